Background: an optimization exercise with open tools, aiming at small area. Do not read the settings as production practice.
Function was checked by simulation only, so behaviour that the tests miss may differ from the original.
The runs stand in the order in which they began. Some may have run side by side, so a run need not build on the results above it, and the first need not be the original design.
Not every run is shown, and edits may drop behaviour that the tests do not exercise.
The clock port is modelled as an ideal driver; clocking choices that lean on that would not hold on a real chip.
No activity file was given, so power comes from the tool's default toggle rates.

`flow/run.sh`:
```
#!/bin/bash
# synth_recipe.tcl (not shown) runs the flow's synth.tcl, then flattens the netlist and writes it again
# the make line also repeats each setting of config.mk as NAME=value (left out here)
make -C /OpenROAD-flow-scripts/flow DESIGN_CONFIG=/design/flow/config.mk WORK_HOME=/design/flow/orfs CLKGATE_MAP_FILE= SYNTH_SCRIPT=/design/flow/synth_recipe.tcl finish
```
`flow/config.mk`:
```
export PLATFORM = sky130hd
export DESIGN_NAME = traffic_top
export DESIGN_NICKNAME = traffic_top
export VERILOG_FILES = /design/flow/design.v
export SDC_FILE = /design/flow/constraint.sdc
export NUM_CORES = 4
export LEC_CHECK = 0
export CAP_MARGIN = 20
export CORE_MARGIN = 2
export CORE_UTILIZATION = 40
export SLEW_MARGIN = 20
```
`flow/constraint.sdc`:
```
create_clock -name core_clock -period 10.0 [get_ports {MAX10_CLK1_50}]
set_input_delay 2.0000 -clock core_clock [delete_from_list [all_inputs] [get_ports {MAX10_CLK1_50}]]
set_output_delay 2.0000 -clock core_clock [all_outputs]
set_load 0.01 [all_outputs]
```
`flow/design.v`:
```
module debounce_button #(
    parameter integer CNT_MAX = 1_000_000    
)(
    input  wire clk,
    input  wire reset_n,       
    input  wire noisy_btn_n,   
    output reg  clean_pulse    
);
    reg sync0, sync1;
    always @(posedge clk or negedge reset_n) begin
        if (!reset_n) begin
            sync0 <= 1'b1;
            sync1 <= 1'b1;
        end else begin
            sync0 <= noisy_btn_n;
            sync1 <= sync0;
        end
    end
    wire btn_level = ~sync1;   
    reg [$clog2(CNT_MAX+1)-1:0] cnt;
    reg stable_level;       
    reg prev_stable_level;  
    always @(posedge clk or negedge reset_n) begin
        if (!reset_n) begin
            cnt              <= 0;
            stable_level     <= 1'b0;
            prev_stable_level<= 1'b0;
            clean_pulse      <= 1'b0;
        end else begin
            clean_pulse <= 1'b0;
            if (btn_level != stable_level) begin
                if (cnt == CNT_MAX) begin
                    stable_level <= btn_level;
                    cnt          <= 0;
                end else begin
                    cnt <= cnt + 1'b1;
                end
            end else begin
                cnt <= 0;
            end
            prev_stable_level <= stable_level;
            if (stable_level && !prev_stable_level) begin
                clean_pulse <= 1'b1;
            end
        end
    end
endmodule
module blink_generator #(
    parameter integer HALF_PERIOD_TICKS = 25_000_000  
)(
    input  wire clk,
    input  wire reset_n,       
    input  wire enable,        
    output reg  blink_out      
);
    reg [$clog2(HALF_PERIOD_TICKS)-1:0] cnt;
    always @(posedge clk or negedge reset_n) begin
        if (!reset_n) begin
            cnt      <= 0;
            blink_out<= 1'b0;
        end else if (enable) begin
            if (cnt == HALF_PERIOD_TICKS - 1) begin
                cnt       <= 0;
                blink_out <= ~blink_out;
            end else begin
                cnt <= cnt + 1'b1;
            end
        end else begin
            cnt       <= 0;
            blink_out <= 1'b0;
        end
    end
endmodule
module phase_timer #(
    parameter integer W = 32
)(
    input  wire clk,
    input  wire reset_n,       
    input  wire state_active,  
	 input wire [W-1:0] duration_ticks,
    output reg  done
);
    reg [W-1:0] cnt;
    reg        prev_active;
    always @(posedge clk or negedge reset_n) begin
        if (!reset_n) begin
            cnt         <= 0;
            done        <= 1'b0;
            prev_active <= 1'b0;
        end else begin
            done <= 1'b0;   
            if (state_active && !prev_active) begin
                cnt <= 0;
            end else if (state_active) begin
                if (cnt >= duration_ticks - 1) begin
                    done <= 1'b1;      
                end else begin
                    cnt <= cnt + 1'b1;
                end
            end else begin
    cnt <= cnt;    
end
            prev_active <= state_active;
        end
    end
endmodule
module sevenseg_decoder(
    input  wire [3:0] bin,
    output reg  [6:0] seg
);
    always @(*) begin
        case (bin)
            4'h0: seg = 7'b1000000;
            4'h1: seg = 7'b1111001;
            4'h2: seg = 7'b0100100;
            4'h3: seg = 7'b0110000;
            4'h4: seg = 7'b0011001;
            4'h5: seg = 7'b0010010;
            4'h6: seg = 7'b0000010;
            4'h7: seg = 7'b1111000;
            4'h8: seg = 7'b0000000;
            4'h9: seg = 7'b0010000;
            4'hA: seg = 7'b0001000;
            4'hB: seg = 7'b0000011;
            4'hC: seg = 7'b1000110;
            4'hD: seg = 7'b0100001;
            4'hE: seg = 7'b0000110;
            4'hF: seg = 7'b0001110;
            default: seg = 7'b1111111;  
        endcase
    end
endmodule
module traffic_fsm(
    input  wire        clk,
    input  wire        reset_n,
    input  wire        clean_ped_button,    
    input  wire        night_mode,          
    input  wire        green_done,
    input  wire        yellow_done,
    input  wire        red_done,
    input  wire        walk_done,
    output reg         red_led,
    output reg         yellow_led,
    output reg         green_led,
    output reg         walk_led,
    output reg         dont_walk_led,
    output reg         walk_enable,         
    output reg         blink_enable,         
	 output reg 		  ped_request_out
);
localparam  S_GREEN  = 3'b000,
            S_YELLOW = 3'b001,
            S_RED    = 3'b010,
            S_WALK   = 3'b011,
            S_NIGHT  = 3'b100;
reg [2:0] state, next_state;
reg ped_request;
always @(posedge clk or negedge reset_n) begin
    if (!reset_n)
        ped_request <= 1'b0;
    else begin
        if (clean_ped_button && !night_mode)
            ped_request <= 1'b1;
        else if (state == S_WALK)
            ped_request <= 1'b0;
    end
end
always @(posedge clk or negedge reset_n) begin
    if (!reset_n)
        state <= S_GREEN;
    else
        state <= next_state;
end
always @(*) begin
    next_state = state;  
    case(state)
        S_GREEN: begin
            if (night_mode)
                next_state = S_NIGHT;
            else if (green_done)
                next_state = S_YELLOW;
        end
        S_YELLOW: begin
            if (night_mode)
                next_state = S_NIGHT;
            else if (yellow_done)
                next_state = S_RED;
        end
        S_RED: begin
            if (night_mode)
                next_state = S_NIGHT;
            else if (red_done && ped_request)
                next_state = S_WALK;
            else if (red_done && !ped_request)
                next_state = S_GREEN;
        end
        S_WALK: begin
            if (night_mode)
                next_state = S_NIGHT;
            else if (walk_done)
                next_state = S_GREEN;
        end
        S_NIGHT: begin
            if (!night_mode)
                next_state = S_GREEN;
        end
        default: next_state = S_GREEN;
    endcase
end
always @(*) begin
    red_led        = 0;
    yellow_led     = 0;
    green_led      = 0;
    walk_led       = 0;
    dont_walk_led  = 1;    
    walk_enable    = 0;
    blink_enable   = 0;
	 ped_request_out = ped_request;
    case(state)
        S_GREEN: begin
            green_led      = 1;
            dont_walk_led  = 1;
        end
        S_YELLOW: begin
            yellow_led     = 1;
            dont_walk_led  = 1;
        end
        S_RED: begin
            red_led        = 1;
            dont_walk_led  = 1;
        end
        S_WALK: begin
            red_led        = 1;
            walk_led       = 1;
            dont_walk_led  = 0;
            walk_enable    = 1;
        end
        S_NIGHT: begin
            blink_enable   = 1;
        end
    endcase
end
endmodule
module walk_countdown_timer #(
    parameter integer START_VALUE    = 4'd5,          
    parameter integer TICKS_PER_SEC  = 50_000_000     
)(
    input  wire       clk,
    input  wire       reset_n,        
    input  wire       start,          
    input  wire       enable,         
    output reg [3:0]  value,          
    output reg        done            
);
    reg [$clog2(TICKS_PER_SEC)-1:0] tick_cnt;
    reg        active;      
    always @(posedge clk or negedge reset_n) begin
        if (!reset_n) begin
            tick_cnt <= 0;
            value    <= START_VALUE;
            active   <= 1'b0;
            done     <= 1'b0;
        end else begin
            done <= 1'b0;   
            if (start) begin
                value    <= START_VALUE;
                tick_cnt <= 0;
                active   <= 1'b1;
            end else if (active && enable) begin
                if (tick_cnt == TICKS_PER_SEC - 1) begin
                    tick_cnt <= 0;
                    if (value != 4'd0) begin
                        value <= value - 4'd1;
                    end else begin
                        active <= 1'b0;    
                        done   <= 1'b1;    
                    end
                end else begin
                    tick_cnt <= tick_cnt + 1'b1;
                end
            end else begin
                tick_cnt <= 0;
            end
        end
    end
endmodule
module traffic_top(
    input  wire        MAX10_CLK1_50,  
    input  wire [1:0]  KEY,            
    input  wire [9:0]  SW,             
    output wire [9:0]  LEDR,           
    output wire [6:0]  HEX0           
);
    localparam integer TICKS_1S = 1000;  
    localparam integer PW = $clog2(10 * TICKS_1S);  
    wire clk        = MAX10_CLK1_50;
    wire reset_n    = KEY[0];       
    wire ped_btn_n  = KEY[1];       
    wire night_mode = SW[0];        
    wire clean_ped_button;
    debounce_button #(
        .CNT_MAX     (TICKS_1S / 50)
    ) db_inst (
        .clk         (clk),
        .reset_n     (reset_n),
        .noisy_btn_n (ped_btn_n),
        .clean_pulse (clean_ped_button)
    );
    wire red_led_raw;
    wire yellow_led_raw;
    wire green_led_raw;
    wire walk_led;
    wire dont_walk_led;
	 wire ped_request_indicator;
    wire walk_enable;
    wire blink_enable;
    wire green_done;
    wire yellow_done;
    wire red_done;
    wire walk_done;
    wire blink_signal;
    wire [3:0] walk_digit;
    wire [6:0] hex0_seg;
    traffic_fsm fsm_inst (
        .clk             (clk),
        .reset_n         (reset_n),
        .clean_ped_button(clean_ped_button),
        .night_mode      (night_mode),
        .green_done      (green_done),
        .yellow_done     (yellow_done),
        .red_done        (red_done),
        .walk_done       (walk_done),
        .red_led         (red_led_raw),
        .yellow_led      (yellow_led_raw),
        .green_led       (green_led_raw),
        .walk_led        (walk_led),
        .dont_walk_led   (dont_walk_led),
        .walk_enable     (walk_enable),
        .blink_enable    (blink_enable),
		  .ped_request_out (ped_request_indicator)
    );
	wire low_mode  = SW[1];
	wire high_mode = SW[2];
	wire [PW-1:0] green_ticks  = high_mode ? (10 * TICKS_1S) :
										low_mode  ? (5  * TICKS_1S) :
														(7  * TICKS_1S);
	wire [PW-1:0] yellow_ticks = high_mode ? (3 * TICKS_1S) :
										low_mode  ? (2 * TICKS_1S) :
														(3 * TICKS_1S);
	wire [PW-1:0] red_ticks    = high_mode ? (7 * TICKS_1S) :
										low_mode  ? (4 * TICKS_1S) :
														(5 * TICKS_1S);
phase_timer #(.W(PW)) green_timer (
    .clk          (clk),
    .reset_n      (reset_n),
    .state_active (green_led_raw),
    .duration_ticks(green_ticks),
    .done         (green_done)
);
phase_timer #(.W(PW)) yellow_timer (
    .clk          (clk),
    .reset_n      (reset_n),
    .state_active (yellow_led_raw),
    .duration_ticks(yellow_ticks),
    .done         (yellow_done)
);
phase_timer #(.W(PW)) red_timer (
    .clk          (clk),
    .reset_n      (reset_n),
    .state_active (red_led_raw),
    .duration_ticks(red_ticks),
    .done         (red_done)
);
    reg walk_enable_d;
    always @(posedge clk or negedge reset_n) begin
        if (!reset_n)
            walk_enable_d <= 1'b0;
        else
            walk_enable_d <= walk_enable;
    end
    wire walk_start_pulse = walk_enable & ~walk_enable_d;
    walk_countdown_timer #(
        .START_VALUE   (4'd7),
        .TICKS_PER_SEC (TICKS_1S)
    ) walk_timer_inst (
        .clk     (clk),
        .reset_n (reset_n),
        .start   (walk_start_pulse),
        .enable  (walk_enable),
        .value   (walk_digit),
        .done    (walk_done)
    );
    sevenseg_decoder hex0_dec (
        .bin (walk_digit),
        .seg (hex0_seg)
    );
    assign HEX0 = hex0_seg;
    blink_generator #(
        .HALF_PERIOD_TICKS(TICKS_1S / 2)  
    ) blink_inst (
        .clk       (clk),
        .reset_n   (reset_n),
        .enable    (blink_enable),
        .blink_out (blink_signal)
    );
    wire yellow_for_led = blink_enable ? blink_signal : yellow_led_raw;
    assign LEDR[0] = green_led_raw;
    assign LEDR[1] = yellow_for_led;
    assign LEDR[2] = red_led_raw;
    assign LEDR[3] = walk_led;
    assign LEDR[4] = dont_walk_led;
	 assign LEDR[5] = ped_request_indicator;
	 assign LEDR[6] = SW[1];  
	 assign LEDR[7] = SW[2];  
    assign LEDR[9:8] = 2'b00;    
endmodule
```
==> impl_metrics.env, run 1 <==
export IMPL_postCtsSetupBuffers=0
export IMPL_whs_endpoint="db_inst.sync1$_DFF_PN1_"
export IMPL_ys_warnings_count=7
export IMPL_die_w_um=117
export IMPL_synth_most_common_cell="dfrtp_1"
export IMPL_p_sw_mw=0.429
export IMPL_critPathRequiredTime_ns=8.00
export IMPL_cts_buffers=9
export IMPL_finClkSkew_ns=0.00811
export IMPL_tightest_slew_ns=0.933
export IMPL_grt_use_total_pct=16.6
export IMPL_power_density_nw_per_um2=208
export IMPL_start_kind="primary input"
export IMPL_fmax_mhz=189
export IMPL_instances_no_fill=740
export IMPL_syn_cell_area_um2=5150
export IMPL_final_util_pct=45.6
export IMPL_wl_per_cell_um=14.2
export IMPL_r2r_start="red_timer.cnt[11]$_DFFE_PN0P_"
export IMPL_hp_class="reg -> reg"
export IMPL_die_h_um=117
export IMPL_wl_mm=10.5
export IMPL_synth_edf_count=0
export IMPL_drc=0
export IMPL_dieArea_um2=13800
export IMPL_seqPwrFrac_pct=41.7
export IMPL_ant_nets=0
export IMPL_yosys_top_cells_count="dfrtp_1, nand2_1, nor2_1"
export IMPL_cts_sinks=89
export IMPL_h_tree_depth=3
export IMPL_leakage_nw=2.49
export IMPL_row_count=41
export IMPL_drive_gt1_share_pct=6.87
export IMPL_busiest_layer="met2"
export IMPL_syn_instance_count=557
export IMPL_yosysTopAreaCell="dfrtp_1"
export IMPL_slew_headroom_pct=37.2
export IMPL_antenna_found_initial=0
export IMPL_cts_tree="built"
export IMPL_clkPwrFrac_pct=28.9
export IMPL_avgSynthCellArea_um2=9.24
export IMPL_grt_setup_unrepaired="false"
export IMPL_critPathKind="in -> out"
export IMPL_ctsHoldBuffers=0
export IMPL_swShare_pct=35.9
export IMPL_synth_async_reset_ratio_pct=100
export IMPL_area_growth_syn_to_layout_pct=11.4
export IMPL_end_kind="primary output"
export IMPL_via_per_inst=5.46
export IMPL_first_pass_iters=4
export IMPL_multi_input_area_um2=2690
export IMPL_setup_slack_ns=4.70
export IMPL_diodes=0
export IMPL_place_gp_congestion=0.820
export IMPL_root_buffer="clkbuf_16"
export IMPL_holdCritStartpoint="db_inst.sync0$_DFF_PN1_"
export IMPL_whs_ns=0.361
export IMPL_arrival_ns=3.30
export IMPL_hold_viol=0
export IMPL_critPathMaxStageDelay_ns=0.68
export IMPL_fin_crit_ns=5.30
export IMPL_grt_ovfl_total=0
export IMPL_maxCapViolCount=0
export IMPL_reg2regPathDepth=7
export IMPL_ys_flop_type="dfrtp_1"
export IMPL_crit_buf_inv=2
export IMPL_drt_iter0_markers=220
export IMPL_final_seq_area_um2=2230
export IMPL_synth_top_area_share_pct=40.8
export IMPL_vias=4044
export IMPL_ioPinCount=30
export IMPL_cp_top_family="buffers and inverters"
export IMPL_critPathMostFrequentCell="clkdlybuf4s50_1"
export IMPL_tns_ns=0
export IMPL_irDropWorstVdd_mv=0.122
export IMPL_grt_start_max_net_pins=70
export IMPL_status="no timing/DRC/antenna violations"
export IMPL_placement_io_buffers=20
export IMPL_post_cts_resized=0
export IMPL_nFillCells=1217
export IMPL_synth_distinct_cells=59
export IMPL_synth_top_cells_by_area="dfrtp_1, ha_1, nand2_1"
export IMPL_dpl_cell_count=724
export IMPL_p_int_mw=0.765
export IMPL_hpwl_mm=7.39
export IMPL_met2_usage_pct=26.4
export IMPL_p_comb_share_pct=29.4
export IMPL_clock_latency_ns=0.35
export IMPL_clock_path_buffers=2
export IMPL_worstPathMaxFanout=8
export IMPL_slew_violations=0
export IMPL_r2r_setup_slack_ns=7.23
export IMPL_synth_seq_cells=89
export IMPL_grt_pass1_vias=3997
export IMPL_design_core_area_um2=12600
export IMPL_worstPathCellList="clkdlybuf4s50_1, clkdlybuf4s50_1"
export IMPL_place_worst_setup_slack_ns=4.71
export IMPL_setup_viol_count_final=0
export IMPL_yosysSeqAreaShare_pct=43.4
export IMPL_num_nets_final=607
export IMPL_use_met1_pct=22.3
export IMPL_initial_core_util_pct=41.0
export IMPL_grt_use_met3_pct=4.38
export IMPL_grt_pass1_wl_mm=19.0
export IMPL_fin_crit_sh_pct=53.0
export IMPL_cp_slowest_cell="clkdlybuf4s50_1"
export IMPL_worstReg2RegEnd="red_timer.cnt[4]$_DFFE_PN0P_"
export IMPL_clk_pin_slew_ns=0.06
export IMPL_hold_depth=0
placed cells by master, fill, tap and decap left out, drive strengths merged, types with 10 or more instances in the layout:
| cell | instances |
|---|---|
| dfrtp | 84 |
| nand2 | 51 |
| nor2 | 49 |
| a21oi | 35 |
| o21ai | 34 |
| ha | 31 |
| nand3 | 29 |
| inv | 22 |
| clkdlybuf4s50 | 19 |
| or3 | 18 |
| or4 | 16 |
| and3 | 13 |
| xnor2 | 13 |
| o211ai | 11 |
| o31ai | 11 |
| nand2b | 10 |
| nand4 | 10 |
power groups by stage:
stage          Clock (mW)  Sequential [mW]  Combinational [mW]
2_1_floorplan           0            0.464               0.272
3_3_place_gp            0            0.500               0.347
3_5_place_dp            0            0.503               0.353
4_1_cts             0.358            0.497               0.355
5_1_grt             0.375            0.510               0.400
6_report            0.345            0.498               0.351
how the worst max path moves through the flow:
stage | startpoint | to | slack [ns] | depth (start not counted)
floorplan | SW[2] | yellow_timer.cnt[8]$_DFFE_PN0P_ | 5.88 | 8
global placement | SW[2] | LEDR[7] | 4.70 | 2
detailed placement | SW[2] | LEDR[7] | 4.71 | 2
CTS | SW[2] | LEDR[7] | 4.71 | 2
global route | SW[2] | LEDR[7] | 4.67 | 2
finish | SW[2] | LEDR[7] | 4.70 | 2
cell families (layout without fill, tap and decap cells):
kind of cell / after synthesis / count (layout) / share of synthesized area (%)
AO/OA/AOI/OAI: 122 / 122 / 15.0
XOR/XNOR: 22 / 22 / 3.74
adder cells (fa/ha/maj): 33 / 33 / 7.95
buffers and inverters: 48 / 58 / 4.40
flip-flops: 89 / 89 / 43.4
multiplexers: 7 / 7 / 1.43
other: 2 / 3 / 0.146
AND/OR/NAND/NOR: 234 / 234 / 23.9
sequential cells by signal (all words and copies together), names as in the netlist, 3 cells and up:
name and count:
db_inst.cnt 5, yellow_timer.cnt 14, walk_timer_inst.value 4, fsm_inst.state 3
red_timer.cnt 14, walk_timer_inst.tick_cnt 10, blink_inst.cnt 9, green_timer.cnt 14
routing by layer:
metal | vias up | share of wire, %
met1 | 1950 | 48
met2 | 64 | 47
met3 | 9 | 3.9
met4 | 0 | 1.1
met5 | - | 0
li1 | 2021 | -
area by class of cell:
type	count	share of cell area, %
multi-input combinational	421	47.0
sequential	89	39.0
clock buffer	9	3.93
tap	172	3.75
timing repair buffer	22	3.71
clock inverter	7	1.38
inverter	20	1.31
per-stage QoR:
step,instance area [um^2],power [mW]
floorplan,5150,0.736
global placement,5430,0.847
detailed placement,5430,0.857
CTS,5730,1.21
global route,5730,1.29
finish,5730,1.19
==> run 2, diff against run 1 <==
==> flow/design.v (replaced) <==
module debounce_button(
    input  wire clk,
    input  wire reset_n,
    input  wire noisy_btn_n,
    output reg  clean_pulse
);
    reg sync0, sync1;
    reg [4:0] cnt;
    reg stable_level, prev_stable_level;
    wire btn_level = ~sync1;
    always @(posedge clk or negedge reset_n) begin
        if (!reset_n) begin
            sync0             <= 1'b1;
            sync1             <= 1'b1;
            cnt               <= 5'd0;
            stable_level      <= 1'b0;
            prev_stable_level <= 1'b0;
            clean_pulse       <= 1'b0;
        end else begin
            sync0 <= noisy_btn_n;
            sync1 <= sync0;
            if (btn_level != stable_level) begin
                if (cnt == 5'd20) begin
                    stable_level <= btn_level;
                    cnt          <= 5'd0;
                end else begin
                    cnt <= cnt + 5'd1;
                end
            end else begin
                cnt <= 5'd0;
            end
            prev_stable_level <= stable_level;
            clean_pulse       <= stable_level & ~prev_stable_level;
        end
    end
endmodule
module blink_generator(
    input  wire half,
    output wire blink_out
);
    assign blink_out = half;
endmodule
module phase_timer(
    input  wire       clk,
    input  wire       reset_n,
    input  wire       clear,
    output reg        half,
    output reg  [3:0] sec
);
    reg [8:0] sub;
    wire sub_end = (sub == 9'd499);
    always @(posedge clk or negedge reset_n) begin
        if (!reset_n) begin
            sub  <= 9'd0;
            half <= 1'b0;
            sec  <= 4'd0;
        end else if (clear) begin
            sub  <= 9'd0;
            half <= 1'b0;
            sec  <= 4'd0;
        end else if (sub_end) begin
            sub  <= 9'd0;
            half <= ~half;
            if (half)
                sec <= sec + 4'd1;
        end else begin
            sub <= sub + 9'd1;
        end
    end
endmodule
module sevenseg_decoder(
    input  wire [2:0] elapsed,
    output reg  [6:0] seg
);
    always @(*) begin
        case (elapsed)
            3'd7: seg = 7'b1000000;  
            3'd6: seg = 7'b1111001;  
            3'd5: seg = 7'b0100100;  
            3'd4: seg = 7'b0110000;  
            3'd3: seg = 7'b0011001;  
            3'd2: seg = 7'b0010010;  
            3'd1: seg = 7'b0000010;  
            default: seg = 7'b1111000;  
        endcase
    end
endmodule
module traffic_fsm(
    input  wire       clk,
    input  wire       reset_n,
    input  wire       clean_ped_button,
    input  wire       night_mode,
    input  wire       low_mode,
    input  wire       high_mode,
    input  wire [3:0] sec,
    output wire       change,
    output wire       green,
    output wire       yellow,
    output wire       red,
    output wire       walk,
    output wire       night,
    output reg        ped_request_out
);
    localparam S_GREEN  = 3'b000,
               S_YELLOW = 3'b001,
               S_RED    = 3'b010,
               S_WALK   = 3'b011,
               S_NIGHT  = 3'b100;
    reg [2:0] state, next_state;
    reg       done;
    assign green  = (state == S_GREEN);
    assign yellow = (state == S_YELLOW);
    assign red    = (state == S_RED);
    assign walk   = (state == S_WALK);
    assign night  = (state == S_NIGHT);
    reg [3:0] secs;
    always @(*) begin
        case (state)
            S_GREEN:  secs = high_mode ? 4'd10 : low_mode ? 4'd5 : 4'd7;
            S_YELLOW: secs = high_mode ? 4'd3  : low_mode ? 4'd2 : 4'd3;
            S_RED:    secs = high_mode ? 4'd7  : low_mode ? 4'd4 : 4'd5;
            default:  secs = 4'd8;
        endcase
    end
    wire expired = ~night & (sec >= secs);
    always @(*) begin
        next_state = state;
        if (night) begin
            if (!night_mode) next_state = S_GREEN;
        end else if (night_mode) begin
            next_state = S_NIGHT;
        end else if (done) begin
            case (state)
                S_GREEN:  next_state = S_YELLOW;
                S_YELLOW: next_state = S_RED;
                S_RED:    next_state = ped_request_out ? S_WALK : S_GREEN;
                default:  next_state = S_GREEN;
            endcase
        end
    end
    assign change = night ? ~night_mode : (night_mode | done);
    always @(posedge clk or negedge reset_n) begin
        if (!reset_n) begin
            state           <= S_GREEN;
            done            <= 1'b0;
            ped_request_out <= 1'b0;
        end else begin
            state <= next_state;
            done  <= expired & ~done;
            if (clean_ped_button && !night_mode)
                ped_request_out <= 1'b1;
            else if (walk)
                ped_request_out <= 1'b0;
        end
    end
endmodule
module walk_countdown_timer(
    input  wire       clk,
    input  wire       reset_n,
    input  wire       walk,
    input  wire [3:0] sec,
    output reg  [2:0] elapsed
);
    always @(posedge clk or negedge reset_n) begin
        if (!reset_n)
            elapsed <= 3'd0;
        else if (walk && !sec[3])
            elapsed <= sec[2:0];
    end
endmodule
module traffic_top(
    input  wire        MAX10_CLK1_50,
    input  wire [1:0]  KEY,
    input  wire [9:0]  SW,
    output wire [9:0]  LEDR,
    output wire [6:0]  HEX0
);
    wire clk        = MAX10_CLK1_50;
    wire reset_n    = KEY[0];
    wire night_mode = SW[0];
    wire clean_ped_button;
    debounce_button db_inst (
        .clk         (clk),
        .reset_n     (reset_n),
        .noisy_btn_n (KEY[1]),
        .clean_pulse (clean_ped_button)
    );
    wire       clear;
    wire       half;
    wire [3:0] sec;
    phase_timer timer_inst (
        .clk     (clk),
        .reset_n (reset_n),
        .clear   (clear),
        .half    (half),
        .sec     (sec)
    );
    wire green, yellow, red, walk, night, ped_request;
    traffic_fsm fsm_inst (
        .clk              (clk),
        .reset_n          (reset_n),
        .clean_ped_button (clean_ped_button),
        .night_mode       (night_mode),
        .low_mode         (SW[1]),
        .high_mode        (SW[2]),
        .sec              (sec),
        .change           (clear),
        .green            (green),
        .yellow           (yellow),
        .red              (red),
        .walk             (walk),
        .night            (night),
        .ped_request_out  (ped_request)
    );
    wire [2:0] elapsed;
    walk_countdown_timer walk_timer_inst (
        .clk     (clk),
        .reset_n (reset_n),
        .walk    (walk),
        .sec     (sec),
        .elapsed (elapsed)
    );
    sevenseg_decoder hex0_dec (
        .elapsed (elapsed),
        .seg     (HEX0)
    );
    wire blink_signal;
    blink_generator blink_inst (
        .half      (half),
        .blink_out (blink_signal)
    );
    assign LEDR[0]   = green;
    assign LEDR[1]   = night ? blink_signal : yellow;
    assign LEDR[2]   = red | walk;
    assign LEDR[3]   = walk;
    assign LEDR[4]   = ~walk;
    assign LEDR[5]   = ped_request;
    assign LEDR[6]   = SW[1];
    assign LEDR[7]   = SW[2];
    assign LEDR[9:8] = 2'b00;
endmodule
==> impl_metrics.env, run 2 <==
export IMPL_synth_edf_count=0
export IMPL_post_cts_resized=0
export IMPL_critPathKind="in -> out"
export IMPL_hold_depth=0
export IMPL_synth_seq_cells=32
export IMPL_hp_class="reg -> reg"
export IMPL_row_count=24
export IMPL_yosys_top_cells_count="dfrtp_1, nor2_1, a21oi_1, inv_1, nand3_1"
export IMPL_path_depth=2
export IMPL_setup_slack_ns=4.92
export IMPL_ys_flop_type="dfrtp_1"
export IMPL_cp_slowest_cell="clkdlybuf4s50_1"
export IMPL_design_core_area_um2=4290
export IMPL_final_cell_mix="dfrtp_1, nor2_1, clkdlybuf4s50_1"
export IMPL_grt_pass1_vias=1236
export IMPL_dpl_cell_count=241
export IMPL_placement_io_buffers=20
export IMPL_place_worst_setup_slack_ns=4.93
export IMPL_syn_cell_area_um2=1760
export IMPL_diodes=0
export IMPL_slew_violations=0
export IMPL_cts_sinks=32
export IMPL_instances_no_fill=249
export IMPL_cp_top_family="buffers and inverters"
export IMPL_clk_pin_slew_ns=0.06
export IMPL_ctsHoldBuffers=0
export IMPL_synth_top_area_share_pct=42.6
export IMPL_reg2regPathDepth=8
export IMPL_tns_ns=0
export IMPL_cts_buffers=5
export IMPL_avgSynthCellArea_um2=9.83
export IMPL_leakage_nw=0.931
export IMPL_drive_gt1_share_pct=9.64
export IMPL_grt_start_max_net_pins=33
export IMPL_drc=0
export IMPL_nFillCells=393
export IMPL_critPathRequiredTime_ns=8.00
export IMPL_irDropWorstVdd_mv=0.0846
export IMPL_cts_tree="built"
export IMPL_synth_async_reset_ratio_pct=100
export IMPL_power_mw=0.283
export IMPL_largest_reg_flops=9
export IMPL_end_kind="primary output"
export IMPL_finClkSkew_ns=0.00958
export IMPL_clock_latency_ns=0.28
export IMPL_yosysTopAreaCell="dfrtp_1"
export IMPL_arrival_ns=3.08
export IMPL_synth_top_cells_by_area="dfrtp_1, nor2_1, ha_1"
export IMPL_wl_per_cell_um=12.6
export IMPL_grt_pass1_wl_mm=5.54
export IMPL_vias=1263
export IMPL_via_per_inst=5.07
export IMPL_ant_nets=0
export IMPL_place_gp_congestion=0.785
export IMPL_ioPinCount=30
export IMPL_worstPathCellList="clkdlybuf4s50_1, clkdlybuf4s50_1"
export IMPL_yosysSeqAreaShare_pct=45.6
export IMPL_grt_use_total_pct=14.3
export IMPL_syn_instance_count=179
export IMPL_grt_ovfl_total=0
export IMPL_die_w_um=70.3
export IMPL_root_buffer="clkbuf_8"
export IMPL_postCtsSetupBuffers=0
export IMPL_critPathMaxStageDelay_ns=0.55
export IMPL_final_common_cell="dfrtp_1"
export IMPL_wl_mm=3.13
export IMPL_largest_register="timer_inst.sub"
export IMPL_maxCapViolCount=0
export IMPL_fin_crit_sh_pct=50.8
export IMPL_fin_crit_ns=5.08
export IMPL_fmax_mhz=197
export IMPL_worstPathMaxFanout=4
export IMPL_power_density_nw_per_um2=136
export IMPL_first_pass_iters=4
export IMPL_num_nets_final=217
export IMPL_whs_ns=0.355
export IMPL_crit_buf_inv=2
export IMPL_setup_viol_count_final=0
export IMPL_antenna_found_initial=0
export IMPL_status="no timing/DRC/antenna violations"
export IMPL_h_tree_depth=2
export IMPL_hold_viol=0
export IMPL_grt_setup_unrepaired="false"
export IMPL_critPathMostFrequentCell="clkdlybuf4s50_1"
export IMPL_initial_core_util_pct=41.0
export IMPL_area_growth_syn_to_layout_pct=17.9
export IMPL_reg_largest_list="timer_inst.sub (9), db_inst.cnt (5), timer_inst.sec (4)"
export IMPL_dieArea_um2=4950
export IMPL_synth_most_common_cell="dfrtp_1"
export IMPL_synth_distinct_cells=43
export IMPL_start_kind="primary input"
export IMPL_die_h_um=70.3
export IMPL_ys_warnings_count=5
export IMPL_clock_path_buffers=2
export IMPL_drt_iter0_markers=37
export IMPL_hpwl_mm=2.34
[run 2: cell count changes in the layout (fill, tap and decap cells not counted), moves of 11 or more]
cell / before / now
dfrtp_1: 84 / 30
nand2_1: 51 / 9
o21ai_0: 33 / 4
a21oi_1: 35 / 10
ha_1: 31 / 8
nor2_1: 49 / 27
nand3_1: 29 / 10
or3_1: 18 / 1
or4_1: 16 / 0
o211ai_1: 11 / 0
o31ai_1: 11 / 0
[run 2: per-layer routing]
metal	wire, um	track usage, %
met5	0	0
met4	61	6.41
met3	120	4.47
met2	1500	23.1
met1	1450	17.5
[run 2: cell families (layout without fill, tap and decap cells)]
| kind of cell | count (synthesis) | in the layout | synth area share, % |
|---|---|---|---|
| compound gates | 23 | 23 | 7.82 |
| xor+xnor | 14 | 14 | 6.97 |
| fa+ha+maj | 8 | 8 | 5.69 |
| buf+inv | 23 | 40 | 6.47 |
| flops | 32 | 32 | 45.6 |
| mux | 7 | 7 | 5.05 |
| other cells | 1 | 2 | 0.213 |
| simple gates | 71 | 71 | 22.2 |
[run 2: through the flow]
step,area [um^2],util (%)
floorplan,1760,-
global placement,1960,45.7
detailed placement,1960,45.7
CTS,2080,48.3
global route,2080,48.3
finish,2080,48.3
[run 2: worst paths after layout]
check	start	slack [ns]	end
worst max-delay path	SW[2]	4.92	LEDR[7]
worst min-delay path	db_inst.sync0$_DFF_PN1_	0.36	db_inst.sync1$_DFF_PN1_
worst max register to register	fsm_inst.state[0]$_DFFE_PN0P_	7.86	fsm_inst.done$_DFF_PN0_
worst min register to register	db_inst.sync0$_DFF_PN1_	0.36	db_inst.sync1$_DFF_PN1_
max in group asynchronous	KEY[0]	7.55	db_inst.sync0$_DFF_PN1_
min in group asynchronous	KEY[0]	2.12	fsm_inst.ped_request_out$_DFFE_PN0P_
[run 2: final cells by class]
class / instances / area, um^2 / area share, %
multi-input cells: 125 / 847 / 40.8
well taps: 52 / 65.1 / 3.13
inverters: 11 / 41.3 / 1.99
repair buffers: 21 / 208 / 10.0
clock inverters: 3 / 42.5 / 2.05
flip-flops and latches: 32 / 803 / 38.7
clock buffers: 5 / 68.8 / 3.32
[run 2: where the power goes]
part	total (mW)	internal (mW)	switching (mW)
sequential	0.138	0.134	0.00453
clock	0.121	0.0736	0.0469
combinational	0.0241	0.0117	0.0124
total	0.283	0.219	0.0638
==> run 3, diff against run 2 <==
--- a/flow/design.v
+++ b/flow/design.v
@@ -9,9 +9,11 @@
     reg stable_level, prev_stable_level;
     wire btn_level = ~sync1;
+    wire differ    = btn_level ^ stable_level;
+    wire cnt_end   = cnt[4] & cnt[2] & cnt[1];
     always @(posedge clk or negedge reset_n) begin
         if (!reset_n) begin
             sync0             <= 1'b1;
             sync1             <= 1'b1;
-            cnt               <= 5'd0;
+            cnt               <= 5'b01000;
             stable_level      <= 1'b0;
             prev_stable_level <= 1'b0;
@@ -20,14 +22,10 @@
             sync0 <= noisy_btn_n;
             sync1 <= sync0;
-            if (btn_level != stable_level) begin
-                if (cnt == 5'd20) begin
-                    stable_level <= btn_level;
-                    cnt          <= 5'd0;
-                end else begin
-                    cnt <= cnt + 5'd1;
-                end
-            end else begin
-                cnt <= 5'd0;
-            end
+            if (differ && !cnt_end)
+                cnt <= {cnt[3:0], ~(cnt[4] ^ cnt[1])};
+            else
+                cnt <= 5'b01000;
+            if (differ && cnt_end)
+                stable_level <= btn_level;
             prev_stable_level <= stable_level;
             clean_pulse       <= stable_level & ~prev_stable_level;
@@ -45,25 +43,22 @@
     input  wire       reset_n,
     input  wire       clear,
-    output reg        half,
-    output reg  [3:0] sec
+    input  wire       expired,
+    output reg  [4:0] hs
 );
     reg [8:0] sub;
-    wire sub_end = (sub == 9'd499);
+    wire sub_end = (sub == 9'b000100001);
     always @(posedge clk or negedge reset_n) begin
         if (!reset_n) begin
-            sub  <= 9'd0;
-            half <= 1'b0;
-            sec  <= 4'd0;
-        end else if (clear) begin
-            sub  <= 9'd0;
-            half <= 1'b0;
-            sec  <= 4'd0;
-        end else if (sub_end) begin
-            sub  <= 9'd0;
-            half <= ~half;
-            if (half)
-                sec <= sec + 4'd1;
+            sub <= 9'd0;
+            hs  <= 5'd0;
         end else begin
-            sub <= sub + 9'd1;
+            if (clear || sub_end)
+                sub <= 9'd0;
+            else
+                sub <= {sub[7:0], ~(sub[8] ^ sub[4])};
+            if (clear)
+                hs <= 5'd0;
+            else
+                hs <= (sub_end ? hs + 5'd1 : hs) | {expired, expired, 3'b000};
         end
     end
@@ -95,4 +90,5 @@
     input  wire [3:0] sec,
     output wire       change,
+    output wire       expired,
     output wire       green,
     output wire       yellow,
@@ -108,5 +104,5 @@
                S_NIGHT  = 3'b100;
     reg [2:0] state, next_state;
-    reg       done;
+    wire      done = sec[3] & sec[2];
     assign green  = (state == S_GREEN);
     assign yellow = (state == S_YELLOW);
@@ -123,5 +119,5 @@
         endcase
     end
-    wire expired = ~night & (sec >= secs);
+    assign expired = ~night & (sec >= secs);
     always @(*) begin
         next_state = state;
@@ -143,9 +139,7 @@
         if (!reset_n) begin
             state           <= S_GREEN;
-            done            <= 1'b0;
             ped_request_out <= 1'b0;
         end else begin
             state <= next_state;
-            done  <= expired & ~done;
             if (clean_ped_button && !night_mode)
                 ped_request_out <= 1'b1;
@@ -186,13 +180,14 @@
         .clean_pulse (clean_ped_button)
     );
-    wire       clear;
-    wire       half;
-    wire [3:0] sec;
+    wire       clear, expired;
+    wire [4:0] hs;
+    wire       half = hs[0];
+    wire [3:0] sec  = hs[4:1];
     phase_timer timer_inst (
         .clk     (clk),
         .reset_n (reset_n),
         .clear   (clear),
-        .half    (half),
-        .sec     (sec)
+        .expired (expired),
+        .hs      (hs)
     );
     wire green, yellow, red, walk, night, ped_request;
@@ -206,4 +201,5 @@
         .sec              (sec),
         .change           (clear),
+        .expired          (expired),
         .green            (green),
         .yellow           (yellow),
==> flow/flow/run.sh (new file) <==
#!/bin/bash
# Standard ORFS layout with two changes:
#  1. after the standard synthesis, the combinational logic is mapped again
#     for area with ABC (the registers are kept as they are, same cells and
#     names), and the new netlist is proven equivalent to the old one;
#  2. port buffers use buf_1 and clock tree synthesis uses small clock buffers
#     without dummy loads.
set -euo pipefail
WORK=$(pwd)
FLOW=$WORK/flow
R=$WORK/orfs/results/$FLOW_PLATFORM/traffic_top/base

bash standard.sh synth > synth.log 2>&1

cp "$R/1_2_yosys.v" resynth_in.v
LIB=$(ls "$FLOW_HOME"/platforms/"$FLOW_PLATFORM"/lib/sky130_fd_sc_hd__tt_025C_1v80.lib)
sed -e "s#@LIB@#$LIB#g" -e "s#@ABC@#$FLOW/area.abc#g" "$FLOW/resynth.ys" > resynth.ys
sed -e "s#@LIB@#$LIB#g" -e "s#@FLOW@#$FLOW#g" "$FLOW/equiv.ys" > equiv.ys
if yosys -s resynth.ys > resynth.log 2>&1 && yosys -s equiv.ys > equiv.log 2>&1; then
    cp resynth_out.v "$R/1_2_yosys.v"
    rm -f "$R/1_synth.odb" "$R/1_synth.sdc"
    echo "resynthesis used" > resynth_status.txt
else
    echo "resynthesis failed, standard netlist kept" > resynth_status.txt
fi

bash standard.sh \
    "BUFFER_PORTS_ARGS=-buffer_cell sky130_fd_sc_hd__buf_1" \
    "CTS_ARGS=-sink_clustering_enable -repair_clock_nets -dont_use_dummy_load -buf_list sky130_fd_sc_hd__clkbuf_2 sky130_fd_sc_hd__clkbuf_4" \
    finish > layout.log 2>&1
==> flow/flow/area.abc (new file) <==
strash
&get -n
&deepsyn -T 40
&dch -f
&nf -R 1000
&put
==> flow/flow/conb.v (new file) <==
module sky130_fd_sc_hd__conb_1(output HI, output LO);
  assign HI = 1'b1;
  assign LO = 1'b0;
endmodule
==> flow/flow/equiv.ys (new file) <==
# Prove the new netlist equivalent to the standard one. The registers are the
# same cells with the same names in both, so equiv_make pairs them.
read_liberty -ignore_miss_func @LIB@
read_verilog -overwrite @FLOW@/conb.v
read_verilog resynth_in.v
rename traffic_top gold
rename -hide gold/w:_*_
read_verilog resynth_out.v
rename traffic_top gate
rename -hide gate/w:_*_
flatten gold gate
delete t:$scopeinfo
async2sync
opt_clean
equiv_make gold gate equiv
hierarchy -top equiv
equiv_simple -undef
equiv_induct -undef
equiv_status -assert
==> flow/flow/resynth.ys (new file) <==
# Map the combinational logic of the standard synthesis again, for area.
read_liberty -ignore_miss_func @LIB@
read_verilog resynth_in.v
hierarchy -top traffic_top
blackbox sky130_fd_sc_hd__df* sky130_fd_sc_hd__conb_1
flatten
delete t:$scopeinfo
opt -purge
abc -liberty @LIB@ -dont_use *lpflow* -dont_use *probe* -dont_use *clkdly* -dont_use *dlygate* -dont_use *dlymetal* -script @ABC@
opt_clean -purge
stat -liberty @LIB@
write_verilog -noattr -noexpr resynth_out.v
==> flow/standard.sh (new file) <==
#!/bin/bash
# synth_recipe.tcl (not shown) runs the flow's synth.tcl, then flattens the netlist and writes it again
# the make line also repeats each setting of config.mk as NAME=value (left out here)
make -C /OpenROAD-flow-scripts/flow DESIGN_CONFIG=/design/flow/config.mk WORK_HOME=/design/flow/orfs CLKGATE_MAP_FILE= SYNTH_SCRIPT=/design/flow/synth_recipe.tcl "${@:-finish}"
removed: flow/run.sh
==> impl_metrics.env, run 3 <==
export IMPL_status="stopped before the end"
export IMPL_placement_io_buffers=20
export IMPL_place_gp_congestion=0.849
export IMPL_syn_cell_area_um2=1290
export IMPL_ys_warnings_count=5
export IMPL_row_count=20
export IMPL_failing_step="4_1_cts"
export IMPL_die_h_um=60.8
export IMPL_initial_core_util_pct=42.3
export IMPL_avgSynthCellArea_um2=10.4
export IMPL_die_w_um=60.8
export IMPL_ioPinCount=30
export IMPL_hpwl_mm=1.56
export IMPL_syn_instance_count=124
export IMPL_first_error="[ERROR STA-0564] clock_tree_synthesis positional arguments not supported."
export IMPL_place_worst_setup_slack_ns=5.72
run 3: power by group through the flow:
stage               sequential, mW  combinational (mW)  clock (mW)
floorplan                    0.146              0.0158           0
global placement             0.147              0.0231           0
detailed placement           0.147              0.0239           0
run 3: how the worst min path moves through the flow:
stage                            startpoint                 endpoint  cells past startpoint
floorplan           db_inst.sync0$_DFF_PN1_  db_inst.sync1$_DFF_PN1_                      0
global placement    db_inst.sync0$_DFF_PN1_  db_inst.sync1$_DFF_PN1_                      0
detailed placement  db_inst.sync0$_DFF_PN1_  db_inst.sync1$_DFF_PN1_                      0
run 3: per-stage QoR:
| stage | power, mW | area (um^2) | instances |
|---|---|---|---|
| after floorplan | 0.161 | 1300 | 125 |
| after global placement | 0.170 | 1430 | 190 |
| after detailed placement | 0.171 | 1430 | 190 |
==> run 4, diff against run 3 <==
--- a/flow/flow/run.sh
+++ b/flow/flow/run.sh
@@ -27,4 +27,4 @@
 bash standard.sh \
     "BUFFER_PORTS_ARGS=-buffer_cell sky130_fd_sc_hd__buf_1" \
-    "CTS_ARGS=-sink_clustering_enable -repair_clock_nets -dont_use_dummy_load -buf_list sky130_fd_sc_hd__clkbuf_2 sky130_fd_sc_hd__clkbuf_4" \
+    "CTS_ARGS=-sink_clustering_enable -repair_clock_nets -dont_use_dummy_load -buf_list {sky130_fd_sc_hd__clkbuf_2 sky130_fd_sc_hd__clkbuf_4}" \
     finish > layout.log 2>&1
==> impl_metrics.env, run 4 <==
export IMPL_clk_pin_slew_ns=0.08
export IMPL_reg_largest_list="timer_inst.sub (9), db_inst.cnt (5), timer_inst.hs (5)"
export IMPL_place_gp_congestion=0.849
export IMPL_ant_nets=0
export IMPL_cts_sinks=31
export IMPL_ioPinCount=30
export IMPL_row_count=20
export IMPL_power_mw=0.227
export IMPL_initial_core_util_pct=42.3
export IMPL_nFillCells=306
export IMPL_ys_warnings_count=5
export IMPL_die_h_um=60.8
export IMPL_avgSynthCellArea_um2=10.4
export IMPL_antenna_found_initial=0
export IMPL_post_cts_resized=0
export IMPL_hold_viol=0
export IMPL_worstPathMaxFanout=3
export IMPL_finClkSkew_ns=0.0188
export IMPL_start_kind="primary input"
export IMPL_postCtsSetupBuffers=0
export IMPL_vias=948
export IMPL_cp_slowest_cell="buf_1"
export IMPL_cts_buffers=5
export IMPL_wl_mm=2.21
export IMPL_cp_top_family="buffers and inverters"
export IMPL_largest_reg_flops=9
export IMPL_drc=0
export IMPL_design_core_area_um2=3050
export IMPL_via_per_inst=4.86
export IMPL_first_pass_iters=4
export IMPL_clock_path_buffers=2
export IMPL_tns_ns=0
export IMPL_syn_cell_area_um2=1290
export IMPL_area_growth_syn_to_layout_pct=13.8
export IMPL_dieArea_um2=3700
export IMPL_grt_start_max_net_pins=32
export IMPL_fmax_mhz=234
export IMPL_maxCapViolCount=0
export IMPL_critPathKind="in -> out"
export IMPL_h_tree_depth=2
export IMPL_fin_crit_ns=4.28
export IMPL_wl_per_cell_um=11.3
export IMPL_critPathMostFrequentCell="buf_1"
export IMPL_arrival_ns=2.28
export IMPL_placement_io_buffers=20
export IMPL_critPathRequiredTime_ns=8.00
export IMPL_end_kind="primary output"
export IMPL_cts_tree="built"
export IMPL_worstPathCellList="buf_1, buf_1"
export IMPL_diodes=0
export IMPL_drt_iter0_markers=64
export IMPL_slew_headroom_pct=37.4
export IMPL_fin_crit_sh_pct=42.8
export IMPL_grt_setup_unrepaired="false"
export IMPL_final_cell_mix="dfrtp_1, buf_1, nor2_1, nand2_1"
export IMPL_leakage_nw=0.664
export IMPL_final_common_cell="dfrtp_1"
export IMPL_num_nets_final=166
export IMPL_clock_latency_ns=0.32
export IMPL_grt_pass1_vias=853
export IMPL_die_w_um=60.8
export IMPL_status="no timing/DRC/antenna violations"
export IMPL_ctsHoldBuffers=0
export IMPL_drive_gt1_share_pct=5.96
export IMPL_hp_class="reg -> reg"
export IMPL_irDropWorstVdd_mv=0.0627
export IMPL_grt_pass1_wl_mm=3.65
export IMPL_largest_register="timer_inst.sub"
export IMPL_grt_use_total_pct=13.8
export IMPL_power_density_nw_per_um2=155
export IMPL_root_buffer="clkbuf_4"
export IMPL_setup_viol_count_final=0
export IMPL_slew_violations=0
export IMPL_syn_instance_count=124
export IMPL_crit_buf_inv=2
export IMPL_grt_ovfl_total=0
export IMPL_tightest_slew_ns=0.939
export IMPL_critPathMaxStageDelay_ns=0.16
export IMPL_hpwl_mm=1.56
[run 4: cell type report]
| type | count | area (um^2) | area share (%) |
|---|---|---|---|
| Sequential cell | 31 | 779 | 53.0 |
| Timing Repair Buffer | 21 | 82.6 | 5.61 |
| Multi-Input combinational cell | 89 | 498 | 33.8 |
| Tap cell | 44 | 55.1 | 3.74 |
| Clock buffer | 5 | 37.5 | 2.55 |
| Inverter | 5 | 18.8 | 1.28 |
[run 4: metrics by stage]
step / std cells / setup slack (ns) / utilization, % / cell area (um^2) / hold slack, ns
2_1_floorplan: 125 / 6.00 / - / 1300 / 0.345
3_3_place_gp: 190 / 5.73 / 47.0 / 1430 / 0.346
3_5_place_dp: 190 / 5.72 / 47.0 / 1430 / 0.349
4_1_cts: 195 / 5.72 / 48.2 / 1470 / 0.361
5_1_grt: 195 / 5.67 / 48.2 / 1470 / 0.364
6_report: 195 / 5.72 / 48.2 / 1470 / 0.360
[run 4: final timing paths]
kind / depth (start not counted) / startpoint / end / slack, ns
max in group asynchronous: 2 / KEY[0] / db_inst.sync1$_DFF_PN1_ / 7.99
min reg2reg: 0 / db_inst.sync0$_DFF_PN1_ / db_inst.sync1$_DFF_PN1_ / 0.36
min: 0 / db_inst.sync0$_DFF_PN1_ / db_inst.sync1$_DFF_PN1_ / 0.36
min in group asynchronous: 2 / KEY[0] / fsm_inst.ped_request_out$_DFFE_PN0P_ / 1.67
max: 2 / SW[2] / LEDR[7] / 5.72
max reg2reg: 6 / fsm_inst.state[0]$_DFFE_PN0P_ / timer_inst.sub[1]$_DFF_PN0_ / 7.78
[run 4: per-layer routing]
metal  part of all wire (%)  track usage, %  vias to the layer above
met5                      0               0                        -
li1                       -               -                      476
met1                     48            16.6                      444
met4                   0.68            7.45                        0
met3                    5.3            4.48                        2
met2                     46            22.1                       26
[run 4: report_power, final]
group	switching (mW)	internal [mW]
Clock	0.0360	0.0234
Sequential	0.00637	0.138
Combinational	0.0130	0.0104
Total	0.0553	0.172
==> run 5, diff against run 4 <==
--- a/flow/design.v
+++ b/flow/design.v
@@ -5,29 +5,33 @@
     output reg  clean_pulse
 );
+    localparam [4:0] CNT_ZERO  = 5'b01010,
+                     CNT_PRESS = 5'b11010;
     reg sync0, sync1;
     reg [4:0] cnt;
-    reg stable_level, prev_stable_level;
+    reg stable_level;
     wire btn_level = ~sync1;
     wire differ    = btn_level ^ stable_level;
-    wire cnt_end   = cnt[4] & cnt[2] & cnt[1];
+    wire cnt_end   = cnt[2] & ~cnt[1] & cnt[0];
+    wire pressed   = cnt[4] & cnt[3] & cnt[1];
+    wire feedback  = (~cnt[4] & ~cnt[1]) | (cnt[4] & cnt[1] & ~cnt[3]);
     always @(posedge clk or negedge reset_n) begin
         if (!reset_n) begin
-            sync0             <= 1'b1;
-            sync1             <= 1'b1;
-            cnt               <= 5'b01000;
-            stable_level      <= 1'b0;
-            prev_stable_level <= 1'b0;
-            clean_pulse       <= 1'b0;
+            sync0        <= 1'b1;
+            sync1        <= 1'b1;
+            cnt          <= CNT_ZERO;
+            stable_level <= 1'b0;
+            clean_pulse  <= 1'b0;
         end else begin
             sync0 <= noisy_btn_n;
             sync1 <= sync0;
             if (differ && !cnt_end)
-                cnt <= {cnt[3:0], ~(cnt[4] ^ cnt[1])};
+                cnt <= {cnt[3:0], feedback};
+            else if (differ && btn_level)
+                cnt <= CNT_PRESS;
             else
-                cnt <= 5'b01000;
+                cnt <= CNT_ZERO;
             if (differ && cnt_end)
                 stable_level <= btn_level;
-            prev_stable_level <= stable_level;
-            clean_pulse       <= stable_level & ~prev_stable_level;
+            clean_pulse <= pressed;
         end
     end
==> flow/flow/run.sh (replaced) <==
#!/bin/bash
# Standard ORFS layout with three changes:
#  1. after the standard synthesis, the combinational logic is mapped again
#     for area with ABC (four seeds, the smallest result is kept); registers
#     keep their cells and names, and the new netlist is proven equivalent to
#     the standard one before it is used;
#  2. port buffers use buf_1;
#  3. the clock tree is a single clock buffer at the centroid of the
#     registers, in place of TritonCTS's H-tree (clock_tree.tcl).
set -euo pipefail
export WORK=$(pwd)

FLOW=$WORK/flow
R=$WORK/orfs/results/$FLOW_PLATFORM/traffic_top/base
LIB=$(ls "$FLOW_HOME"/platforms/"$FLOW_PLATFORM"/lib/sky130_fd_sc_hd__tt_025C_1v80.lib)
PORTS="BUFFER_PORTS_ARGS=-buffer_cell sky130_fd_sc_hd__buf_1"

bash standard.sh synth > synth.log 2>&1

cp "$R/1_2_yosys.v" resynth_in.v
best=""
best_area=""
for seed in 0 1 2 3; do
    printf 'strash\n&get -n\n&deepsyn -T 40 -S %d\n&dch -f\n&nf -R 1000\n&put\n' $seed > area_$seed.abc
    sed -e "s#@LIB@#$LIB#g" -e "s#@ABC@#$WORK/area_$seed.abc#g" \
        -e "s#resynth_out.v#resynth_out_$seed.v#" "$FLOW/resynth.ys" > resynth_$seed.ys
    yosys -s resynth_$seed.ys > resynth_$seed.log 2>&1 &
done
wait || true
for seed in 0 1 2 3; do
    a=$(grep "Chip area" resynth_$seed.log | tail -1 | awk '{print $NF}' || true)
    [[ -n "$a" && -f resynth_out_$seed.v ]] || continue
    if [[ -z "$best" ]] || awk "BEGIN{exit !($a < $best_area)}"; then
        best=$seed; best_area=$a
    fi
done
echo "best seed: ${best:-none} area ${best_area:-none}" > resynth_status.txt
if [[ -n "$best" ]]; then
    cp resynth_out_$best.v resynth_out.v
    sed -e "s#@LIB@#$LIB#g" -e "s#@FLOW@#$FLOW#g" "$FLOW/equiv.ys" > equiv.ys
    if yosys -s equiv.ys > equiv.log 2>&1; then
        cp resynth_out.v "$R/1_2_yosys.v"
        rm -f "$R/1_synth.odb" "$R/1_synth.sdc"
        echo "resynthesis used" >> resynth_status.txt
    else
        echo "equivalence not proven, standard netlist kept" >> resynth_status.txt
    fi
fi

bash standard.sh "$PORTS" place > place.log 2>&1

openroad -no_init -exit "$FLOW/clock_tree.tcl" > clock_tree.log 2>&1

bash standard.sh "$PORTS" finish > layout.log 2>&1
==> flow/flow/clock_tree.tcl (new file) <==
# Clock tree: one clock buffer at the centroid of the registers drives every
# register; written as the CTS step's results so the standard flow goes on
# from there.
set results $::env(WORK)/orfs/results/$::env(FLOW_PLATFORM)/traffic_top/base
set platform $::env(FLOW_HOME)/platforms/$::env(FLOW_PLATFORM)
read_lef $platform/lef/sky130_fd_sc_hd.tlef
read_lef $platform/lef/sky130_fd_sc_hd_merged.lef
read_liberty $platform/lib/sky130_fd_sc_hd__tt_025C_1v80.lib
read_db $results/3_place.odb
read_sdc $results/3_place.sdc
source $platform/setRC.tcl

set block [ord::get_db_block]

set clk_net [$block findNet MAX10_CLK1_50]
set sx 0
set sy 0
set n 0
foreach it [$clk_net getITerms] {
  set b [[$it getInst] getBBox]
  set sx [expr {$sx + ([$b xMin] + [$b xMax]) / 2}]
  set sy [expr {$sy + ([$b yMin] + [$b yMax]) / 2}]
  incr n
}
set dbu [$block getDbUnitsPerMicron]
set x [expr {double($sx) / $n / $dbu}]
set y [expr {double($sy) / $n / $dbu}]
puts "clock sinks $n, buffer at $x $y"
insert_buffer -buffer_cell sky130_fd_sc_hd__clkbuf_16 -net MAX10_CLK1_50 \
  -location [list $x $y] -buffer_name clkbuf_root -net_name clk_root
set buf_inst [[lindex [[$block findNet MAX10_CLK1_50] getITerms] 0] getInst]
puts "clock buffer [$buf_inst getName], net [[[$buf_inst findITerm X] getNet] getName]"
[[$buf_inst findITerm X] getNet] setSigType CLOCK
global_connect
detailed_placement
check_placement -verbose
set_propagated_clock [all_clocks]
estimate_parasitics -placement
report_clock_skew
report_checks -path_delay min_max
write_db $results/4_1_cts.odb
write_sdc -no_timestamp $results/4_cts.sdc
removed: flow/flow/area.abc
==> impl_metrics.env, run 5 <==
export IMPL_ant_nets=0
export IMPL_fin_crit_ns=4.32
export IMPL_finClkSkew_ns=0.00359
export IMPL_syn_cell_area_um2=1280
export IMPL_syn_instance_count=122
export IMPL_leakage_nw=0.621
export IMPL_postLayoutCellArea_um2=1460
export IMPL_whs_endpoint="db_inst.sync1$_DFF_PN1_"
export IMPL_critPathMaxStageDelay_ns=0.17
export IMPL_num_nets_final=160
export IMPL_arrival_ns=2.32
export IMPL_largest_reg_flops=9
export IMPL_irDropWorstVdd_mv=0.0744
export IMPL_antenna_found_initial=0
export IMPL_final_common_cell="dfrtp_1"
export IMPL_hpwl_mm=1.56
export IMPL_start_kind="primary input"
export IMPL_die_w_um=60.7
export IMPL_cp_slowest_cell="buf_1"
export IMPL_r2r_setup_slack_ns=7.88
export IMPL_hold_viol=0
export IMPL_clk_pin_slew_ns=0.11
export IMPL_power_density_nw_per_um2=160
export IMPL_setup_viol_count_final=0
export IMPL_worstPathMaxFanout=4
export IMPL_vias=944
export IMPL_status="no timing/DRC/antenna violations"
export IMPL_design_core_area_um2=3050
export IMPL_diodes=0
export IMPL_row_count=20
export IMPL_critPathKind="in -> out"
export IMPL_place_gp_congestion=0.808
export IMPL_dieArea_um2=3680
export IMPL_ys_warnings_count=5
export IMPL_multi_input_area_um2=527
export IMPL_wl_per_cell_um=11.7
export IMPL_cp_top_family="buffers and inverters"
export IMPL_area_growth_syn_to_layout_pct=13.5
export IMPL_worstReg2RegEnd="timer_inst.hs[3]$_DFF_PN0_"
export IMPL_hp_class="reg -> reg"
export IMPL_reg2regPathDepth=7
export IMPL_grt_setup_unrepaired="false"
export IMPL_crit_buf_inv=2
export IMPL_final_util_pct=47.7
export IMPL_clock_latency_ns=0.17
export IMPL_grt_use_total_pct=13.0
export IMPL_drt_iter0_markers=50
export IMPL_reg_largest_list="timer_inst.sub (9), db_inst.cnt (5), timer_inst.hs (5)"
export IMPL_drive_gt1_share_pct=4.83
export IMPL_grt_pass1_wl_mm=3.86
export IMPL_holdCritStartpoint="db_inst.sync0$_DFF_PN1_"
export IMPL_first_pass_iters=4
export IMPL_drc=0
export IMPL_nFillCells=315
export IMPL_avgSynthCellArea_um2=10.5
export IMPL_placed_area_um2=1430
export IMPL_via_per_inst=4.99
export IMPL_grt_pass1_vias=834
export IMPL_hold_depth=0
export IMPL_final_cell_mix="dfrtp_1, buf_1, nor2_1, nand2_1, nor2b_1"
export IMPL_maxCapViolCount=0
export IMPL_die_h_um=60.7
export IMPL_tightest_slew_ns=0.734
export IMPL_initial_core_util_pct=42.0
export IMPL_grt_ovfl_total=0
export IMPL_worstPathCellList="buf_1, buf_1"
export IMPL_fmax_mhz=232
export IMPL_grt_start_max_net_pins=31
export IMPL_ioPinCount=30
export IMPL_slew_headroom_pct=50.6
export IMPL_fin_crit_sh_pct=43.2
export IMPL_placement_io_buffers=20
export IMPL_largest_register="timer_inst.sub"
export IMPL_critPathMostFrequentCell="buf_1"
export IMPL_final_seq_area_um2=756
export IMPL_r2r_start="timer_inst.sub[7]$_DFF_PN0_"
export IMPL_wl_mm=2.21
export IMPL_slew_violations=0
export IMPL_tns_ns=0
export IMPL_end_kind="primary output"
export IMPL_critPathRequiredTime_ns=8.00
run 5: stage by stage:
step,cells,hold WS (ns),worst slack [ns],power [mW]
global placement,188,0.347,5.69,0.186
global route,189,0.372,5.65,0.247
detailed placement,188,0.352,5.68,0.187
finish,189,0.365,5.68,0.234
floorplan,123,0.345,6.00,0.175
run 5: layout make-up:
cell class	instances	share of cell area, %
multi-input combinational	90	36.2
clock buffer	1	1.72
sequential	30	51.9
timing repair buffer	21	5.67
tap	44	3.78
inverter	3	0.773
run 5: how the worst max path moves through the flow:
| stage | slack [ns] | to | depth (start not counted) | startpoint |
|---|---|---|---|---|
| 6_report | 5.68 | LEDR[7] | 2 | SW[2] |
| 5_1_grt | 5.65 | LEDR[7] | 2 | SW[2] |
| 3_5_place_dp | 5.68 | LEDR[7] | 2 | SW[2] |
| 3_3_place_gp | 5.69 | LEDR[7] | 2 | SW[2] |
| 2_1_floorplan | 6.00 | LEDR[6] | 0 | SW[1] |
run 5: routing by layer:
layer	wire length, um	track usage [%]
met1	1120	19.6
met2	968	21.8
met3	107	0.853
met4	10	0.621
met5	0	0
run 5: power by group:
part           total (mW)  internal (mW)  switching [mW]  leakage, nW
clock network      0.0491         0.0187          0.0304       0.0123
logic              0.0327         0.0146          0.0182        0.220
registers           0.152          0.140          0.0115        0.388
total               0.234          0.174          0.0600        0.621
==> run 6, diff against run 5 <==
--- a/flow/design.v
+++ b/flow/design.v
@@ -102,45 +102,34 @@
     output reg        ped_request_out
 );
-    localparam S_GREEN  = 3'b000,
-               S_YELLOW = 3'b001,
-               S_RED    = 3'b010,
-               S_WALK   = 3'b011,
-               S_NIGHT  = 3'b100;
-    reg [2:0] state, next_state;
-    wire      done = sec[3] & sec[2];
-    assign green  = (state == S_GREEN);
-    assign yellow = (state == S_YELLOW);
-    assign red    = (state == S_RED);
-    assign walk   = (state == S_WALK);
-    assign night  = (state == S_NIGHT);
-    reg [3:0] secs;
+    reg [2:0] state;
+    assign night  = state[2];
+    assign green  = ~state[2] & ~state[1] & ~state[0];
+    assign yellow = ~state[1] & state[0];
+    assign red    = state[1] & ~state[0];
+    assign walk   = state[1] & state[0];
+    wire done = sec[3] & sec[2];
+    reg expired_r;
     always @(*) begin
-        case (state)
-            S_GREEN:  secs = high_mode ? 4'd10 : low_mode ? 4'd5 : 4'd7;
-            S_YELLOW: secs = high_mode ? 4'd3  : low_mode ? 4'd2 : 4'd3;
-            S_RED:    secs = high_mode ? 4'd7  : low_mode ? 4'd4 : 4'd5;
-            default:  secs = 4'd8;
+        case (state[1:0])
+            2'b00:   expired_r = high_mode ? sec[3] & sec[1] :
+                                 low_mode  ? sec[3] | sec[2] & (sec[1] | sec[0]) :
+                                             sec[3] | sec[2] & sec[1] & sec[0];
+            2'b01:   expired_r = sec[1] & (sec[0] | low_mode & ~high_mode);
+            2'b10:   expired_r = sec[2] & (high_mode ? sec[1] & sec[0] :
+                                           low_mode  | sec[1] | sec[0]);
+            default: expired_r = sec[3];
         endcase
     end
-    assign expired = ~night & (sec >= secs);
-    always @(*) begin
-        next_state = state;
-        if (night) begin
-            if (!night_mode) next_state = S_GREEN;
-        end else if (night_mode) begin
-            next_state = S_NIGHT;
-        end else if (done) begin
-            case (state)
-                S_GREEN:  next_state = S_YELLOW;
-                S_YELLOW: next_state = S_RED;
-                S_RED:    next_state = ped_request_out ? S_WALK : S_GREEN;
-                default:  next_state = S_GREEN;
-            endcase
-        end
-    end
+    assign expired = expired_r;
+    wire       advance = ~night & done;
+    wire       red_to_walk = red & ped_request_out;
+    wire [1:0] after   = {yellow | red_to_walk, ~state[1] & ~state[0] | red_to_walk};
+    wire [2:0] next_state = night_mode ? 3'b100 :
+                            night      ? 3'b000 :
+                            advance    ? {1'b0, after} : state;
     assign change = night ? ~night_mode : (night_mode | done);
     always @(posedge clk or negedge reset_n) begin
         if (!reset_n) begin
-            state           <= S_GREEN;
+            state           <= 3'b000;
             ped_request_out <= 1'b0;
         end else begin
==> impl_metrics.env, run 6 <==
export IMPL_start_kind="primary input"
export IMPL_critPathMostFrequentCell="buf_1"
export IMPL_clk_pin_slew_ns=0.11
export IMPL_ys_warnings_count=5
export IMPL_drt_iter0_markers=72
export IMPL_wl_mm=2.23
export IMPL_drive_gt1_share_pct=4.03
export IMPL_fin_crit_sh_pct=43.2
export IMPL_antenna_found_initial=0
export IMPL_hold_viol=0
export IMPL_grt_ovfl_total=0
export IMPL_vias=953
export IMPL_fmax_mhz=232
export IMPL_critPathKind="in -> out"
export IMPL_arrival_ns=2.32
export IMPL_die_h_um=60.3
export IMPL_tightest_slew_ns=0.922
export IMPL_cp_slowest_cell="buf_1"
export IMPL_ant_nets=0
export IMPL_maxCapViolCount=0
export IMPL_critPathMaxStageDelay_ns=0.17
export IMPL_tns_ns=0
export IMPL_row_count=20
export IMPL_final_seq_area_um2=756
export IMPL_grt_pass1_wl_mm=3.64
export IMPL_irDropWorstVdd_mv=0.0821
export IMPL_hp_class="reg -> reg"
export IMPL_cp_top_family="buffers and inverters"
export IMPL_grt_start_max_net_pins=31
export IMPL_largest_register="timer_inst.sub"
export IMPL_wl_per_cell_um=11.6
export IMPL_die_w_um=60.3
export IMPL_end_kind="primary output"
export IMPL_via_per_inst=4.94
export IMPL_grt_setup_unrepaired="false"
export IMPL_ioPinCount=30
export IMPL_dieArea_um2=3630
export IMPL_crit_buf_inv=2
export IMPL_design_core_area_um2=3030
export IMPL_hpwl_mm=1.61
export IMPL_first_pass_iters=4
export IMPL_grt_pass1_vias=862
export IMPL_drc=0
export IMPL_worstPathCellList="buf_1, buf_1"
export IMPL_critPathRequiredTime_ns=8.00
export IMPL_avgSynthCellArea_um2=10.1
export IMPL_slew_violations=0
export IMPL_syn_cell_area_um2=1270
export IMPL_largest_reg_flops=9
export IMPL_syn_instance_count=126
export IMPL_place_gp_congestion=0.716
export IMPL_power_density_nw_per_um2=158
export IMPL_holdCritStartpoint="db_inst.sync0$_DFF_PN1_"
export IMPL_nFillCells=297
export IMPL_clock_latency_ns=0.17
export IMPL_fin_crit_ns=4.32
export IMPL_slew_headroom_pct=38.6
export IMPL_setup_slack_ns=5.68
export IMPL_initial_core_util_pct=41.9
export IMPL_num_nets_final=164
export IMPL_grt_use_total_pct=12.6
export IMPL_place_worst_setup_slack_ns=5.68
export IMPL_final_common_cell="dfrtp_1"
export IMPL_placement_io_buffers=20
export IMPL_final_cell_mix="dfrtp_1, buf_1, nand2_1, nor2_1, a21oi_1"
export IMPL_final_util_pct=47.4
export IMPL_status="no timing/DRC/antenna violations"
export IMPL_setup_viol_count_final=0
export IMPL_leakage_nw=0.653
export IMPL_area_growth_syn_to_layout_pct=13.1
export IMPL_finClkSkew_ns=0.00714
export IMPL_diodes=0
export IMPL_startpoint="SW[2]"
export IMPL_reg_largest_list="timer_inst.sub (9), db_inst.cnt (5), timer_inst.hs (5)"
export IMPL_worstPathMaxFanout=4
export IMPL_multi_input_area_um2=489
export IMPL_r2r_start="timer_inst.sub[7]$_DFF_PN0_"
==> run 6: layout make-up <==
type | instances | share of cell area [%]
Sequential cell | 30 | 52.7
Inverter | 7 | 1.83
Tap cell | 44 | 3.84
Multi-Input combinational cell | 90 | 34.1
Timing Repair Buffer | 21 | 5.76
Clock buffer | 1 | 1.75
==> run 6: final timing paths <==
check / to / slack [ns] / cells after the start
worst max-delay path: LEDR[7] / 5.68 / 2
worst min-delay path: db_inst.sync1$_DFF_PN1_ / 0.36 / 0
worst max register to register: timer_inst.hs[3]$_DFF_PN0_ / 7.93 / 7
worst min register to register: db_inst.sync1$_DFF_PN1_ / 0.36 / 0
max in group asynchronous: db_inst.cnt[3]$_DFF_PN1_ / 7.86 / 2
min in group asynchronous: walk_timer_inst.elapsed[0]$_DFFE_PN0P_ / 1.82 / 2
==> run 6: layer usage <==
layer / wire length [um] / up-vias / track usage (%)
met5: 0 / - / 0
met4: 12 / 0 / 0.635
met3: 74 / 2 / 0.866
met2: 1050 / 21 / 22.8
met1: 1090 / 460 / 17.2
li1: - / 470 / -
==> run 6: power breakdown <==
group	internal [mW]	total, mW	switching (mW)
combinational	0.0129	0.0286	0.0157
clock	0.0186	0.0481	0.0295
sequential	0.139	0.150	0.0107
==> run 6: metrics by stage <==
stage	total power, mW	std cells	hold slack, ns	cell area [um^2]
global route	0.239	193	0.368	1430
floorplan	0.171	127	0.345	1270
detailed placement	0.181	192	0.347	1410
finish	0.227	193	0.362	1430
global placement	0.180	192	0.347	1410
==> run 7, diff against run 6 <==
--- a/flow/config.mk
+++ b/flow/config.mk
@@ -9,3 +9,4 @@
 export CORE_MARGIN = 2
 export CORE_UTILIZATION = 40
+export GPL_TIMING_DRIVEN = 0
 export SLEW_MARGIN = 20
==> impl_metrics.env, run 7 <==
export IMPL_hpwl_mm=1.56
export IMPL_slew_headroom_pct=37.1
export IMPL_path_depth=2
export IMPL_clkPwrFrac_pct=21.3
export IMPL_worstPathMaxFanout=4
export IMPL_p_comb_share_pct=12.6
export IMPL_p_int_mw=0.171
export IMPL_tightest_slew_ns=0.943
export IMPL_antenna_found_initial=0
export IMPL_status="no timing/DRC/antenna violations"
export IMPL_wl_mm=2.14
export IMPL_diodes=0
export IMPL_ant_nets=0
export IMPL_grt_setup_unrepaired="false"
export IMPL_design_core_area_um2=3030
export IMPL_row_count=20
export IMPL_critPathKind="in -> out"
export IMPL_dieArea_um2=3630
export IMPL_clock_latency_ns=0.17
export IMPL_swShare_pct=24.7
export IMPL_grt_pass1_wl_mm=3.62
export IMPL_fin_crit_ns=4.33
export IMPL_critPathMostFrequentCell="buf_1"
export IMPL_via_per_inst=4.95
export IMPL_reg_largest_list="timer_inst.sub (9), db_inst.cnt (5), timer_inst.hs (5)"
export IMPL_multi_input_area_um2=489
export IMPL_initial_core_util_pct=41.9
export IMPL_start_kind="primary input"
export IMPL_first_pass_iters=4
export IMPL_num_nets_final=163
export IMPL_final_cell_mix="dfrtp_1, buf_1, nand2_1, nor2_1, a21oi_1"
export IMPL_final_seq_area_um2=756
export IMPL_arrival_ns=2.33
export IMPL_slew_violations=0
export IMPL_placement_io_buffers=20
export IMPL_crit_buf_inv=2
export IMPL_hold_depth=0
export IMPL_leakage_nw=0.651
export IMPL_worstPathCellList="buf_1, buf_1"
export IMPL_instances_no_fill=192
export IMPL_dpl_cell_count=191
export IMPL_maxCapViolCount=0
export IMPL_fmax_mhz=231
export IMPL_grt_pass1_vias=854
export IMPL_vias=950
export IMPL_die_w_um=60.3
export IMPL_hold_viol=0
export IMPL_irDropWorstVdd_mv=0.0851
export IMPL_finClkSkew_ns=0.0102
export IMPL_reg2regPathDepth=7
export IMPL_critPathRequiredTime_ns=8.00
export IMPL_largest_register="timer_inst.sub"
export IMPL_drt_iter0_markers=91
export IMPL_nFillCells=305
export IMPL_syn_cell_area_um2=1270
export IMPL_avgSynthCellArea_um2=10.1
export IMPL_seqPwrFrac_pct=66.1
export IMPL_power_density_nw_per_um2=159
export IMPL_hp_class="reg -> reg"
export IMPL_ioPinCount=30
export IMPL_grt_start_max_net_pins=31
export IMPL_place_gp_congestion=0.743
export IMPL_final_common_cell="dfrtp_1"
export IMPL_grt_use_total_pct=12.4
export IMPL_setup_viol_count_final=0
export IMPL_drive_gt1_share_pct=4.05
export IMPL_grt_ovfl_total=0
export IMPL_largest_reg_flops=9
export IMPL_die_h_um=60.3
export IMPL_tns_ns=0
export IMPL_area_growth_syn_to_layout_pct=12.6
export IMPL_cp_top_family="buffers and inverters"
export IMPL_clk_pin_slew_ns=0.11
export IMPL_critPathMaxStageDelay_ns=0.17
export IMPL_ys_warnings_count=5
export IMPL_fin_crit_sh_pct=43.3
export IMPL_wl_per_cell_um=11.1
export IMPL_end_kind="primary output"
export IMPL_drc=0
export IMPL_p_sw_mw=0.0560
export IMPL_syn_instance_count=126
export IMPL_cp_slowest_cell="buf_1"
-- run 7: final timing paths --
kind	from	end	slack, ns
max in group asynchronous	KEY[0]	timer_inst.hs[3]$_DFF_PN0_	7.73
min in group asynchronous	KEY[0]	walk_timer_inst.elapsed[1]$_DFFE_PN0P_	1.84
worst max register to register	timer_inst.sub[7]$_DFF_PN0_	timer_inst.hs[3]$_DFF_PN0_	7.99
worst min register to register	db_inst.sync0$_DFF_PN1_	db_inst.sync1$_DFF_PN1_	0.36
worst max-delay path	SW[2]	LEDR[7]	5.67
worst min-delay path	db_inst.sync0$_DFF_PN1_	db_inst.sync1$_DFF_PN1_	0.36
-- run 7: cell type report --
| cell class | count | area share (%) |
|---|---|---|
| Sequential cell | 30 | 52.9 |
| Timing Repair Buffer | 20 | 5.35 |
| Inverter | 7 | 1.84 |
| Clock buffer | 1 | 1.75 |
| Multi-Input combinational cell | 90 | 34.3 |
| Tap cell | 44 | 3.86 |
-- run 7: stage by stage --
stage / util, % / power (mW) / setup slack (ns) / hold WS [ns] / instance area, um^2
2_1_floorplan: - / 0.171 / 6.00 / 0.345 / 1270
3_3_place_gp: 46.3 / 0.180 / 5.69 / 0.346 / 1400
3_5_place_dp: 46.3 / 0.182 / 5.68 / 0.348 / 1400
5_1_grt: 47.1 / 0.238 / 5.61 / 0.367 / 1430
6_report: 47.1 / 0.227 / 5.67 / 0.363 / 1430
-- run 7: power groups by stage --
stage | clock, mW | sequential, mW | combinational, mW
2_1_floorplan | 0 | 0.149 | 0.0212
3_5_place_dp | 0 | 0.153 | 0.0291
3_3_place_gp | 0 | 0.152 | 0.0279
5_1_grt | 0.0540 | 0.152 | 0.0319
6_report | 0.0482 | 0.150 | 0.0286
-- run 7: metal layers --
metal | vias up | global-route usage, % | wire length, um
li1 | 471 | - | -
met5 | - | 0 | 0
met4 | 0 | 0.952 | 12
met1 | 460 | 16.1 | 993
met3 | 2 | 0.866 | 71
met2 | 17 | 23.3 | 1060
==> run 8, diff against run 7 <==
--- a/flow/flow/run.sh
+++ b/flow/flow/run.sh
@@ -1,11 +1,3 @@
 #!/bin/bash
-# Standard ORFS layout with three changes:
-#  1. after the standard synthesis, the combinational logic is mapped again
-#     for area with ABC (four seeds, the smallest result is kept); registers
-#     keep their cells and names, and the new netlist is proven equivalent to
-#     the standard one before it is used;
-#  2. port buffers use buf_1;
-#  3. the clock tree is a single clock buffer at the centroid of the
-#     registers, in place of TritonCTS's H-tree (clock_tree.tcl).
 set -euo pipefail
 export WORK=$(pwd)
@@ -21,12 +13,23 @@
 best=""
 best_area=""
-for seed in 0 1 2 3; do
-    printf 'strash\n&get -n\n&deepsyn -T 40 -S %d\n&dch -f\n&nf -R 1000\n&put\n' $seed > area_$seed.abc
+SEEDS="0 1 2 3 4 5 6 7"
+for seed in $SEEDS; do
+    {
+        printf 'strash\n&get -n\n&deepsyn -T 40 -S %d\n&dch -f\n&nf -R 1000\n&put\n' $seed
+        for round in 1 2 3; do
+            printf 'strash\n&get -n\n&dch -f\n&nf -R 1000\n&put\n'
+        done
+    } > area_$seed.abc
     sed -e "s#@LIB@#$LIB#g" -e "s#@ABC@#$WORK/area_$seed.abc#g" \
         -e "s#resynth_out.v#resynth_out_$seed.v#" "$FLOW/resynth.ys" > resynth_$seed.ys
-    yosys -s resynth_$seed.ys > resynth_$seed.log 2>&1 &
 done
-wait || true
-for seed in 0 1 2 3; do
+# four at a time, one per core
+for batch in "0 1 2 3" "4 5 6 7"; do
+    for seed in $batch; do
+        yosys -s resynth_$seed.ys > resynth_$seed.log 2>&1 &
+    done
+    wait || true
+done
+for seed in $SEEDS; do
     a=$(grep "Chip area" resynth_$seed.log | tail -1 | awk '{print $NF}' || true)
     [[ -n "$a" && -f resynth_out_$seed.v ]] || continue
==> impl_metrics.env, run 8 <==
export IMPL_drc=0
export IMPL_slew_violations=0
export IMPL_finClkSkew_ns=0.00414
export IMPL_critPathRequiredTime_ns=8.00
export IMPL_grt_use_total_pct=12.9
export IMPL_die_w_um=60.1
export IMPL_crit_buf_inv=2
export IMPL_setup_viol_count_final=0
export IMPL_postLayoutCellArea_um2=1420
export IMPL_avgSynthCellArea_um2=10.5
export IMPL_placed_area_um2=1390
export IMPL_maxCapViolCount=0
export IMPL_initial_core_util_pct=41.5
export IMPL_ant_nets=0
export IMPL_drt_iter0_markers=49
export IMPL_critPathMostFrequentCell="buf_1"
export IMPL_num_nets_final=157
export IMPL_first_pass_iters=4
export IMPL_worstPathCellList="buf_1, buf_1"
export IMPL_drive_gt1_share_pct=4.23
export IMPL_slew_headroom_pct=34.8
export IMPL_largest_register="timer_inst.sub"
export IMPL_design_core_area_um2=3030
export IMPL_holdCritStartpoint="db_inst.sync0$_DFF_PN1_"
export IMPL_grt_setup_unrepaired="false"
export IMPL_clock_latency_ns=0.17
export IMPL_dpl_cell_count=185
export IMPL_worstReg2RegEnd="timer_inst.hs[3]$_DFF_PN0_"
export IMPL_start_kind="primary input"
export IMPL_tightest_slew_ns=0.978
export IMPL_grt_ovfl_total=0
export IMPL_whs_endpoint="db_inst.sync1$_DFF_PN1_"
export IMPL_cp_slowest_cell="buf_1"
export IMPL_leakage_nw=0.647
export IMPL_arrival_ns=2.32
export IMPL_largest_reg_flops=9
export IMPL_grt_pass1_vias=830
export IMPL_grt_pass1_wl_mm=3.70
export IMPL_antenna_found_initial=0
export IMPL_row_count=20
export IMPL_hpwl_mm=1.61
export IMPL_final_common_cell="dfrtp_1"
export IMPL_setup_slack_ns=5.68
export IMPL_reg_largest_list="timer_inst.sub (9), db_inst.cnt (5), timer_inst.hs (5)"
export IMPL_wl_mm=2.19
export IMPL_grt_start_max_net_pins=31
export IMPL_end_kind="primary output"
export IMPL_worstPathMaxFanout=4
export IMPL_cp_top_family="buffers and inverters"
export IMPL_diodes=0
export IMPL_instances_no_fill=186
export IMPL_clk_pin_slew_ns=0.11
export IMPL_syn_cell_area_um2=1260
export IMPL_critPathKind="in -> out"
export IMPL_fmax_mhz=232
export IMPL_ioPinCount=30
export IMPL_tns_ns=0
export IMPL_hp_class="reg -> reg"
export IMPL_place_worst_setup_slack_ns=5.68
export IMPL_die_h_um=60.1
export IMPL_ys_warnings_count=5
export IMPL_hold_depth=0
export IMPL_r2r_start="timer_inst.sub[4]$_DFF_PN0_"
export IMPL_reg2regPathDepth=6
export IMPL_power_density_nw_per_um2=160
export IMPL_syn_instance_count=120
export IMPL_area_growth_syn_to_layout_pct=12.7
export IMPL_placement_io_buffers=20
export IMPL_vias=929
export IMPL_place_gp_congestion=0.756
export IMPL_whs_ns=0.365
export IMPL_critPathMaxStageDelay_ns=0.17
export IMPL_fin_crit_ns=4.32
export IMPL_wl_per_cell_um=11.7
export IMPL_hold_viol=0
export IMPL_final_cell_mix="dfrtp_1, buf_1, nor2_1, a21oi_1"
export IMPL_dieArea_um2=3610
export IMPL_status="no timing/DRC/antenna violations"
export IMPL_irDropWorstVdd_mv=0.0816
export IMPL_fin_crit_sh_pct=43.2
export IMPL_r2r_setup_slack_ns=7.82
export IMPL_via_per_inst=4.99
## run 8: through the flow
step / total power, mW / util [%]
finish: 0.227 / 46.8
global route: 0.239 / 46.8
floorplan: 0.170 / -
global placement: 0.179 / 46.0
detailed placement: 0.181 / 46.0
## run 8: layout make-up
class                      instances  area, um^2
sequential                        30         756
inverter                           4        15.0
tap                               44        55.1
clock buffer                       1        25.0
multi-input combinational         87         490
timing repair buffer              20        76.3
fill                             294        1610
## run 8: worst max-delay path by stage
| stage | startpoint | endpoint | depth (start not counted) |
|---|---|---|---|
| final | SW[1] | LEDR[6] | 2 |
| after global routing | SW[1] | LEDR[6] | 2 |
| after detailed placement | SW[1] | LEDR[6] | 2 |
| after global placement | SW[1] | LEDR[6] | 2 |
| after floorplan | SW[1] | LEDR[6] | 0 |
## run 8: metal layers
layer  global-route usage, %  routed length (um)  vias to the layer above
met5                       0                   0                        -
met4                   0.635                  13                        0
met3                   0.866                  66                        2
met2                    22.5                1050                       16
met1                    18.4                1060                      450
li1                        -                   -                      461
## run 8: worst reg2reg max path: stages (launching register included)
cell	delay, ns
dfrtp_1	0.42
nor3_1	0.20
nand4b_1	0.12
nor4_1	0.69
and4_1	0.36
xnor2_1	0.14
a21oi_1	0.09
## run 8: where the power goes
| group | leakage (nW) | internal, mW | switching [mW] | total (mW) |
|---|---|---|---|---|
| clock network | 0.0123 | 0.0186 | 0.0302 | 0.0488 |
| registers | 0.390 | 0.139 | 0.0105 | 0.150 |
| logic | 0.245 | 0.0122 | 0.0161 | 0.0283 |
| total | 0.647 | 0.170 | 0.0568 | 0.227 |
==> run 9, diff against run 8 <==
--- a/flow/design.v
+++ b/flow/design.v
@@ -5,6 +5,6 @@
     output reg  clean_pulse
 );
-    localparam [4:0] CNT_ZERO  = 5'b01010,
-                     CNT_PRESS = 5'b11010;
+    localparam [4:0] CNT_ZERO  = 5'b10000,
+                     CNT_PRESS = 5'b00000;
     reg sync0, sync1;
     reg [4:0] cnt;
@@ -12,7 +12,7 @@
     wire btn_level = ~sync1;
     wire differ    = btn_level ^ stable_level;
-    wire cnt_end   = cnt[2] & ~cnt[1] & cnt[0];
-    wire pressed   = cnt[4] & cnt[3] & cnt[1];
-    wire feedback  = (~cnt[4] & ~cnt[1]) | (cnt[4] & cnt[1] & ~cnt[3]);
+    wire cnt_end   = cnt[0] & ~cnt[2] & ~cnt[3] & cnt[4];
+    wire pressed   = ~cnt[0] & ~cnt[3] & ~cnt[4];
+    wire feedback  = (~cnt[4] & ~cnt[0] & ~cnt[2]) | (~cnt[4] & ~cnt[0] & cnt[2]) | (~cnt[4] & cnt[0] & ~cnt[2]) | (cnt[4] & ~cnt[0] & ~cnt[2]) | (cnt[4] & cnt[0] & cnt[2]);
     always @(posedge clk or negedge reset_n) begin
         if (!reset_n) begin
==> impl_metrics.env, run 9 <==
export IMPL_status="no timing/DRC/antenna violations"
export IMPL_hp_class="reg -> reg"
export IMPL_finClkSkew_ns=0.00349
export IMPL_hpwl_mm=1.48
export IMPL_critPathRequiredTime_ns=8.00
export IMPL_antenna_found_initial=0
export IMPL_ioPinCount=30
export IMPL_whs_endpoint="db_inst.sync1$_DFF_PN1_"
export IMPL_maxCapViolCount=0
export IMPL_vias=881
export IMPL_postLayoutCellArea_um2=1380
export IMPL_dpl_cell_count=171
export IMPL_r2r_start="timer_inst.hs[3]$_DFF_PN0_"
export IMPL_reg2regPathDepth=4
export IMPL_dieArea_um2=3540
export IMPL_diodes=0
export IMPL_hold_viol=0
export IMPL_wl_per_cell_um=11.3
export IMPL_final_common_cell="dfrtp_1"
export IMPL_first_pass_iters=4
export IMPL_critPathMaxStageDelay_ns=0.17
export IMPL_num_nets_final=154
export IMPL_syn_instance_count=117
export IMPL_instances_no_fill=172
export IMPL_grt_start_max_net_pins=31
export IMPL_fin_crit_ns=4.31
export IMPL_r2r_setup_slack_ns=8.25
export IMPL_leakage_nw=0.619
export IMPL_ant_nets=0
export IMPL_setup_viol_count_final=0
export IMPL_wl_mm=1.94
export IMPL_crit_buf_inv=2
export IMPL_place_worst_setup_slack_ns=5.69
export IMPL_arrival_ns=2.31
export IMPL_avgSynthCellArea_um2=10.5
export IMPL_syn_cell_area_um2=1230
export IMPL_reg_largest_list="timer_inst.sub (9), db_inst.cnt (5), timer_inst.hs (5)"
export IMPL_cp_slowest_cell="buf_1"
export IMPL_area_growth_syn_to_layout_pct=11.9
export IMPL_power_density_nw_per_um2=161
export IMPL_worstPathMaxFanout=4
export IMPL_tightest_slew_ns=0.911
export IMPL_placed_area_um2=1350
export IMPL_fmax_mhz=232
export IMPL_worstReg2RegEnd="timer_inst.sub[1]$_DFF_PN0_"
export IMPL_holdCritStartpoint="db_inst.sync0$_DFF_PN1_"
export IMPL_via_per_inst=5.12
export IMPL_grt_pass1_vias=754
export IMPL_largest_reg_flops=9
export IMPL_ys_warnings_count=5
export IMPL_design_core_area_um2=3000
export IMPL_start_kind="primary input"
export IMPL_die_w_um=59.5
export IMPL_row_count=20
export IMPL_slew_violations=0
export IMPL_largest_register="timer_inst.sub"
export IMPL_die_h_um=59.5
export IMPL_clk_pin_slew_ns=0.10
export IMPL_end_kind="primary output"
export IMPL_grt_setup_unrepaired="false"
export IMPL_irDropWorstVdd_mv=0.0750
export IMPL_hold_depth=0
export IMPL_fin_crit_sh_pct=43.1
export IMPL_cp_top_family="buffers and inverters"
export IMPL_critPathMostFrequentCell="buf_1"
export IMPL_power_mw=0.222
export IMPL_worstPathCellList="buf_1, buf_1"
export IMPL_initial_core_util_pct=41.0
export IMPL_drt_iter0_markers=41
export IMPL_critPathKind="in -> out"
export IMPL_slew_headroom_pct=39.2
export IMPL_placement_io_buffers=20
export IMPL_setup_slack_ns=5.69
export IMPL_grt_use_total_pct=11.2
export IMPL_clock_latency_ns=0.16
export IMPL_drive_gt1_share_pct=3.60
export IMPL_tns_ns=0
export IMPL_place_gp_congestion=0.750
export IMPL_final_cell_mix="dfrtp_1, buf_1, nand2_1, nor2_1, o21ai_0"
export IMPL_grt_pass1_wl_mm=3.23
export IMPL_drc=0
export IMPL_grt_ovfl_total=0
## run 9: cell type report
| type | instances | area (um^2) |
|---|---|---|
| inverter | 5 | 18.8 |
| fill | 285 | 1620 |
| tap | 33 | 41.3 |
| multi-input combinational | 83 | 463 |
| sequential | 30 | 754 |
| timing repair buffer | 20 | 76.3 |
| clock buffer | 1 | 25.0 |
## run 9: power by group
group | total [mW] | internal (mW) | switching (mW) | leakage [nW]
clock network | 0.0467 | 0.0185 | 0.0282 | 0.0123
logic | 0.0307 | 0.0130 | 0.0177 | 0.216
registers | 0.145 | 0.137 | 0.00780 | 0.391
total | 0.222 | 0.168 | 0.0537 | 0.619
## run 9: routing by layer
metal / vias up / wire length, um / track usage, %
met2: 20 / 895 / 19.3
met3: 2 / 74 / 0.655
met4: 0 / 8 / 0.635
met5: - / 0 / 0
li1: 451 / - / -
met1: 408 / 958 / 16.3
## run 9: how the worst max path moves through the flow
stage | startpoint | end | slack [ns] | depth (start not counted)
floorplan | SW[1] | LEDR[6] | 6.00 | 0
global placement | SW[2] | LEDR[7] | 5.70 | 2
detailed placement | SW[2] | LEDR[7] | 5.69 | 2
global route | SW[2] | LEDR[7] | 5.65 | 2
finish | SW[2] | LEDR[7] | 5.69 | 2
## run 9: per-stage QoR
stage | hold WS, ns | util, %
finish | 0.362 | 45.9
global route | 0.370 | 45.9
detailed placement | 0.347 | 45.1
global placement | 0.346 | 45.0
floorplan | 0.345 | -
==> run 10, diff against run 9 <==
--- a/flow/design.v
+++ b/flow/design.v
@@ -3,8 +3,9 @@
     input  wire reset_n,
     input  wire noisy_btn_n,
-    output reg  clean_pulse
-);
-    localparam [4:0] CNT_ZERO  = 5'b10000,
-                     CNT_PRESS = 5'b00000;
+    output wire clean_pulse
+);
+    localparam [4:0] CNT_ZERO  = 5'b00000,
+                     CNT_PRESS = 5'b01000,
+                     CNT_PULSE = 5'b10000;
     reg sync0, sync1;
     reg [4:0] cnt;
@@ -12,7 +13,8 @@
     wire btn_level = ~sync1;
     wire differ    = btn_level ^ stable_level;
-    wire cnt_end   = cnt[0] & ~cnt[2] & ~cnt[3] & cnt[4];
-    wire pressed   = ~cnt[0] & ~cnt[3] & ~cnt[4];
-    wire feedback  = (~cnt[4] & ~cnt[0] & ~cnt[2]) | (~cnt[4] & ~cnt[0] & cnt[2]) | (~cnt[4] & cnt[0] & ~cnt[2]) | (cnt[4] & ~cnt[0] & ~cnt[2]) | (cnt[4] & cnt[0] & cnt[2]);
+    wire cnt_end   = ~cnt[3] & cnt[2] & ~cnt[1] & ~cnt[0];
+    wire pressed   = cnt[3] & ~cnt[2] & ~cnt[1] & ~cnt[0];
+    wire feedback  = cnt[4] ? cnt[2] | ~cnt[3] : ~cnt[2];
+    assign clean_pulse = cnt[4] & ~cnt[3] & ~cnt[2] & ~cnt[1];
     always @(posedge clk or negedge reset_n) begin
         if (!reset_n) begin
@@ -21,5 +23,4 @@
             cnt          <= CNT_ZERO;
             stable_level <= 1'b0;
-            clean_pulse  <= 1'b0;
         end else begin
             sync0 <= noisy_btn_n;
@@ -29,9 +30,10 @@
             else if (differ && btn_level)
                 cnt <= CNT_PRESS;
+            else if (pressed)
+                cnt <= CNT_PULSE;
             else
                 cnt <= CNT_ZERO;
             if (differ && cnt_end)
                 stable_level <= btn_level;
-            clean_pulse <= pressed;
         end
     end
--- a/flow/config.mk
+++ b/flow/config.mk
@@ -8,5 +8,5 @@
 export CAP_MARGIN = 20
 export CORE_MARGIN = 2
-export CORE_UTILIZATION = 40
+export CORE_UTILIZATION = 33
 export GPL_TIMING_DRIVEN = 0
 export SLEW_MARGIN = 20
==> impl_metrics.env, run 10 <==
export IMPL_multi_input_area_um2=467
export IMPL_slew_headroom_pct=35.1
export IMPL_num_nets_final=153
export IMPL_cp_slowest_cell="buf_1"
export IMPL_status="no timing/DRC/antenna violations"
export IMPL_final_common_cell="dfrtp_1"
export IMPL_place_gp_congestion=0.736
export IMPL_hp_class="reg -> reg"
export IMPL_start_kind="primary input"
export IMPL_grt_pass1_vias=871
export IMPL_grt_ovfl_total=0
export IMPL_hpwl_mm=1.66
export IMPL_largest_reg_flops=9
export IMPL_final_cell_mix="dfrtp_1, buf_1, nor2_1, nand2_1"
export IMPL_power_density_nw_per_um2=161
export IMPL_die_h_um=64.6
export IMPL_nFillCells=367
export IMPL_crit_buf_inv=2
export IMPL_maxCapViolCount=0
export IMPL_setup_viol_count_final=0
export IMPL_first_pass_iters=4
export IMPL_leakage_nw=0.605
export IMPL_irDropWorstVdd_mv=0.112
export IMPL_grt_start_max_net_pins=30
export IMPL_avgSynthCellArea_um2=10.5
export IMPL_fin_crit_ns=4.30
export IMPL_ant_nets=0
export IMPL_reg_largest_list="timer_inst.sub (9), db_inst.cnt (5), timer_inst.hs (5)"
export IMPL_grt_pass1_wl_mm=3.76
export IMPL_initial_core_util_pct=33.7
export IMPL_syn_instance_count=116
export IMPL_fmax_mhz=232
export IMPL_grt_use_total_pct=10.9
export IMPL_antenna_found_initial=0
export IMPL_via_per_inst=4.96
export IMPL_critPathMaxStageDelay_ns=0.17
export IMPL_area_growth_syn_to_layout_pct=13.6
export IMPL_drc=0
export IMPL_final_util_pct=38.2
export IMPL_instances_no_fill=186
export IMPL_end_kind="primary output"
export IMPL_cp_top_family="buffers and inverters"
export IMPL_tightest_slew_ns=0.973
export IMPL_clock_latency_ns=0.16
export IMPL_placement_io_buffers=20
export IMPL_worstPathCellList="buf_1, buf_1"
export IMPL_drt_iter0_markers=11
export IMPL_power_mw=0.223
export IMPL_drive_gt1_share_pct=2.90
export IMPL_largest_register="timer_inst.sub"
export IMPL_fin_crit_sh_pct=43.0
export IMPL_design_core_area_um2=3610
export IMPL_finClkSkew_ns=0.00355
export IMPL_critPathKind="in -> out"
export IMPL_diodes=0
export IMPL_worstPathMaxFanout=4
export IMPL_hold_viol=0
export IMPL_die_w_um=64.6
export IMPL_row_count=22
export IMPL_clk_pin_slew_ns=0.10
export IMPL_critPathRequiredTime_ns=8.00
export IMPL_final_seq_area_um2=728
export IMPL_tns_ns=0
export IMPL_vias=923
export IMPL_ioPinCount=30
export IMPL_slew_violations=0
export IMPL_grt_setup_unrepaired="false"
export IMPL_wl_mm=2.17
export IMPL_wl_per_cell_um=11.7
export IMPL_dpl_cell_count=185
export IMPL_ys_warnings_count=5
export IMPL_critPathMostFrequentCell="buf_1"
export IMPL_dieArea_um2=4180
export IMPL_arrival_ns=2.30
export IMPL_syn_cell_area_um2=1210
run 10: path summary, 6_finish.rpt:
| path | startpoint | endpoint | slack (ns) | cells past startpoint |
|---|---|---|---|---|
| max | SW[1] | LEDR[6] | 5.70 | 2 |
| min | db_inst.sync0$_DFF_PN1_ | db_inst.sync1$_DFF_PN1_ | 0.36 | 0 |
| max reg2reg | timer_inst.sub[1]$_DFF_PN0_ | timer_inst.hs[3]$_DFF_PN0_ | 7.64 | 6 |
| min reg2reg | db_inst.sync0$_DFF_PN1_ | db_inst.sync1$_DFF_PN1_ | 0.36 | 0 |
| max in group asynchronous | KEY[0] | timer_inst.sub[5]$_DFF_PN0_ | 7.76 | 1 |
| min in group asynchronous | KEY[0] | db_inst.cnt[4]$_DFF_PN0_ | 1.84 | 1 |
run 10: through the flow:
| step | setup slack [ns] | area [um^2] | hold WS [ns] |
|---|---|---|---|
| floorplan | 6.00 | 1220 | 0.345 |
| global placement | 5.70 | 1350 | 0.349 |
| detailed placement | 5.70 | 1350 | 0.350 |
| global route | 5.68 | 1380 | 0.368 |
| finish | 5.70 | 1380 | 0.363 |
run 10: final cells by class:
class / instances / share of cell area [%]
repair buffers: 20 / 5.54
clock buffers: 1 / 1.81
inverters: 6 / 1.63
multi-input cells: 82 / 33.8
well taps: 48 / 4.36
flip-flops and latches: 29 / 52.8
run 10: metal layers:
metal / part of all wire [%] / vias up / GRT usage, %
li1: - / 451 / -
met1: 45 / 450 / 14.2
met2: 51 / 20 / 21.0
met3: 3.7 / 2 / 0.521
met4: 0.46 / 0 / 0.798
met5: 0 / - / 0
run 10: where the power goes:
part | internal [mW] | total [mW] | leakage (nW) | switching [mW]
Sequential | 0.131 | 0.142 | 0.384 | 0.0111
Clock | 0.0185 | 0.0461 | 0.0123 | 0.0276
Combinational | 0.0153 | 0.0345 | 0.209 | 0.0192
Total | 0.165 | 0.223 | 0.605 | 0.0579

[what the ideal ports hide]
In the flow no input, the clock included, has a driving cell. The finished layouts below were timed again as built, in two steps. Step 1 (the two cells are an assumption about what drives the block):
set clk [get_ports {MAX10_CLK1_50}]
set_driving_cell -lib_cell sky130_fd_sc_hd__clkbuf_16 $clk
set_driving_cell -lib_cell sky130_fd_sc_hd__buf_2 [delete_from_list [all_inputs] $clk]
Step 2 moves the port delays by t, midway between the first and last clock arrival at a register: inputs arrive t later, outputs are due t later. That takes back most of the time a late clock gives input paths. Three values: ideal ports, drivers, drivers and shift; two values: the first two.
run | t, ns | setup WS [ns] | worst hold slack (ns) | worst register clock-pin slew, ns | worst data-port slew with drivers (ns)
run 1 | 0.382 | 4.705 / 4.675 / 4.675 | 0.361 / 0.361 / 0.361 | 0.07 / 0.07 | 0.03
run 2 | 0.305 | 4.924 / 4.899 / 4.899 | 0.355 / 0.355 / 0.355 | 0.07 / 0.07 | 0.03
run 4 | 0.331 | 5.721 / 5.696 / 5.696 | 0.360 / 0.360 / 0.360 | 0.09 / 0.09 | 0.03
run 5 | 0.194 | 5.682 / 5.657 / 5.657 | 0.365 / 0.365 / 0.365 | 0.11 / 0.11 | 0.03
run 6 | 0.194 | 5.681 / 5.657 / 5.657 | 0.362 / 0.362 / 0.362 | 0.11 / 0.11 | 0.03
run 7 | 0.193 | 5.672 / 5.649 / 5.649 | 0.363 / 0.363 / 0.363 | 0.11 / 0.11 | 0.03
run 8 | 0.197 | 5.682 / 5.658 / 5.658 | 0.365 / 0.365 / 0.365 | 0.11 / 0.11 | 0.03
run 9 | 0.189 | 5.695 / 5.672 / 5.672 | 0.362 / 0.362 / 0.362 | 0.10 / 0.10 | 0.03
run 10 | 0.189 | 5.697 / 5.677 / 5.677 | 0.363 / 0.363 / 0.363 | 0.10 / 0.10 | 0.03
After both steps setup and hold are still met in every run listed. The setup slack of run 1, which loses most, moves by -0.030 ns with the drivers and by -0.030 ns with both steps.
